This design comes from an exercise in tuning for small area and a short achievable clock period on the open sky130 flow, not from production work.
The RTL was checked by simulation tests, not by an equivalence proof against the original design.
The runs stand in the order in which they began. Some may have run side by side, so a run need not build on the results above it, and the first need not be the original design.
Not every run is shown, and edits may drop behaviour that the tests do not exercise.
Power figures rest on the tool's default switching activity, not on a simulated workload.

==> design/flow/design.v <==
`timescale 1ns / 1ps
module mux2_1#(parameter width=32)(
    input [width-1:0] a, 
    input [width-1:0] b, 
    input op,
    output wire [width-1:0] c
    );
    assign c=(op==1'b1)?a:b;
endmodule
`timescale 1ns / 1ps
module adder(
	input wire[31:0] a,b,
	output wire signed[31:0] y
    );
	wire signed [31:0]a1 = a;
	wire signed [31:0]b1 = b;
	assign y = a + b;
endmodule
`timescale 1ns / 1ps
module sleft(
    input [31:0]data,
    output wire [31:0]sl_data
    );
    assign sl_data={data[30:0],1'b0};
endmodule
`timescale 1ns / 1ps
module ALU(
    input [31:0]num1, 
    input [31:0]num2, 
    input [3:0]alucontrol,
    output reg [31:0]ans
    );
    wire signed [31:0]r1 = num1;
    wire signed [31:0]r2 = num2;
    always@(*)begin
        case(alucontrol)
            4'b0001:begin
                ans<=num1+num2;
            end
            4'b0010:begin
                ans<=num1-num2;
            end
            4'b0011:begin
                ans<=num1&num2;
            end
            4'b0100:begin
                ans<=num1|num2;
            end
            4'b0101:begin
                ans<=num1^num2;
            end
            4'b0110:begin
                ans<=num1<<num2;
            end
            4'b0111:begin
                ans<=num1>>num2;
            end
            4'b1000:begin
                ans<=$signed(num1)>>>num2;
            end
            4'b1001:begin
                ans<=(num1<num2)?32'b1:32'b0;
            end
            4'b1010:begin
                ans<=(r1<r2)?32'b1:32'b0;
            end
            4'b0000:begin
                ans<=num2;  
            end
            default:begin
                ans<=32'b0;
            end
        endcase
    end
endmodule
`timescale 1ns / 1ps
module compare(
    input [4:0]opcode,
    input [2:0]f3, 
    input [31:0]rd1,
    input [31:0]rd2,
    output reg cmp
    );
    wire signed [31:0] a1 = rd1;
    wire signed [31:0] b1 = rd2;
    always@(*)begin
        if(opcode==5'b11011||opcode==5'b11001)cmp=1'b1;
        else begin
            case(f3)
                3'b000: begin
                    if(rd1==rd2)cmp=1'b1;
                    else cmp=1'b0;
                end
                3'b101: begin
                    if(a1>=b1)cmp=1'b1;
                    else cmp =1'b0;
                end
                3'b111: begin
                    if(rd1>=rd2)cmp=1'b1;
                    else cmp=1'b0;
                end
                3'b100: begin
                    if(a1<b1)cmp=1'b1;
                    else cmp=1'b0;
                end
                3'b110: begin
                    if(rd1<rd2)cmp=1'b1;
                    else cmp=1'b0;
                end
                3'b001: begin
                    if(rd1!=rd2)cmp=1'b1;
                    else cmp=1'b0;
                end
                default:begin
                    cmp = 1'b0;
                end
            endcase
        end
    end
endmodule
`timescale 1ns / 1ps
module alu_control(
    input [1:0]aluop, 
    input [3:0]f4, 
    output reg [3:0]alucontrol 
    );
    always@(*)begin
        case(aluop)
            2'b11:begin
                alucontrol=4'b0000;
            end
            2'b10:begin
                case(f4)
                    4'b0000:begin
                        alucontrol=4'b0001; 
                    end
                    4'b1000:begin
                        alucontrol=4'b0010; 
                    end
                    4'b0111:begin
                        alucontrol=4'b0011; 
                    end
                    4'b0110:begin
                        alucontrol=4'b0100; 
                    end
                    4'b0100:begin
                        alucontrol=4'b0101; 
                    end
                    4'b0001:begin
                        alucontrol=4'b0110; 
                    end
                    4'b0101:begin
                        alucontrol=4'b0111; 
                    end
                    4'b1101:begin
                        alucontrol=4'b1000; 
                    end
                    4'b0011:begin
                        alucontrol=4'b1001; 
                    end
                    4'b0010:begin 
                        alucontrol=4'b1010;
                    end
                    default:begin
                        alucontrol=4'b1111;
                    end
                endcase
            end
            2'b01:begin
                case(f4[2:0])
                    3'b000:begin
                        alucontrol=4'b0001; 
                    end
                    3'b111:begin
                        alucontrol=4'b0011; 
                    end
                    3'b110:begin
                        alucontrol=4'b0100; 
                    end
                    3'b100:begin
                        alucontrol=4'b0101; 
                    end
                    3'b001:begin
                        alucontrol=4'b0110; 
                    end
                    3'b101:begin
                        if(f4[3]==1'b0)alucontrol=4'b0111; 
                        else alucontrol=4'b1000;
                    end
                    3'b011:begin
                        alucontrol=4'b1001; 
                    end
                    3'b010:begin 
                        alucontrol=4'b1010;
                    end
                    default:begin
                        alucontrol=4'b1111;
                    end
                endcase
            end
            2'b00:begin
                alucontrol=4'b0001; 
            end
        endcase
    end
endmodule
`timescale 1ns / 1ps
module main_control(
    input [4:0]opcode,
    input [2:0]f3,
    output reg [1:0]aluop,
    output reg regwrite,regsrc,memread,memwrite,pc_rs1_sel,branch,alusrc,
    output reg [2:0]immsel
);
    always@(*)begin
        case(opcode)
            5'b01100:begin 
                aluop=2'b10;
                regwrite=1'b1;
                memwrite=1'b0;
                regsrc=1'b0; 
                memread=1'b0;
                immsel=3'b0;
                alusrc=1'b0; 
                pc_rs1_sel=1'b0;
                branch<=1'b0;
            end
            5'b00100:begin
                aluop=2'b01;
                regwrite=1'b1;
                memwrite=1'b0;
                regsrc=1'b0;
                memread=1'b0;
                case(f3)
                    3'b101:begin
                        immsel=3'b001;
                    end
                    3'b001:begin
                        immsel=3'b001;
                    end
                    default:begin
                        immsel=3'b000;
                    end
                endcase
                alusrc=1'b1;
                pc_rs1_sel=1'b0;
                branch<=1'b0;
            end
            5'b00000:begin  
                aluop=2'b00;
                regwrite=1'b1;
                memwrite=1'b0;
                regsrc=1'b1;
                memread=1'b1;
                immsel=3'b000;
                alusrc=1'b1;
                pc_rs1_sel=1'b0;
                branch<=1'b0;
            end
            5'b01000:begin  
                aluop=2'b00;
                regwrite=1'b0;
                memwrite=1'b1;
                regsrc=1'b0;
                memread=1'b0;
                immsel=3'b010;
                alusrc=1'b1;
                pc_rs1_sel=1'b0;
                branch<=1'b0;
            end
            5'b11000:begin
                aluop=2'b00;
                regwrite=1'b0;
                memwrite=1'b0;
                regsrc=1'b0;
                memread=1'b0;
                immsel=3'b011;
                alusrc=1'b0;
                pc_rs1_sel=1'b0;
                branch<=1'b1;
            end
            5'b11011:begin 
                aluop=2'b11;
                regwrite=1'b1;
                memread=1'b0;
                memwrite=1'b0;
                regsrc=1'b0;
                alusrc=1'b0;
                immsel= 3'b100;
                pc_rs1_sel=1'b0;    
                branch<=1'b1;   
            end
            5'b11001:begin 
                aluop=2'b11;
                regwrite=1'b1;
                regsrc=1'b0;
                memread=1'b0;
                memwrite=1'b0;
                alusrc=1'b0;
                immsel=3'b100;
                pc_rs1_sel=1'b1;
                branch<=1'b1;
            end
            5'b01101:begin 
                aluop=2'b11;
                regwrite=1'b1;
                memwrite=1'b0;
                regsrc=1'b0;
                memread=1'b0;
                immsel=3'b101;
                alusrc=1'b1;
                pc_rs1_sel=1'b0;
                branch<=1'b0;
            end
            5'b00101:begin 
                aluop=2'b00;
                regwrite=1'b1;
                memwrite=1'b0;
                regsrc=1'b0;
                memread=1'b0;
                immsel=3'b101;
                alusrc=1'b1;
                pc_rs1_sel=1'b0;
                branch<=1'b0;
            end
            default:begin
                aluop=2'b00;
                regwrite=1'b0;
                memwrite=1'b0;
                regsrc=1'b0;
                memread=1'b0;
                immsel=3'b000;
                alusrc=1'b0;
                pc_rs1_sel=1'b0;
                branch<=1'b0;
            end
        endcase
    end
endmodule
`timescale 1ns / 1ps
module controller(
    input [31:0]instr,  
    output [13:0]sigs
    );
    wire [1:0]aluop;
    main_control main_control(
        .opcode(instr[6:2]),
        .f3(instr[14:12]),
        .aluop(aluop),
        .regwrite(sigs[0]),
        .regsrc(sigs[1]),
        .memread(sigs[2]),
        .memwrite(sigs[3]),
        .pc_rs1_sel(sigs[4]),
        .branch(sigs[5]),
        .alusrc(sigs[6]),
        .immsel(sigs[13:11])
    );
    alu_control alu_control(
        .aluop(aluop),
        .f4({instr[30],instr[14:12]}),
        .alucontrol(sigs[10:7])
    );
endmodule
`timescale 1ns / 1ps
module Hazard_detect(
    input memread,
    input [4:0] rs1, rs2, opcode, rd,
    output reg  hazard
    );
    always@(*)begin
        if(memread==1'b1 && rd!=5'b0)begin
            if(rs1==rd)begin
                if(opcode==5'b01100||opcode==5'b00100||opcode==5'b00000||opcode==5'b01000||opcode==5'b11000||opcode==5'b11001)hazard=1'b1;
                else hazard=1'b0; 
            end 
            else begin
                if(rs2!=rd)hazard=1'b0;
                else begin
                    if(opcode==5'b01100||opcode==5'b01000||opcode==5'b11000)hazard=1'b1;
                    else hazard=1'b0;
                end
            end
        end 
        else hazard =1'b0;
    end
endmodule
`timescale 1ns / 1ps
module Forward_detect(
    input [4:0]opcode,rdM,rdW,rs1,rs2,
    input regwriteM,regwriteW,
    output reg[1:0] forwardA,forwardB
);
    always@(*)begin
        if(regwriteM && (rdM != 5'b0) && (rdM == rs1))forwardA<=2'b10;
        else if(regwriteW && (rdW != 5'b0) && (rdW == rs1))forwardA<=2'b01;
        else forwardA<=2'b00;
        if(regwriteM && (rdM != 5'b0) && (rdM == rs2))forwardB<=2'b10;
        else if(regwriteW && (rdW != 5'b0) && (rdW == rs2))forwardB<=2'b01;
        else forwardB<=2'b00;
    end
endmodule
`timescale 1ns / 1ps
module IF(
    input [31:0]dest,lastpc,
    input error,jump,validE,hazard,clk,rst,memhazard,
    input [31:0]imem_rdata,
    output [31:0]imem_addr,
    output reg[31:0]pc, npc, instr,
    output reg validD
);
    wire [1:0]st[31:0];
    wire [31:0]buf_q[31:0];
    wire [4:0]li = lastpc[4:0];
    wire [1:0]stl = st[li];
    assign imem_addr = (error==1'b1) ? dest : npc;
    reg st_we, buf_we;
    reg [1:0]st_d;
    always@(*)begin
        st_we = 1'b0;
        buf_we = 1'b0;
        st_d = stl;
        if(memhazard==1'b0)begin
            if(error==1'b1)begin
                st_we = 1'b1;
                if(jump==1'b1)begin
                    if(stl==2'b01)begin st_d = 2'b10; buf_we = 1'b1; end
                    else st_d = 2'b01;
                end
                else begin
                    if(stl==2'b10)begin st_d = 2'b01; buf_we = 1'b1; end
                    else st_d = 2'b10;
                end
            end
            else if(validE==1'b1)begin
                if(jump==1'b1)begin
                    if(stl==2'b10)begin st_d = 2'b11; st_we = 1'b1; end
                end
                else begin
                    if(stl==2'b01)begin st_d = 2'b00; st_we = 1'b1; end
                end
            end
        end
    end
    genvar g;
    generate
        for(g=0;g<32;g=g+1)begin: entry
            reg [1:0]state;
            reg [31:0]buffer;
            always@(posedge clk or posedge rst)begin
                if(rst)begin
                    state<=2'b00;
                    buffer<=g+1;
                end
                else begin
                    if(st_we==1'b1 && li==g)state<=st_d;
                    if(buf_we==1'b1 && li==g)buffer<=dest;
                end
            end
            assign st[g] = state;
            assign buf_q[g] = buffer;
        end
    endgenerate
    always@(posedge clk or posedge rst)begin
        if(rst)begin
            pc<=32'b0;
            npc<=32'b0;
            instr<=32'h00000013;
            validD<=1'b0;
        end
        else if(memhazard==1'b1)begin
            pc<=pc;
            npc<=npc;
            instr<=instr;
        end
        else if(error==1'b1)begin
            pc<=dest;
            npc<=buf_q[dest[4:0]];
            instr<=imem_rdata;
            validD<=1'b1;
        end
        else if(hazard==1'b0)begin
            pc<=npc;
            npc<=buf_q[npc[4:0]];
            instr<=imem_rdata;
            validD<=1'b1;
        end
    end
endmodule
`timescale 1ns / 1ps
module ID(
        input clk,rst,hazard,flush,pc_rs1_sel,memread,regwrite,memwrite,alusrc,regsrc,memhazard,validD,
        input [31:0]pc,instr,predictpc,
        input [3:0]alucontrol,
        input [2:0]immsel,
        output reg [31:0]pcE,predictpcE,imm,
        output reg regwriteE,regsrcE,memreadE,memwriteE,alusrcE,branch,pc_rs1_selE,validE,
        output reg [3:0]alucontrolE,
        output reg [4:0]rs1,rs2,rdE,opcode,
        output reg [2:0]f3
    );
    always@(posedge clk)begin
        if(rst||((flush==1'b1||hazard==1'b1)&&memhazard==1'b0))begin
            regwriteE<=1'b0;
            memreadE <=1'b0;
            memwriteE<=1'b0; 
            alusrcE<=1'b0;
            regsrcE <=1'b0;
            alucontrolE <= 4'b0;
            pcE<=32'b0;
            rs1<=5'b0;
            rs2<=5'b0;
            rdE<=5'b0;
            branch<=1'b0;
            opcode<=5'b0;
            pc_rs1_selE<=1'b0;
            f3<=3'b0;
            predictpcE<=32'b0;
            imm<=32'b0;
            validE<=1'b0;
        end 
        else if(memhazard==1'b0)begin
            regwriteE<=regwrite;
            memreadE <=memread;
            memwriteE<=memwrite; 
            alusrcE<=alusrc;
            regsrcE <=regsrc;
            alucontrolE <= alucontrol;
            pcE<=pc;
            rs1<=instr[19:15];
            rs2<=instr[24:20];
            rdE<=instr[11:7];
            if(instr[6:2]==5'b11000||instr[6:2]==5'b11011||instr[6:2]==5'b11001)branch<=1'b1;
            else branch<=1'b0;
            opcode<=instr[6:2];
            pc_rs1_selE<=pc_rs1_sel;
            f3<=instr[14:12];
            predictpcE<=predictpc;
            validE<=validD;
            case(immsel)
                3'b000: imm<={{20{instr[31]}},instr[31:20]};
                3'b001: imm<={27'b0,instr[24:20]};
                3'b010: imm<={{20{instr[31]}},instr[31:25],instr[11:7]};
                3'b011: imm<={{20{instr[31]}},instr[31],instr[7],instr[30:25],instr[11:8]};
                3'b100: imm<={{12{instr[31]}},instr[31],instr[19:12],instr[20],instr[30:21]};
                3'b101: imm<={instr[31:12],{12{1'b0}}};
                default: imm<=32'b0;
            endcase
        end
    end
endmodule
`timescale 1ns / 1ps
module EX(
        input clk,rst,regwrite,regsrc,memread,memwrite,memhazard,
        input [4:0]rd,
        input [31:0]ans,ans2,
        input [2:0]f3,
        output reg [2:0]f3M,
        output reg [31:0]B, aluout,
        output reg [4:0]rdM,
        output reg regsrcM,regwriteM,memreadM,memwriteM
);
    always@(posedge clk)begin
        if(rst)begin
            regsrcM<=1'b0;
            regwriteM<=1'b0;
            memreadM<=1'b0;
            memwriteM<=1'b0;
            aluout <=32'b0;
            B<=32'b0;
            rdM<=5'b0;
            f3M<=3'b0;
        end
        else if(memhazard==1'b1)begin
            regsrcM<=regsrcM;
            regwriteM<=regwriteM;
            memreadM<=memreadM;
            memwriteM<=memwriteM;
            aluout <=aluout;
            B<=B;
            rdM<=rdM;
            f3M<=f3M;
        end 
        else begin
            regsrcM<=regsrc;
            regwriteM<=regwrite;
            memreadM<=memread;
            memwriteM<=memwrite;
            aluout <=ans;
            B<=ans2;
            rdM<=rd;
            f3M<=f3;
        end
    end
endmodule
`timescale 1ns / 1ps
module MEM(
    input clk,rst,regsrc,regwrite,memread,memwrite,
    input [4:0]rd,
    input [31:0]aluout,B,
    input [2:0]f3,
    input [31:0]dmem_rdata,
    output dmem_en,dmem_we,
    output [9:0]dmem_addr,
    output [31:0]dmem_wdata,
    output reg[4:0]rdW,
    output reg regsrcW,regwriteW,memreadW,
    output hazard,
    output reg[31:0]ldata,aluoutW
);
    reg [31:0]D_cache[31:0];
    reg [24:0]tag[31:0];
    reg [31:0]valid,dirty;
    reg hazard_again,wb_pend;
    reg [9:0]wb_addr;
    reg [31:0]wb_data;
    wire [4:0]index = aluout[6:2];
    wire [24:0]atag = aluout[31:7];
    wire [31:0]line = D_cache[index];
    wire [24:0]ltag = tag[index];
    wire hit = valid[index]==1'b1 && ltag==atag;
    wire rmiss = memread==1'b1 && !hit;
    wire wmiss = memwrite==1'b1 && valid[index]==1'b1 && ltag!=atag;
    wire [9:0]victim = {ltag[2:0],index,2'b00};
    wire wmiss_wb = !hazard_again && !rmiss && wmiss && dirty[index]==1'b1;
    assign hazard = rmiss || hazard_again;
    assign dmem_en = hazard_again ? wb_pend : (rmiss | wmiss_wb);
    assign dmem_we = hazard_again ? wb_pend : wmiss_wb;
    assign dmem_addr = hazard_again ? wb_addr : (rmiss ? aluout[9:0] : victim);
    assign dmem_wdata = hazard_again ? wb_data : line;
    always@(posedge clk)begin
        if(!rst)begin
            if(hazard_again==1'b1)D_cache[index]<=dmem_rdata;
            else if(rmiss==1'b1)tag[index]<=atag;
            else if(memwrite==1'b1)begin
                D_cache[index]<=B;
                tag[index]<=atag;
            end
        end
    end
    always@(posedge clk or posedge rst)begin
        if(rst)begin
            regsrcW<=1'b0;
            regwriteW<=1'b0;
            ldata<=32'b0;
            aluoutW<=32'b0;
            rdW<=5'b0;
            memreadW<=1'b0;
            valid<=32'b0;
            dirty<=32'b0;
            hazard_again<=1'b0;
            wb_pend<=1'b0;
            wb_addr<=10'b0;
            wb_data<=32'b0;
        end
        else begin
            if(hazard_again==1'b1)begin
                hazard_again<=1'b0;
                wb_pend<=1'b0;
                dirty[index]<=1'b0;
            end
            else if(rmiss==1'b1)begin
                hazard_again<=1'b1;
                wb_pend<=dirty[index];
                wb_addr<=victim;
                wb_data<=line;
                valid[index]<=1'b1;
            end
            else begin
                memreadW<=memread;
                regsrcW<=regsrc;
                regwriteW<=regwrite;
                aluoutW<=aluout;
                rdW<=rd;
                if(memread==1'b1)begin
                    case(f3)
                        3'b000: ldata<={{24{line[7]}},line[7:0]};
                        3'b001: ldata<={{16{line[15]}},line[15:0]};
                        3'b010: ldata<=line;
                        3'b100: ldata<={{24{1'b0}},line[7:0]};
                        3'b101: ldata<={{16{1'b0}},line[15:0]};
                        default: ldata<=32'b0;
                    endcase
                end
                else ldata<=32'b0;
                if(memwrite==1'b1)begin
                    valid[index]<=1'b1;
                    dirty[index]<=1'b1;
                end
            end
        end
    end
endmodule
`timescale 1ns / 1ps
module WB(
	input clk,memhazard,
	input wena,
	input [4:0] rs1,rs2,wrd,
	input [31:0] wdata,
	output reg [31:0] rd1,rd2
    );
	reg [31:0] rf[31:0];
	always @(posedge clk) begin
		if(memhazard==1'b1)begin
			rd1<=rd1;
			rd2<=rd2;
		end
		else begin
			if(wena) begin
				rf[wrd] <= wdata;
			end
			if(rs1==5'b0)rd1<=32'b0;
			else if(wena && rs1==wrd)rd1<=wdata;
			else rd1<=rf[rs1];
			if(rs2==5'b0)rd2<=32'b0;
			else if(wena && rs2==wrd)rd2<=wdata;
			else rd2<=rf[rs2];
		end
	end
endmodule
`timescale 1ns / 1ps
module datapath(
        input clk, rst, hazard,
        input [31:0]imem_rdata,dmem_rdata,
        input [13:0]sigs, 
        input [1:0]forwardA,forwardB,
        output [31:0]instr,rd2M,npc,dest,aluoutM,
        output error,memreadM,memwriteM, memreadE,regwriteM,regwriteW,
        output [4:0]opcodeE,rdE,rdM,rdW,rs1,rs2,
        output [31:0]imem_addr,
        output dmem_en,dmem_we,
        output [9:0]dmem_addr,
        output [31:0]dmem_wdata,
        output wb_en,
        output [31:0]wb_data
    );
    wire [31:0]pc,pcE,predictpcE,ldata,regwritedata,rd1,rd2,imm,tpc,immsl1,r1,aluoutW,r11,r2,r22,r222,rd2true,rd1true,ans,Btrue1,Btrue2,tdest;
    wire regwriteE,regsrcE,memwriteE,alusrcE,branchE,pc_rs1_selE,regsrcW,regsrcM,cmp,jump,memreadW,memhazard;
    wire [3:0]alucontrolE;
    wire [2:0]f3E,f3M;
    wire validD,validE;
    IF IF(
        .clk(clk),
        .rst(rst),
        .error(error),
        .jump(jump),
        .validE(validE),
        .imem_rdata(imem_rdata),
        .imem_addr(imem_addr),
        .validD(validD),
        .lastpc(pcE),
        .dest(dest/4),
        .hazard(hazard),
        .memhazard(memhazard),
        .pc(pc),
        .npc(npc),
        .instr(instr)
    );
    ID ID(
        .clk(clk),
        .rst(rst),
        .pc(pc),
        .instr(instr),
        .hazard(hazard),
        .flush(error),
        .pc_rs1_sel(sigs[4]),
        .memread(sigs[2]),
        .regwrite(sigs[0]),
        .memwrite(sigs[3]),
        .alusrc(sigs[6]),
        .regsrc(sigs[1]),
        .alucontrol(sigs[10:7]),
        .predictpc(npc),
        .immsel(sigs[13:11]),
        .memhazard(memhazard),
        .validD(validD),
        .predictpcE(predictpcE),
        .validE(validE),
        .pcE(pcE),
        .regwriteE(regwriteE),
        .regsrcE(regsrcE),
        .memreadE(memreadE),
        .memwriteE(memwriteE),
        .alusrcE(alusrcE),
        .alucontrolE(alucontrolE),
        .rs1(rs1),
        .rs2(rs2),
        .rdE(rdE),
        .branch(branchE),
        .opcode(opcodeE),
        .pc_rs1_selE(pc_rs1_selE),
        .f3(f3E),
        .imm(imm)
    );
    assign wb_en = regwriteW & ~memhazard;
    assign wb_data = regwritedata;
    mux2_1 m1(.b(aluoutW),.a(ldata),.op(regsrcW),.c(regwritedata));
    WB WB(
        .clk(clk),
        .wena(regwriteW),
        .wrd(rdW),
        .wdata(regwritedata),
        .rs1(instr[19:15]),
        .rs2(instr[24:20]),
        .memhazard(memhazard),
        .rd1(rd1),
        .rd2(rd2)
    );
    mux2_1 m2(.a(rd1),.b(pcE*4),.op(pc_rs1_selE),.c(tpc));
    sleft sleft(.data(imm),.sl_data(immsl1));
    adder adder(.a(tpc),.b(immsl1),.y(tdest));
    assign dest=(branchE==1'b1&&cmp==1'b1)?tdest:4*pcE+32'd4;
    mux2_1 m3(.b(rd1),.a(aluoutM),.op(forwardA[1]),.c(r1));
    wire [31:0]t1,t2;
    mux2_1 m12(.b(aluoutW),.a(ldata),.op(memreadW==1'b1),.c(t1));
    mux2_1 m4(.b(r1),.a(t1),.op(forwardA[0]),.c(r11));
    mux2_1 m5(.b(rd2),.a(aluoutM),.op(forwardB[1]),.c(r2));
    mux2_1 m13(.b(aluoutW),.a(ldata),.op(memreadW==1'b1),.c(t2));
    mux2_1 m6(.b(r2),.a(t2),.op(forwardB[0]),.c(r22));
    mux2_1 m7(.b(r22),.a(imm),.op(alusrcE),.c(r222));
    mux2_1 m8(.b(r11),.a(4*pcE),.op((opcodeE==5'b00101)?1'b1:1'b0),.c(rd1true));
    mux2_1 m9(.b(r222),.a(4*pcE+32'd4),.op((opcodeE==5'b11011||opcodeE==5'b11001)?1'b1:1'b0),.c(rd2true));
    ALU alu(.num1(rd1true),.num2(rd2true),.alucontrol(alucontrolE),.ans(ans));
    mux2_1 m10(.b(rd2),.a(aluoutM),.op(forwardB[1]),.c(Btrue1));
    mux2_1 m11(.b(Btrue1),.a(t2),.op(forwardB[0]),.c(Btrue2));
    EX EX(
        .clk(clk),
        .rst(rst),
        .rd(rdE),
        .ans(ans),
        .ans2(Btrue2), 
        .regwrite(regwriteE),
        .regsrc(regsrcE),   
        .memread(memreadE),    
        .memwrite(memwriteE),
        .f3(f3E),
        .memhazard(memhazard),
        .B(rd2M),
        .aluout(aluoutM),
        .rdM(rdM),
        .regsrcM(regsrcM),
        .regwriteM(regwriteM),
        .memreadM(memreadM),
        .memwriteM(memwriteM),
        .f3M(f3M)
    );
    compare compare(
        .opcode(opcodeE),
        .f3(f3E),
        .rd1(rd1true),
        .rd2(rd2true),
        .cmp(cmp)
    );
    assign jump = (cmp==1'b1 && branchE==1'b1)?1'b1:1'b0; 
    assign error = validE==1'b1 && !((branchE==1'b0 && predictpcE==pcE+1) ||
                                    (branchE==1'b1 && dest/4==predictpcE));
    MEM MEM(
      .clk(clk),
      .rst(rst),
      .regsrc(regsrcM),
      .regwrite(regwriteM),
      .memread(memreadM),
      .memwrite(memwriteM),
      .rd(rdM),
      .aluout(aluoutM),
      .B(rd2M),
      .f3(f3M),
      .dmem_rdata(dmem_rdata),
      .dmem_en(dmem_en),
      .dmem_we(dmem_we),
      .dmem_addr(dmem_addr),
      .dmem_wdata(dmem_wdata),
      .memreadW(memreadW),
      .rdW(rdW),
      .regsrcW(regsrcW),
      .regwriteW(regwriteW),
      .ldata(ldata),
      .aluoutW(aluoutW),
      .hazard(memhazard)
    );
endmodule
`timescale 1ns / 1ps
module riscv(
    input clk,rst,
    output [31:0]memwdata,memaddra,pc,dest, 
    output memreadM,memwriteM,error,
    output [31:0]imem_addr,
    input [31:0]imem_rdata,
    output dmem_en,dmem_we,
    output [9:0]dmem_addr,
    output [31:0]dmem_wdata,
    input [31:0]dmem_rdata,
    output wb_en,
    output [4:0]wb_rd,
    output [31:0]wb_data
    );
    wire [31:0]instr;
    wire [13:0]sigs;
    wire [4:0]rdE,rdM,rdW,rs1,rs2,opcodeE;
    wire hazard,memreadE,regwriteM,regwriteW;
    wire [1:0]forwardA,forwardB;
    controller controller(
        .instr(instr),  
        .sigs(sigs)
    );
    datapath datapath(
        .clk(clk),
        .rst(rst),
        .hazard(hazard),
        .sigs(sigs),
        .imem_rdata(imem_rdata),
        .dmem_rdata(dmem_rdata),
        .imem_addr(imem_addr),
        .dmem_en(dmem_en),
        .dmem_we(dmem_we),
        .dmem_addr(dmem_addr),
        .dmem_wdata(dmem_wdata),
        .wb_en(wb_en),
        .wb_data(wb_data), 
        .forwardA(forwardA),
        .forwardB(forwardB),
        .instr(instr),
        .rd2M(memwdata),
        .npc(pc),
        .dest(dest),
        .error(error),
        .aluoutM(memaddra),
        .memreadM(memreadM),
        .memwriteM(memwriteM),
        .memreadE(memreadE),
        .opcodeE(opcodeE),
        .regwriteM(regwriteM),
        .regwriteW(regwriteW),
        .rdE(rdE),
        .rdM(rdM),
        .rdW(rdW),
        .rs1(rs1),
        .rs2(rs2)
    );
    assign wb_rd = rdW;
    Hazard_detect Hazard_detect(
        .opcode(instr[6:2]),
        .memread(memreadE),
        .rd(rdE),
        .rs1(instr[19:15]),
        .rs2(instr[24:20]),
        .hazard(hazard)
    );
    Forward_detect Forward_detect(
        .opcode(opcodeE),
        .rdM(rdM),
        .rdW(rdW),
        .rs1(rs1),
        .rs2(rs2),
        .regwriteM(regwriteM),
        .regwriteW(regwriteW),
        .forwardA(forwardA),
        .forwardB(forwardB)
    );
endmodule
`timescale 1ns / 1ps
module top(
    input clk,rst,
    output [31:0]imem_addr,
    input [31:0]imem_rdata,
    output dmem_en,dmem_we,
    output [9:0]dmem_addr,
    output [31:0]dmem_wdata,
    input [31:0]dmem_rdata,
    output [31:0]memwdata,memaddra,
    output memreadM,memwriteM,
    output wb_en,
    output [4:0]wb_rd,
    output [31:0]wb_data
);
    wire [31:0]pc,dest;
    wire error;
    riscv riscv(
        .clk(clk),
        .rst(rst),
        .memwdata(memwdata),
        .memaddra(memaddra),
        .pc(pc),
        .dest(dest),
        .memreadM(memreadM),
        .memwriteM(memwriteM),
        .error(error),
        .imem_addr(imem_addr),
        .imem_rdata(imem_rdata),
        .dmem_en(dmem_en),
        .dmem_we(dmem_we),
        .dmem_addr(dmem_addr),
        .dmem_wdata(dmem_wdata),
        .dmem_rdata(dmem_rdata),
        .wb_en(wb_en),
        .wb_rd(wb_rd),
        .wb_data(wb_data)
    );
endmodule
==> design/flow/run.sh <==
#!/bin/bash
# synth_recipe.tcl (not shown) runs the flow's synth.tcl, then flattens the netlist and writes it again
# the make line also repeats each setting of config.mk as NAME=value (left out here)
make -C /OpenROAD-flow-scripts/flow DESIGN_CONFIG=/design/flow/config.mk WORK_HOME=/design/flow/orfs CLKGATE_MAP_FILE= SYNTH_SCRIPT=/design/flow/synth_recipe.tcl finish
==> design/flow/config.mk <==
export PLATFORM = sky130hd
export DESIGN_NAME = top
export DESIGN_NICKNAME = top
export VERILOG_FILES = /design/flow/design.v
export SDC_FILE = /design/flow/constraint.sdc
export NUM_CORES = 4
export LEC_CHECK = 0
export CAP_MARGIN = 20
export CORE_MARGIN = 2
export CORE_UTILIZATION = 40
export SLEW_MARGIN = 20
==> design/flow/constraint.sdc <==
create_clock -name core_clock -period 20.0 [get_ports {clk}]
set_input_delay 4.0000 -clock core_clock [delete_from_list [all_inputs] [get_ports {clk}]]
set_output_delay 4.0000 -clock core_clock [all_outputs]
set_load 0.01 [all_outputs]
==> results.txt, run 1 <==
Critical path
STA classifies the critical path endpoint as an output pin. The kind of cell with the highest combined delay on the critical path is simple AND/OR/NAND/NOR gates. The most numerous cell on the critical path is sky130_fd_sc_hd__buf_4.

The critical path runs through a total of 28 cells. Measured in cells, the most critical reg-to-reg path has a length of 30. The startpoint type of the worst setup path is a register. Counting both buffers and inverters, the worst setup path holds a total of 7. The library cell contributing the largest single delay on the critical path is sky130_fd_sc_hd__nor4_1.

The category of the most critical setup path is register to output pin. Data arrives at the worst endpoint at about 13 ns. The delay of the slowest cell on the worst path is about 0.8 ns. The highest fanout seen on the critical path is between 40 and 50.

The required time reported for the critical path endpoint is 16.00 ns.

Timing
The shortest clock period the worst path allows after layout is ~17 ns. At the pin with the least slew margin, the transition time is about 1.3 ns. The number of hold violations in the final report was 0.

The setup total negative slack is 0 ns. The clock skew after layout is roughly 0.16 ns. The number of failing setup endpoints in the final timing report is 0.

The share of the clock period used by the worst path is 0.869. Setup repair after global routing left no endpoint under its margin. The relative slew slack is 0.107. The final-report max-slew violation count is 0.

The top achievable clock speed is 0.0575 GHz.

Synth
The combined area of all synthesized cells is 0.206 sq mm. The number of flops mapped to enable cells by yosys is 2912. In the synthesized netlist the dominant register cell turns out to be sky130_fd_sc_hd__edfxtp_1. By area the synthesized netlist is led by sky130_fd_sc_hd__edfxtp_1 43%, sky130_fd_sc_hd__dfrtp_1 15%, sky130_fd_sc_hd__mux4_2 13%, sky130_fd_sc_hd__mux2_2 7.0%, sky130_fd_sc_hd__a22oi_1 2.1%. After synthesis, the mean cell area works out to 15.3 sq um. By count the netlist is led by 2912 x sky130_fd_sc_hd__edfxtp_1, 1272 x sky130_fd_sc_hd__mux2_2, 1226 x sky130_fd_sc_hd__mux4_2. The area share of the largest cell type after synthesis is 0.425. Synthesis instantiated 95 different standard cells from the library. Synthesis produced a netlist whose cell count is 13500. The post-synthesis register bit count is around 4400.

The Yosys step of the flow raised 11 warnings. The most repeated cell in the gate-level netlist after synthesis is sky130_fd_sc_hd__edfxtp_1. The fraction of registers with async set or reset after synthesis is 0.293. The biggest area consumer among synthesized cells is sky130_fd_sc_hd__edfxtp_1.

The share of the Yosys chip area taken by registers is 0.603.

Floorplan
For this configuration, the core starts out at a cell density of 0.401. The chip height is 721 microns. The area of the core region is 0.513 sq mm. The floorplan die area is slightly above 0.5 sq mm.

The I/O pin total is between 200 and 250. The die is between 700 and 800 microns wide. Row generation in the floorplan step produced about 260 rows.

Global route
The first global-routing pass estimated between 1000000 and 1500000 microns of wire. The via count of the first global-routing pass was 134000. The number of antenna violations at the first check in global routing is 49.

Global routing finished with a remaining overflow of 0. In the global route stage, overall resource usage came out at 0.298. The largest net degree at the start of global routing is 170.

Routing
The total wirelength of the detailed-routed design is 798000 microns. The number of detailed-route iterations in the first pass is 7. Once detail routing completed, the nets flagged for antenna violations numbered 0. The detailed router placed 140000 vias in this run.

After detailed routing, the average wire length per cell comes to 38.4 microns. The via count normalized by instance count is 6.75. The initial DRC count is 22900. In the routed design, unresolved DRC markers number 0.

Placement
The number of buffer cells added on primary ports is 241. The placer congestion estimate is 0.994. The instance area after placement is 0.218 sq mm. Summed over all nets, the half-perimeter wirelength after detailed placement is around 470000 microns.

CTS
The number of gates resized after cts is 0. The TritonCTS clock tree is built. The number of H-tree levels is 5. For the worst-skew pair, the clock arrives at the later sink with an insertion delay of around 1.1 ns.

The number of buffers inserted by post-CTS setup repair is 0. The number of buffers on the longest clock path is 4. In this run, CTS created clock tree buffers numbering approximately 460.

The root buffer cell is sky130_fd_sc_hd__clkbuf_16. The clock transition at the registers of the reported paths is approximately 0.060 ns. The number of sinks driven by the clock tree is ~4400. Hold repair after CTS inserted 0 buffers.

Pwr
The leakage component of the power is between 80 and 90 nW. For this design the ratio of total power to cell area is 109 mW/mm^2. VDD sags by at most ~90 uV.

Layout
The storage element area is 0.124 sq mm. For this run, the post-layout net count is between 10000 and 15000. The final standard cell area without fillers is 0.233 sq mm. The multi-input combinational cells in the finished layout cover a total of 0.0785 sq mm. The synthesis-to-layout area growth is 13.4%. Counting the fill cells in the layout gives 44800.

The fraction of final layout cells sized beyond drive strength 1 is 0.296.

Worst hold path
The worst hold path passes through 2 cells. The min-delay analysis places its worst path in the category register to register.

Run
Across the run, the number of max-cap violations was 0.

Run status
The run finished with no timing, DRC or antenna violations.
## cell type report
class | count | area share
sequential | 4410 | 0.532
multi-input combinational | 7801 | 0.336
clock buffer | 629 | 0.0546
tap | 6757 | 0.0362
timing repair buffer | 780 | 0.0284
clock inverter | 224 | 0.00947
inverter | 158 | 0.00258
antenna | 19 | 0.000204
## report_power, final
| part | switching, W | internal, W | total, W |
|---|---|---|---|
| combinational | 0.00394 | 0.00215 | 0.00609 |
| clock | 0.00379 | 0.00481 | 0.00861 |
| sequential | 0.000445 | 0.0103 | 0.0108 |
## per-stage QoR
stage / cells / utilization / hold WS (ns) / setup slack [ns] / power [W]
final: 20800 / 0.455 / 0.447 / 2.62 / 0.0255
after global routing: 20800 / 0.455 / 0.466 / 2.45 / 0.0261
after CTS: 20800 / 0.455 / 0.454 / 2.52 / 0.0254
after detailed placement: 19900 / 0.426 / 0.441 / 3.71 / 0.0168
after global placement: 19900 / 0.426 / 0.433 / 3.75 / 0.0168
after floorplan: 13500 / - / 0.423 / -6.24 / 0.0141
## per-layer routing
layer / vias to the layer above / track usage / share of wire
met2: 9846 / 0.433 / 0.43
met3: 2350 / 0.0871 / 0.12
met5: - / 0 / 0.00034
li1: 54500 / - / -
met4: 28 / 0.153 / 0.064
met1: 73500 / 0.407 / 0.39
## sequential cells by signal (all words and copies together), names as in the netlist, 64 cells and up, named ones only
name	count
riscv.datapath.MEM.D_cache	1024
riscv.datapath.WB.rf	1024
riscv.datapath.IF.entry.buffer	960
riscv.datapath.MEM.tag	800
riscv.datapath.IF.entry.state	64
## cell families (layout without fill, tap and decap cells)
family                     Yosys count  after routing  share of synthesized area
other                                1             21                  0.0000182
xor gates and xnor gates           175            175                    0.00752
buffers and inverters             1270           1791                     0.0239
AOI/OAI and AO/OA                 2602           2602                     0.0905
DFF                               4410           4410                      0.603
and+or+nand+nor                   2082           2082                     0.0476
muxes                             2795           2795                      0.219
adders and majority gates          145            145                    0.00893
## worst min-delay path, delay by kind of cell (launching register included)
family | cells | cell delay [ns]
compound gates | 1 | 0.10
flops | 1 | 0.37
simple gates | 1 | 0.06
## placed cells by master (no fill, tap or decap), drive strengths merged, types with 136 or more instances in the layout
master / Yosys / final
clkbuf: 852 / 629
dfxtp: 206 / 206
inv: 153 / 167
o21ai: 351 / 351
a22oi: 586 / 586
edfxtp: 2912 / 2912
a221oi: 211 / 211
clkdlybuf4s50: 0 / 240
nand2: 585 / 585
dfrtp: 1210 / 1210
mux4: 1226 / 1226
nand3: 161 / 161
a21oi: 408 / 408
nor3: 136 / 136
mux2i: 240 / 240
buf: 260 / 540
ha: 142 / 142
mux2: 1329 / 1329
nand4: 165 / 165
clkinv: 5 / 181
nor2: 636 / 636
a22o: 254 / 254
## path summary, 6_finish.rpt
path                                                                    from                                            endpoint  slack (ns)
max                                    riscv.datapath.MEM.rdW[4]$_DFFE_PP0P_                                        imem_addr[0]        2.62
min in group asynchronous                                                rst             riscv.datapath.MEM.ldata[8]$_DFFE_PP0P_        3.24
min                        riscv.datapath.IF.entry[0].buffer[21]$_DFFE_PP0P_               riscv.datapath.IF.npc[21]$_DFFE_PP0P_        0.45
min reg2reg                riscv.datapath.IF.entry[0].buffer[21]$_DFFE_PP0P_               riscv.datapath.IF.npc[21]$_DFFE_PP0P_        0.45
max reg2reg                            riscv.datapath.MEM.rdW[4]$_DFFE_PP0P_  riscv.datapath.IF.entry[15].buffer[27]$_DFFE_PP0P_        6.90
max in group asynchronous                                                rst   riscv.datapath.IF.entry[0].buffer[18]$_DFFE_PP0P_       12.19
==> run 2: changes to the inputs <==
==> design/flow/design.v (replaced) <==
`timescale 1ns / 1ps
module top(
    input clk,rst,
    output [31:0]imem_addr,
    input [31:0]imem_rdata,
    output dmem_en,dmem_we,
    output [9:0]dmem_addr,
    output [31:0]dmem_wdata,
    input [31:0]dmem_rdata,
    output [31:0]memwdata,memaddra,
    output memreadM,memwriteM,
    output wb_en,
    output [4:0]wb_rd,
    output [31:0]wb_data
);
    reg [29:0] pcD, npcD;
    reg [31:0] instr;
    reg validD;
    wire [1:0]  st [0:31];
    wire [31:0] bw;
    wire [29:0] bdata [0:31];
    reg validE, errE, jumpE;
    reg [29:0] destE;
    reg [4:0] pcE;
    reg regwriteE, memreadE, memwriteE;
    reg [4:0] rdE;
    reg [2:0] f3E;
    reg alusrcE;
    reg [31:0] immE;
    reg fAM, fAW, fBM, fBW;
    reg [10:0] opE;
    reg [31:0] rd1, rd2;
    reg [31:0] rf [1:31];
    reg regwriteM, memreadM_r, memwriteM_r;
    reg [4:0] rdM;
    reg [2:0] f3M;
    reg [31:0] aluM, BM;
    reg [31:0] lineM;
    reg [2:0] ltagM;
    reg validM, dirtyM, teqM;
    reg regwriteW;
    reg [4:0] rdW;
    reg [31:0] wdW;
    reg [31:0] dc [0:31];
    reg [24:0] tg [0:31];
    reg [31:0] valid, dirty;
    reg hagain, wb_pend;
    reg [9:0] wb_addr;
    reg [31:0] wb_dat;
    localparam OADD=0, OSUB=1, OAND=2, OOR=3, OXOR=4, OSLL=5, OSRL=6, OSRA=7, OSLTU=8, OSLT=9, OPB=10;
    wire hitM = validM & teqM;
    wire rmiss = memreadM_r & ~hitM;
    wire mh = rmiss | hagain;
    wire wmiss_wb = ~hagain & memwriteM_r & validM & ~teqM & dirtyM;
    wire [4:0] idxM = aluM[6:2];
    assign dmem_en = hagain ? wb_pend : (rmiss | wmiss_wb);
    assign dmem_we = hagain ? wb_pend : wmiss_wb;
    assign dmem_addr = hagain ? wb_addr : (rmiss ? aluM[9:0] : {ltagM, idxM, 2'b00});
    assign dmem_wdata = hagain ? wb_dat : lineM;
    assign memaddra = aluM;
    assign memwdata = BM;
    assign memreadM = memreadM_r;
    assign memwriteM = memwriteM_r;
    reg [31:0] ldext;
    always @(*) begin
        case (f3M)
            3'b000: ldext = {{24{lineM[7]}}, lineM[7:0]};
            3'b001: ldext = {{16{lineM[15]}}, lineM[15:0]};
            3'b010: ldext = lineM;
            3'b100: ldext = {24'b0, lineM[7:0]};
            3'b101: ldext = {16'b0, lineM[15:0]};
            default: ldext = 32'b0;
        endcase
    end
    wire [31:0] resM = memreadM_r ? ldext : aluM;
    wire dc_we = hagain | (~rmiss & memwriteM_r);
    wire [31:0] dc_wd = hagain ? dmem_rdata : BM;
    wire tg_we = ~hagain & (rmiss | memwriteM_r);
    wire v_set = tg_we;
    wire d_set = ~hagain & ~rmiss & memwriteM_r;
    always @(posedge clk) begin
        if (dc_we) dc[idxM] <= dc_wd;
        if (tg_we) tg[idxM] <= aluM[31:7];
    end
    always @(posedge clk or posedge rst) begin
        if (rst) begin
            valid <= 32'b0;
            dirty <= 32'b0;
            hagain <= 1'b0;
        end else begin
            if (v_set) valid[idxM] <= 1'b1;
            if (hagain) dirty[idxM] <= 1'b0;
            else if (d_set) dirty[idxM] <= 1'b1;
            hagain <= rmiss;
        end
    end
    always @(posedge clk) begin
        if (rmiss) begin
            wb_pend <= dirtyM;
            wb_addr <= {ltagM, idxM, 2'b00};
            wb_dat <= lineM;
        end
    end
    always @(posedge clk or posedge rst) begin
        if (rst) regwriteW <= 1'b0;
        else if (~mh) regwriteW <= regwriteM;
    end
    always @(posedge clk) begin
        if (~mh) begin
            rdW <= rdM;
            wdW <= resM;
        end
    end
    assign wb_en = regwriteW & ~mh;
    assign wb_rd = rdW;
    assign wb_data = wdW;
    wire [31:0] A  = fAM ? aluM : (fAW ? wdW : rd1);
    wire [31:0] Bf = fBM ? aluM : (fBW ? wdW : rd2);
    wire [31:0] Bo = alusrcE ? immE : Bf;
    wire sub = opE[OSUB] | opE[OSLT] | opE[OSLTU];
    wire [32:0] sum = {1'b0, A} + {1'b0, sub ? ~Bo : Bo} + {32'b0, sub};
    wire ltu = ~sum[32];
    wire lts = (A[31] ^ Bo[31]) ? A[31] : sum[31];
    wire big = |Bo[31:5];
    wire [4:0] sh = Bo[4:0];
    wire [31:0] sll_r = A << sh;
    wire [31:0] srl_r = A >> sh;
    wire [31:0] sra_r = $signed(A) >>> sh;
    wire [31:0] ansE =
          ({32{opE[OADD] | opE[OSUB]}} & sum[31:0])
        | ({32{opE[OAND]}} & (A & Bo))
        | ({32{opE[OOR]}}  & (A | Bo))
        | ({32{opE[OXOR]}} & (A ^ Bo))
        | ({32{opE[OSLL] & ~big}} & sll_r)
        | ({32{opE[OSRL] & ~big}} & srl_r)
        | ({32{opE[OSRA]}} & (big ? {32{A[31]}} : sra_r))
        | {31'b0, (opE[OSLTU] & ltu) | (opE[OSLT] & lts)}
        | ({32{opE[OPB]}} & Bo);
    wire [31:0] aN = mh ? aluM : sum[31:0];
    wire [4:0] idxN = aN[6:2];
    wire same = idxN == idxM;
    wire [31:0] lineN = (dc_we & same) ? dc_wd : dc[idxN];
    wire [24:0] tagN = (tg_we & same) ? aluM[31:7] : tg[idxN];
    wire validN = (v_set & same) | valid[idxN];
    wire dirtyN = (same & hagain) ? 1'b0 : ((same & d_set) | dirty[idxN]);
    wire teqN = tagN == aN[31:7];
    always @(posedge clk) begin
        lineM <= lineN;
        ltagM <= tagN[2:0];
        teqM <= teqN;
    end
    always @(posedge clk or posedge rst) begin
        if (rst) begin
            validM <= 1'b0;
            dirtyM <= 1'b0;
        end else begin
            validM <= validN;
            dirtyM <= dirtyN;
        end
    end
    always @(posedge clk or posedge rst) begin
        if (rst) begin
            regwriteM <= 1'b0;
            memreadM_r <= 1'b0;
            memwriteM_r <= 1'b0;
        end else if (~mh) begin
            regwriteM <= regwriteE;
            memreadM_r <= memreadE;
            memwriteM_r <= memwriteE;
        end
    end
    always @(posedge clk) begin
        if (~mh) begin
            rdM <= rdE;
            f3M <= f3E;
            aluM <= ansE;
            BM <= Bf;
        end
    end
    wire [4:0] op5 = instr[6:2];
    wire [2:0] f3 = instr[14:12];
    wire [4:0] rs1D = instr[19:15];
    wire [4:0] rs2D = instr[24:20];
    wire [4:0] rdD = instr[11:7];
    wire isR = op5 == 5'b01100;
    wire isI = op5 == 5'b00100;
    wire isLd = op5 == 5'b00000;
    wire isSt = op5 == 5'b01000;
    wire isB = op5 == 5'b11000;
    wire isJal = op5 == 5'b11011;
    wire isJalr = op5 == 5'b11001;
    wire isLui = op5 == 5'b01101;
    wire isAuipc = op5 == 5'b00101;
    wire regwriteD = isR | isI | isLd | isJal | isJalr | isLui | isAuipc;
    wire branchD = isB | isJal | isJalr;
    wire [31:0] immI = {{20{instr[31]}}, instr[31:20]};
    wire [31:0] immS = {{20{instr[31]}}, instr[31:25], instr[11:7]};
    wire [31:0] offB = {{19{instr[31]}}, instr[31], instr[7], instr[30:25], instr[11:8], 1'b0};
    wire [31:0] offJ = {{11{instr[31]}}, instr[31], instr[19:12], instr[20], instr[30:21], 1'b0};
    wire [31:0] immU = {instr[31:12], 12'b0};
    wire L1 = isR | isI | isLd | isSt | isB | isJalr;
    wire L2 = isR | isSt | isB;
    wire hz = memreadE & (rdE != 5'b0) & (((rs1D == rdE) & L1) | ((rs2D == rdE) & L2));
    wire [31:0] rfr1 = rf[rs1D];
    wire [31:0] rfr2 = rf[rs2D];
    wire [31:0] rf1 = (rs1D == 5'b0) ? 32'b0 : ((regwriteW & (rs1D == rdW)) ? wdW : rfr1);
    wire [31:0] rf2 = (rs2D == 5'b0) ? 32'b0 : ((regwriteW & (rs2D == rdW)) ? wdW : rfr2);
    wire fAMn = regwriteE & (rdE != 5'b0) & (rdE == rs1D);
    wire fAWn = regwriteM & (rdM != 5'b0) & (rdM == rs1D);
    wire fBMn = regwriteE & (rdE != 5'b0) & (rdE == rs2D);
    wire fBWn = regwriteM & (rdM != 5'b0) & (rdM == rs2D);
    wire [31:0] nA = fAMn ? ansE : (fAWn ? resM : rf1);
    wire [31:0] nB = fBMn ? ansE : (fBWn ? resM : rf2);
    wire ceq = nA == nB;
    wire cltu = nA < nB;
    wire clt = $signed(nA) < $signed(nB);
    reg cmpD;
    always @(*) begin
        case (f3)
            3'b000: cmpD = ceq;
            3'b001: cmpD = ~ceq;
            3'b100: cmpD = clt;
            3'b101: cmpD = ~clt;
            3'b110: cmpD = cltu;
            3'b111: cmpD = ~cltu;
            default: cmpD = 1'b0;
        endcase
    end
    wire [31:0] tbase = isJalr ? rf1 : {pcD, 2'b00};
    wire [31:0] toff = isAuipc ? immU : (isB ? offB : offJ);
    wire [31:0] tsum = tbase + toff;
    wire [30:0] pc1 = {1'b0, pcD} + 31'd1;
    wire eq_t = tsum[31:2] == npcD;
    wire eq_n = pc1[29:0] == npcD;
    wire takenD = isJal | isJalr | (isB & cmpD);
    wire errD = validD & (branchD ? (takenD ? ~eq_t : ~eq_n) : (~eq_n | pc1[30]));
    wire [29:0] destD = takenD ? tsum[31:2] : pc1[29:0];
    reg [10:0] opD;
    always @(*) begin
        opD = 11'b0;
        if (isR) begin
            case ({instr[30], f3})
                4'b0000: opD[OADD] = 1'b1;
                4'b1000: opD[OSUB] = 1'b1;
                4'b0111: opD[OAND] = 1'b1;
                4'b0110: opD[OOR] = 1'b1;
                4'b0100: opD[OXOR] = 1'b1;
                4'b0001: opD[OSLL] = 1'b1;
                4'b0101: opD[OSRL] = 1'b1;
                4'b1101: opD[OSRA] = 1'b1;
                4'b0011: opD[OSLTU] = 1'b1;
                4'b0010: opD[OSLT] = 1'b1;
                default: opD = 11'b0;
            endcase
        end else if (isI) begin
            case (f3)
                3'b000: opD[OADD] = 1'b1;
                3'b111: opD[OAND] = 1'b1;
                3'b110: opD[OOR] = 1'b1;
                3'b100: opD[OXOR] = 1'b1;
                3'b001: opD[OSLL] = 1'b1;
                3'b101: if (instr[30]) opD[OSRA] = 1'b1; else opD[OSRL] = 1'b1;
                3'b011: opD[OSLTU] = 1'b1;
                default: opD[OSLT] = 1'b1;
            endcase
        end else if (isJal | isJalr | isLui | isAuipc) opD[OPB] = 1'b1;
        else opD[OADD] = 1'b1;
    end
    wire alusrcD = isI | isLd | isSt | isJal | isJalr | isLui | isAuipc;
    wire [31:0] immD = isI ? (((f3 == 3'b001) | (f3 == 3'b101)) ? {27'b0, instr[24:20]} : immI) :
                       isSt ? immS :
                       isLui ? immU :
                       isAuipc ? tsum :
                       (isJal | isJalr) ? {pc1[29:0], 2'b00} : immI;
    wire bubble = errE | hz;
    always @(posedge clk or posedge rst) begin
        if (rst) begin
            validE <= 1'b0;
            errE <= 1'b0;
            jumpE <= 1'b0;
            regwriteE <= 1'b0;
            memreadE <= 1'b0;
            memwriteE <= 1'b0;
        end else if (~mh) begin
            validE <= validD & ~bubble;
            errE <= errD & ~bubble;
            jumpE <= takenD & ~bubble;
            regwriteE <= regwriteD & ~bubble;
            memreadE <= isLd & ~bubble;
            memwriteE <= isSt & ~bubble;
        end
    end
    always @(posedge clk) begin
        if (~mh) begin
            destE <= destD;
            pcE <= pcD[4:0];
            rdE <= rdD;
            f3E <= f3;
            alusrcE <= alusrcD;
            immE <= immD;
            opE <= opD;
            fAM <= fAMn;
            fAW <= fAWn;
            fBM <= fBMn;
            fBW <= fBWn;
            rd1 <= rf1;
            rd2 <= rf2;
            if (regwriteW & (rdW != 5'b0)) rf[rdW] <= wdW;
        end
    end
    wire [29:0] fpc = errE ? destE : npcD;
    assign imem_addr = {2'b00, fpc};
    wire [4:0] fi = fpc[4:0];
    wire [5:0] fi1 = {1'b0, fi} + 6'd1;
    wire [29:0] predN = bw[fi] ? bdata[fi] : {24'b0, fi1};
    always @(posedge clk or posedge rst) begin
        if (rst) begin
            pcD <= 30'b0;
            npcD <= 30'b0;
            instr <= 32'h00000013;
            validD <= 1'b0;
        end else if (~mh & (errE | ~hz)) begin
            pcD <= fpc;
            npcD <= predN;
            instr <= imem_rdata;
            validD <= 1'b1;
        end
    end
    wire [1:0] stl = st[pcE];
    reg st_we, buf_we;
    reg [1:0] st_d;
    always @(*) begin
        st_we = 1'b0;
        buf_we = 1'b0;
        st_d = stl;
        if (~mh) begin
            if (errE) begin
                st_we = 1'b1;
                if (jumpE) begin
                    if (stl == 2'b01) begin st_d = 2'b10; buf_we = 1'b1; end
                    else st_d = 2'b01;
                end else begin
                    if (stl == 2'b10) begin st_d = 2'b01; buf_we = 1'b1; end
                    else st_d = 2'b10;
                end
            end else if (validE) begin
                if (jumpE) begin
                    if (stl == 2'b10) begin st_d = 2'b11; st_we = 1'b1; end
                end else begin
                    if (stl == 2'b01) begin st_d = 2'b00; st_we = 1'b1; end
                end
            end
        end
    end
    genvar g;
    generate
        for (g = 0; g < 32; g = g + 1) begin : pe
            reg [1:0] s;
            reg w;
            reg [29:0] b;
            always @(posedge clk or posedge rst) begin
                if (rst) begin
                    s <= 2'b00;
                    w <= 1'b0;
                end else begin
                    if (st_we && pcE == g) s <= st_d;
                    if (buf_we && pcE == g) w <= 1'b1;
                end
            end
            always @(posedge clk) begin
                if (buf_we && pcE == g) b <= destE;
            end
            assign st[g] = s;
            assign bw[g] = w;
            assign bdata[g] = b;
        end
    endgenerate
endmodule
==> run 2 against run 1 <==
  * Synthesized cell count decreased by 3.5%
  * Hold slack got worse by 0.030 ns
  * Highest routed layer unchanged
  * Maximum frequency increased by 54%
  * Core utilization increased by 0.31 points
==> results.txt, run 2 <==
Timing
The share of the clock period used by the worst path came to 0.563 (-0.306). The setup total negative slack is 0 ns (unchanged). The number of failing setup endpoints in the final timing report is 0 (unchanged). The number of hold violations in the final report came to 0 (unchanged). The worst-margin pin slew is 1.40 ns (+0.0669 ns). The relative slew slack is 0.0677 (-0.0397). Setup repair after global routing left no endpoint under its margin. The top achievable clock speed is 0.0888 GHz (+54%). The shortest clock period the worst path allows after layout is 11.26 ns (-6.12 ns).

The final-report max-slew violation count is 0 (unchanged). The clock skew after layout was 0.121 ns (-0.0355 ns).

Synth
The number of warnings printed during yosys synthesis is 1 (-10). The simple-gate share of the synthesized area is 0.0653 (+0.0177). The share of cell area taken by muxes after synthesis is 0.128 (-0.0902). The share of synthesized area occupied by flip-flops and latches was 0.670 (+0.0667). The post-synthesis compound-gate area fraction is 0.0937 (+0.00325). The biggest area consumer among synthesized cells is sky130_fd_sc_hd__edfxtp_1. By area, the combinational part of the netlist is dominated by multiplexers. The combined area of all synthesized cells is 0.193 sq mm (-6.1%). The post-synthesis register bit count came to 4354 (-1.3%). The instance count of the mapped netlist is 13000 (-3.5%). The most repeated cell in the gate-level netlist after synthesis is sky130_fd_sc_hd__edfxtp_1. The most used flip-flop cell after synthesis is sky130_fd_sc_hd__edfxtp_1. The area share of fa/ha/maj cells after synthesis is 0.0112 (+0.00222). The commonest cells after synthesis are 4081 x sky130_fd_sc_hd__edfxtp_1, 1455 x sky130_fd_sc_hd__nand2_1, 825 x sky130_fd_sc_hd__a21oi_1. The count of distinct cell types in the synthesized netlist is 96 (+1.1%). The post-synthesis average cell area is 14.8 sq um (-2.7%). The area share of the largest cell type after synthesis came to 0.634 (+0.209). The xor-xnor portion of the synthesized cell area is 0.0109 (+0.00337). The number of flops mapped to enable cells by yosys is 4081 (+40%). After synthesis, the cell types taking the most area are sky130_fd_sc_hd__edfxtp_1 63%, sky130_fd_sc_hd__mux4_2 8.7%, sky130_fd_sc_hd__dfrtp_1 3.4%, sky130_fd_sc_hd__nand2_1 2.8%, sky130_fd_sc_hd__mux2i_1 2.7%. The fraction of registers with async set or reset after synthesis is 0.0606 (-0.232).

Routing
The post-route DRC violation count came to 0 (unchanged). The total wirelength of the detailed-routed design is 674000 microns (-15%). The number of detailed-route iterations in the first pass is 6 (-1). The initial DRC count is 16900 (-26%). The via count normalized by instance count is 6.22 (-7.7%).

The number of vias after detailed routing came to 125000 (-11%). The detail-routed net length per standard cell came to 33.5 microns (-13%). The count of nets left with antenna violations after detail routing is 0 (unchanged).

Layout
The register with the most flip-flops is dc. The largest registers in the layout are dc (1024), rf (992), pe.b (960). The flip-flop count of the largest register after layout is 1024.

The core occupancy in the finished layout is 0.458 (+0.00314). The final net count came to 13500 (-2.0%). The fraction of final layout cells sized beyond drive strength 1 is 0.179 (-0.117). The synthesis-to-layout area growth is 14.2%. The area taken by multi-input logic gates was 0.0611 sq mm (-22%).

The library cells used most frequently in the layout, excluding fill and tap cells, are 4081 x sky130_fd_sc_hd__edfxtp_1, 1452 x sky130_fd_sc_hd__nand2_1, 823 x sky130_fd_sc_hd__a21oi_1. The number of fill cells came to 41700 (-6.8%). The storage element area was 0.129 sq mm (+4.3%).

The library cell used most frequently in the layout, excluding fill and tap cells, is sky130_fd_sc_hd__edfxtp_1.

Critical path
The worst path arrival time came to 12.20 ns (-1.18 ns). By startpoint and endpoint, the worst setup path is classified as register to register. The worst reg2reg path depth is 36 (+20%). STA classifies the critical path endpoint as a register. The worst register-to-register path ends at errE$_DFFE_PP0N_. The launch point of the worst reg-to-reg path is fBW$_DFFE_PN_. The delay of the slowest cell on the worst path was 0.77 ns (-0.03 ns). The endpoint of the worst setup timing path is errE$_DFFE_PP0N_.

STA classifies the critical path startpoint as a register. The worst setup slack for register-to-register paths is 8.74 ns (+1.84 ns). The highest fanout seen on the critical path is 61 (+39%). Among all stages on the critical path, the largest delay is contributed by sky130_fd_sc_hd__o21ai_0. Counting stages on the worst path, the most repeated cell is sky130_fd_sc_hd__a21oi_1.

The most critical setup path has its startpoint at fBW$_DFFE_PN_. The required time reported for the critical path endpoint is 20.94 ns (+4.94 ns).

CTS
The number of buffers inserted by post-CTS setup repair is 0 (unchanged). The hold buffer count at cts is 0 (unchanged). The number of gates resized after cts is 0 (unchanged). The number of buffers on the longest clock path is 4 (unchanged).

The number of buffers inserted during clock tree synthesis was 449 (-2.8%). Clock tree synthesis selected as its root buffer the cell sky130_fd_sc_hd__clkbuf_16. The number of sinks driven by the clock tree is 4354 (-1.3%). The worst-skew pair later-pin latency is 1.08 ns (-0.04 ns). The TritonCTS clock tree is built. The number of H-tree levels is 5 (unchanged). The clock transition at the registers of the reported paths was 0.07 ns (about the same).

Global route
The number of antenna violations at the first check in global routing is 36 (-27%). The global-route wire length before repair is 933000 microns (-15%). The remaining global-route overflow came to 0 (unchanged).

The via count of the first global-routing pass came to 119000 (-11%). The overall global routing resource usage is 0.267 (-0.0306). The largest net degree at the start of global routing was 179 (+5.3%).

Floorplan
The chip width is 699 microns (-3.1%). The area of the core region is 0.481 sq mm (-6.1%). The floorplan die area was 0.488 sq mm (-6.1%). The chip height came to 699 microns (-3.1%). The number of placement rows is 255 (-3.0%).

The I/O pin total is 246 (unchanged). The initial core utilization was 0.401 (about the same).

Run
The max-cap violation count is 0 (unchanged).

Placement
The HPWL after detailed placement came to 406000 microns (-14%). The placer congestion estimate is 0.973 (-2.1%). The number of buffer cells added on primary ports is 241 (unchanged).

Worst hold path
The path class of the tightest hold or removal check is register to register. The startpoint of the lowest-slack hold path is f3E[1]$_DFFE_PN_.

Run status
The run finished with no timing, DRC or antenna violations.
==> run 2: stage by stage <==
stage / hold WS, ns / worst slack, ns / area [sq um] / cells
floorplan: 0.400 / 8.73 / 193000 / 13000
global placement: 0.403 / 8.95 / 205000 / 19300
detailed placement: 0.413 / 9.01 / 205000 / 19300
CTS: 0.424 / 9.02 / 220000 / 20100
global route: 0.436 / 8.39 / 221000 / 20100
finish: 0.416 / 8.74 / 221000 / 20100
==> run 2: worst min path at each step <==
stage	end	slack, ns	cells after the start
after global placement	f3M[1]$_DFFE_PN_	0.40	0
after global routing	f3M[1]$_DFFE_PN_	0.44	0
after floorplan	f3M[0]$_DFFE_PN_	0.40	0
after detailed placement	f3M[1]$_DFFE_PN_	0.41	0
final	f3M[1]$_DFFE_PN_	0.42	0
after CTS	f3M[1]$_DFFE_PN_	0.42	0
==> run 2: cell type report <==
type | instances | share of cell area
Clock buffer | 571 | 0.0544
Multi-Input combinational cell | 7610 | 0.277
Sequential cell | 4354 | 0.587
Clock inverter | 269 | 0.0133
Antenna cell | 11 | 0.000125
Timing Repair Buffer | 720 | 0.0289
Inverter | 169 | 0.00303
Tap cell | 6425 | 0.0365
==> run 2: worst max-delay path, delay by kind of cell, from the launching register on <==
kind	cells	cell delay, ns
compound gates	18	5.54
xor+xnor	1	0.23
fa+ha+maj	2	0.89
buf+inv	3	0.97
flops	1	0.33
mux	2	0.69
simple gates	10	2.44
==> run 2: per-layer routing <==
metal / track usage / vias to the layer above / routed length, microns
met4: 0.109 / 14 / 32800
met5: 0 / - / 103
li1: - / 52000 / -
met2: 0.426 / 6835 / 314000
met1: 0.364 / 65100 / 266000
met3: 0.0468 / 1316 / 62000
==> run 2: cell families after synthesis <==
family / count (synthesis)
xor gates and xnor gates: 237
other: 1
and+or+nand+nor: 2908
buffers and inverters: 1049
adders and majority gates: 171
muxes: 1511
AOI/OAI and AO/OA: 2781
DFF: 4354
Power of run 2 is not shown: default switching activity piles up to over one toggle a cycle in this logic, so the estimate is an artifact.
==> run 3: changes to the inputs <==
--- a/design/flow/design.v
+++ b/design/flow/design.v
@@ -1,3 +1,167 @@
 `timescale 1ns / 1ps
+module ohmux #(parameter W = 32, parameter N = 32) (
+    input [N-1:0] sel,
+    input [N*W-1:0] d,
+    output [W-1:0] q
+);
+    wire [W-1:0] t [0:N];
+    assign t[0] = {W{1'b0}};
+    genvar i;
+    generate
+        for (i = 0; i < N; i = i + 1) begin : m
+            assign t[i+1] = t[i] | ({W{sel[i]}} & d[i*W +: W]);
+        end
+    endgenerate
+    assign q = t[N];
+endmodule
+module dec32 (
+    input [4:0] a,
+    output [31:0] y
+);
+    genvar i;
+    generate
+        for (i = 0; i < 32; i = i + 1) begin : d
+            assign y[i] = a == i;
+        end
+    endgenerate
+endmodule
+`timescale 1ns / 1ps
+module ks_add #(parameter N = 32, parameter L = 5) (
+    input [N-1:0] a, b,
+    input ci,
+    output [N-1:0] s,
+    output co
+);
+    wire [N-1:0] G [0:L];
+    wire [N-1:0] P [0:L];
+    wire [N-1:0] c;
+    genvar i, l;
+    generate
+        for (i = 0; i < N; i = i + 1) begin : lv0
+            if (i == 0) begin : b0
+                assign G[0][0] = (a[0] & b[0]) | ((a[0] | b[0]) & ci);
+            end else begin : bi
+                assign G[0][i] = a[i] & b[i];
+            end
+            assign P[0][i] = a[i] | b[i];
+        end
+        for (l = 0; l < L; l = l + 1) begin : lv
+            for (i = 0; i < N; i = i + 1) begin : bt
+                if (i >= (1 << l)) begin : m
+                    assign G[l+1][i] = G[l][i] | (P[l][i] & G[l][i-(1<<l)]);
+                    assign P[l+1][i] = P[l][i] & P[l][i-(1<<l)];
+                end else begin : p
+                    assign G[l+1][i] = G[l][i];
+                    assign P[l+1][i] = P[l][i];
+                end
+            end
+        end
+        for (i = 0; i < N; i = i + 1) begin : sm
+            if (i == 0) begin : c0
+                assign c[0] = ci;
+            end else begin : ci_
+                assign c[i] = G[L][i-1];
+            end
+            assign s[i] = a[i] ^ (b[i] ^ c[i]);
+        end
+    endgenerate
+    assign co = G[L][N-1];
+endmodule
+`timescale 1ns / 1ps
+module cmp_tree #(parameter N = 32) (
+    input [N-1:0] a, b,
+    output lt, eq
+);
+    wire gt;
+    cmp_node #(N) n(.a(a), .b(b), .lt(lt), .gt(gt));
+    assign eq = ~(lt | gt);
+endmodule
+module cmp_node #(parameter N = 32) (
+    input [N-1:0] a, b,
+    output lt, gt
+);
+    generate
+        if (N == 1) begin : leaf
+            assign lt = ~a[0] & b[0];
+            assign gt = a[0] & ~b[0];
+        end else begin : node
+            localparam H = N / 2;
+            wire lt_h, gt_h, lt_l, gt_l;
+            cmp_node #(N - H) hi(.a(a[N-1:H]), .b(b[N-1:H]), .lt(lt_h), .gt(gt_h));
+            cmp_node #(H) lo(.a(a[H-1:0]), .b(b[H-1:0]), .lt(lt_l), .gt(gt_l));
+            assign lt = lt_h | (~gt_h & lt_l);
+            assign gt = gt_h | (~lt_h & gt_l);
+        end
+    endgenerate
+endmodule
+module br_cmp (
+    input [31:0] x, y,
+    input ci,
+    input [31:0] s,
+    input c1,
+    input sbit,
+    input [31:0] ex,
+    input [31:0] za, zb,
+    input fam, fbm, cadd, cslt,
+    output eq, ltu, lt
+);
+    wire both = fam & fbm;
+    wire one = fam ^ fbm;
+    wire nlt, neq;
+    cmp_tree #(32) ncmp(.a(za), .b(zb), .lt(nlt), .eq(neq));
+    wire nslt = (za[31] ^ zb[31]) ? za[31] : nlt;
+    wire [31:0] z = fam ? zb : za;
+    wire elt, eeq;
+    cmp_tree #(32) ecmp(.a(ex), .b(z), .lt(elt), .eq(eeq));
+    wire eslt = (ex[31] ^ z[31]) ? ex[31] : elt;
+    wire [31:0] k = (x & y) | ((x | y) & ~z);
+    wire [31:0] r = x ^ y ^ z;
+    wire eqS = &(~(r ^ {k[30:0], ci}));
+    wire [31:0] unused_s;
+    wire c32;
+    ks_add #(32) csa(.a(~r), .b({k[30:0], ci}), .ci(1'b1), .s(unused_s), .co(c32));
+    wire geS = c1 ? (k[31] & c32) : (k[31] | c32);
+    wire ltuS = ~geS;
+    wire ltS = (s[31] ^ z[31]) ? s[31] : ltuS;
+    wire zhi0 = ~(|z[31:1]);
+    wire eqB = zhi0 & (z[0] == sbit);
+    wire ltuB = ~zhi0 | (z[0] & ~sbit);
+    wire ltB = ~z[31] & ltuB;
+    wire veq  = cadd ? eqS : cslt ? eqB : eeq;
+    wire vltu = cadd ? ltuS : cslt ? ltuB : elt;
+    wire vlt  = cadd ? ltS : cslt ? ltB : eslt;
+    assign eq  = both | (one ? veq : neq);
+    assign ltu = ~both & (one ? (fam ? vltu : (~vltu & ~veq)) : nlt);
+    assign lt  = ~both & (one ? (fam ? vlt : (~vlt & ~veq)) : nslt);
+endmodule
+module tag_eq (
+    input [31:0] a, b,
+    input ci,
+    input [24:0] t,
+    output eq
+);
+    wire [6:0] low_unused;
+    wire c7;
+    ks_add #(7, 3) lowadd(.a(a[6:0]), .b(b[6:0]), .ci(ci), .s(low_unused), .co(c7));
+    wire [24:0] ah = a[31:7];
+    wire [24:0] bh = b[31:7];
+    wire [24:0] r = ah ^ bh ^ t;
+    wire [24:0] k = (ah & bh) | ((ah | bh) & ~t);
+    assign eq = &(~(r ^ {k[23:0], c7}));
+endmodule
+module sum_eq30 (
+    input [31:0] a, b,
+    input ci,
+    input [29:0] t,
+    output eq
+);
+    wire c2 = (a[1] & b[1]) | ((a[1] | b[1]) & ((a[0] & b[0]) | ((a[0] | b[0]) & ci)));
+    wire [29:0] ah = a[31:2];
+    wire [29:0] bh = b[31:2];
+    wire [29:0] r = ah ^ bh ^ t;
+    wire [29:0] k = (ah & bh) | ((ah | bh) & ~t);
+    assign eq = &(~(r ^ {k[28:0], c2}));
+endmodule
+`timescale 1ns / 1ps
 module top(
     input clk,rst,
@@ -19,17 +183,18 @@
     wire [1:0]  st [0:31];
     wire [31:0] bw;
-    wire [29:0] bdata [0:31];
     reg validE, errE, jumpE;
-    reg [29:0] destE;
     reg [4:0] pcE;
+    reg [4:0] idxE;
+    reg [4:0] shE;
+    reg bigE;
     reg regwriteE, memreadE, memwriteE;
     reg [4:0] rdE;
     reg [2:0] f3E;
-    reg alusrcE;
     reg [31:0] immE;
-    reg fAM, fAW, fBM, fBW;
+    reg sAM, sAW, sAR, sFM, sFW, sFR, sBM, sBW, sBR, sBI;
     reg [10:0] opE;
     reg [31:0] rd1, rd2;
-    reg [31:0] rf [1:31];
+    wire [32*32-1:0] rfq;
+    reg [31:0] rs1OH, rs2OH;
     reg regwriteM, memreadM_r, memwriteM_r;
     reg [4:0] rdM;
@@ -37,25 +202,23 @@
     reg [31:0] aluM, BM;
     reg [31:0] lineM;
-    reg [2:0] ltagM;
-    reg validM, dirtyM, teqM;
+    reg rmissR;
+    reg dmem_enR, dmem_weR, wb_enR;
+    reg [9:0] dmem_addrR;
     reg regwriteW;
     reg [4:0] rdW;
     reg [31:0] wdW;
-    reg [31:0] dc [0:31];
-    reg [24:0] tg [0:31];
+    wire [32*32-1:0] dcq;
+    wire [32*25-1:0] tgq;
+    reg [31:0] idxOH;
     reg [31:0] valid, dirty;
-    reg hagain, wb_pend;
-    reg [9:0] wb_addr;
-    reg [31:0] wb_dat;
+    reg hagain;
     localparam OADD=0, OSUB=1, OAND=2, OOR=3, OXOR=4, OSLL=5, OSRL=6, OSRA=7, OSLTU=8, OSLT=9, OPB=10;
-    wire hitM = validM & teqM;
-    wire rmiss = memreadM_r & ~hitM;
+    wire rmiss = rmissR;
     wire mh = rmiss | hagain;
-    wire wmiss_wb = ~hagain & memwriteM_r & validM & ~teqM & dirtyM;
     wire [4:0] idxM = aluM[6:2];
-    assign dmem_en = hagain ? wb_pend : (rmiss | wmiss_wb);
-    assign dmem_we = hagain ? wb_pend : wmiss_wb;
-    assign dmem_addr = hagain ? wb_addr : (rmiss ? aluM[9:0] : {ltagM, idxM, 2'b00});
-    assign dmem_wdata = hagain ? wb_dat : lineM;
+    assign dmem_en = dmem_enR;
+    assign dmem_we = dmem_weR;
+    assign dmem_addr = dmem_addrR;
+    assign dmem_wdata = lineM;
     assign memaddra = aluM;
     assign memwdata = BM;
@@ -74,13 +237,20 @@
     end
     wire [31:0] resM = memreadM_r ? ldext : aluM;
-    wire dc_we = hagain | (~rmiss & memwriteM_r);
+    wire dc_we = hagain | memwriteM_r;
     wire [31:0] dc_wd = hagain ? dmem_rdata : BM;
-    wire tg_we = ~hagain & (rmiss | memwriteM_r);
-    wire v_set = tg_we;
-    wire d_set = ~hagain & ~rmiss & memwriteM_r;
-    always @(posedge clk) begin
-        if (dc_we) dc[idxM] <= dc_wd;
-        if (tg_we) tg[idxM] <= aluM[31:7];
-    end
+    wire tg_we = rmiss | memwriteM_r;
+    genvar gc;
+    generate
+        for (gc = 0; gc < 32; gc = gc + 1) begin : cl
+            reg [31:0] d;
+            reg [24:0] t;
+            always @(posedge clk) begin
+                if (dc_we && idxM == gc) d <= dc_wd;
+                if (tg_we && idxM == gc) t <= aluM[31:7];
+            end
+            assign dcq[gc*32 +: 32] = d;
+            assign tgq[gc*25 +: 25] = t;
+        end
+    endgenerate
     always @(posedge clk or posedge rst) begin
         if (rst) begin
@@ -89,17 +259,10 @@
             hagain <= 1'b0;
         end else begin
-            if (v_set) valid[idxM] <= 1'b1;
+            if (tg_we) valid[idxM] <= 1'b1;
             if (hagain) dirty[idxM] <= 1'b0;
-            else if (d_set) dirty[idxM] <= 1'b1;
+            else if (memwriteM_r) dirty[idxM] <= 1'b1;
             hagain <= rmiss;
         end
     end
-    always @(posedge clk) begin
-        if (rmiss) begin
-            wb_pend <= dirtyM;
-            wb_addr <= {ltagM, idxM, 2'b00};
-            wb_dat <= lineM;
-        end
-    end
     always @(posedge clk or posedge rst) begin
         if (rst) regwriteW <= 1'b0;
@@ -112,22 +275,24 @@
         end
     end
-    assign wb_en = regwriteW & ~mh;
+    assign wb_en = wb_enR;
     assign wb_rd = rdW;
     assign wb_data = wdW;
-    wire [31:0] A  = fAM ? aluM : (fAW ? wdW : rd1);
-    wire [31:0] Bf = fBM ? aluM : (fBW ? wdW : rd2);
-    wire [31:0] Bo = alusrcE ? immE : Bf;
+    wire [31:0] A  = ({32{sAM}} & aluM) | ({32{sAW}} & wdW) | ({32{sAR}} & rd1);
+    wire [31:0] Bf = ({32{sFM}} & aluM) | ({32{sFW}} & wdW) | ({32{sFR}} & rd2);
+    wire [31:0] Bo = ({32{sBM}} & aluM) | ({32{sBW}} & wdW) | ({32{sBR}} & rd2) | ({32{sBI}} & immE);
     wire sub = opE[OSUB] | opE[OSLT] | opE[OSLTU];
-    wire [32:0] sum = {1'b0, A} + {1'b0, sub ? ~Bo : Bo} + {32'b0, sub};
+    wire [31:0] Bx = Bo ^ {32{sub}};
+    wire [32:0] sum;
+    ks_add #(32) alu_add(.a(A), .b(Bx), .ci(sub), .s(sum[31:0]), .co(sum[32]));
     wire ltu = ~sum[32];
     wire lts = (A[31] ^ Bo[31]) ? A[31] : sum[31];
-    wire big = |Bo[31:5];
-    wire [4:0] sh = Bo[4:0];
+    wire big = bigE;
+    wire [4:0] sh = shE;
     wire [31:0] sll_r = A << sh;
     wire [31:0] srl_r = A >> sh;
     wire [31:0] sra_r = $signed(A) >>> sh;
-    wire [31:0] ansE =
-          ({32{opE[OADD] | opE[OSUB]}} & sum[31:0])
-        | ({32{opE[OAND]}} & (A & Bo))
+    wire addE = opE[OADD] | opE[OSUB];
+    wire [31:0] ansNA =
+          ({32{opE[OAND]}} & (A & Bo))
         | ({32{opE[OOR]}}  & (A | Bo))
         | ({32{opE[OXOR]}} & (A ^ Bo))
@@ -135,26 +300,46 @@
         | ({32{opE[OSRL] & ~big}} & srl_r)
         | ({32{opE[OSRA]}} & (big ? {32{A[31]}} : sra_r))
-        | {31'b0, (opE[OSLTU] & ltu) | (opE[OSLT] & lts)}
         | ({32{opE[OPB]}} & Bo);
-    wire [31:0] aN = mh ? aluM : sum[31:0];
-    wire [4:0] idxN = aN[6:2];
-    wire same = idxN == idxM;
-    wire [31:0] lineN = (dc_we & same) ? dc_wd : dc[idxN];
-    wire [24:0] tagN = (tg_we & same) ? aluM[31:7] : tg[idxN];
-    wire validN = (v_set & same) | valid[idxN];
-    wire dirtyN = (same & hagain) ? 1'b0 : ((same & d_set) | dirty[idxN]);
-    wire teqN = tagN == aN[31:7];
+    wire sltE = opE[OSLTU] | opE[OSLT];
+    wire sbit = (opE[OSLTU] & ltu) | (opE[OSLT] & lts);
+    wire [31:0] ansE = ({32{addE}} & sum[31:0]) | {31'b0, sbit} | ansNA;
+    wire regwriteW_n = mh ? regwriteW : regwriteM;
+    wire [4:0] idxS = idxE;
+    wire sameS = (idxS == idxM) & memwriteM_r;
+    wire [24:0] tgS;
+    wire [31:0] dcS;
+    ohmux #(25, 32) tgrd(.sel(idxOH), .d(tgq), .q(tgS));
+    ohmux #(32, 32) dcrd(.sel(idxOH), .d(dcq), .q(dcS));
+    wire [31:0] lineS = sameS ? BM : dcS;
+    wire teqS;
+    tag_eq teq(.a(A), .b(Bx), .ci(sub), .t(sameS ? aluM[31:7] : tgS), .eq(teqS));
+    wire validS = sameS | (|(valid & idxOH));
+    wire dirtyS = sameS | (|(dirty & idxOH));
+    wire [2:0] ltagS = sameS ? aluM[9:7] : tgS[2:0];
+    wire dirtyH = dirty[idxM];
+    reg [2:0] ltagH;
+    integer ih;
+    always @(*) begin
+        ltagH = 3'b0;
+        for (ih = 0; ih < 32; ih = ih + 1)
+            if (idxM == ih) ltagH = tgq[ih*25 +: 3];
+    end
+    wire rmiss_n = ~mh & memreadE & ~(validS & teqS);
+    wire wmwb_n = ~mh & memwriteE & validS & ~teqS & dirtyS;
     always @(posedge clk) begin
-        lineM <= lineN;
-        ltagM <= tagN[2:0];
-        teqM <= teqN;
+        lineM <= mh ? (hagain ? dmem_rdata : lineM) : lineS;
+        dmem_addrR <= mh ? {ltagH, idxM, 2'b00} : (memreadE ? sum[9:0] : {ltagS, idxS, 2'b00});
     end
     always @(posedge clk or posedge rst) begin
         if (rst) begin
-            validM <= 1'b0;
-            dirtyM <= 1'b0;
+            rmissR <= 1'b0;
+            dmem_enR <= 1'b0;
+            dmem_weR <= 1'b0;
+            wb_enR <= 1'b0;
         end else begin
-            validM <= validN;
-            dirtyM <= dirtyN;
+            rmissR <= rmiss_n;
+            dmem_enR <= rmiss ? dirtyH : (rmiss_n | wmwb_n);
+            dmem_weR <= rmiss ? dirtyH : wmwb_n;
+            wb_enR <= regwriteW_n & ~(rmiss_n | rmiss);
         end
     end
@@ -202,17 +387,29 @@
     wire L2 = isR | isSt | isB;
     wire hz = memreadE & (rdE != 5'b0) & (((rs1D == rdE) & L1) | ((rs2D == rdE) & L2));
-    wire [31:0] rfr1 = rf[rs1D];
-    wire [31:0] rfr2 = rf[rs2D];
-    wire [31:0] rf1 = (rs1D == 5'b0) ? 32'b0 : ((regwriteW & (rs1D == rdW)) ? wdW : rfr1);
-    wire [31:0] rf2 = (rs2D == 5'b0) ? 32'b0 : ((regwriteW & (rs2D == rdW)) ? wdW : rfr2);
+    wire [31:0] rfr1, rfr2;
+    ohmux #(32, 32) rfrd1(.sel(rs1OH), .d(rfq), .q(rfr1));
+    ohmux #(32, 32) rfrd2(.sel(rs2OH), .d(rfq), .q(rfr2));
+    reg byp1, byp2;
+    wire [31:0] rf1 = byp1 ? wdW : rfr1;
+    wire [31:0] rf2 = byp2 ? wdW : rfr2;
     wire fAMn = regwriteE & (rdE != 5'b0) & (rdE == rs1D);
     wire fAWn = regwriteM & (rdM != 5'b0) & (rdM == rs1D);
     wire fBMn = regwriteE & (rdE != 5'b0) & (rdE == rs2D);
     wire fBWn = regwriteM & (rdM != 5'b0) & (rdM == rs2D);
-    wire [31:0] nA = fAMn ? ansE : (fAWn ? resM : rf1);
-    wire [31:0] nB = fBMn ? ansE : (fBWn ? resM : rf2);
-    wire ceq = nA == nB;
-    wire cltu = nA < nB;
-    wire clt = $signed(nA) < $signed(nB);
+    wire [31:0] nBfull = ({32{fBMn}} & ansE) | ({32{~fBMn & fBWn}} & resM) | ({32{~fBMn & ~fBWn}} & rf2);
+    wire [31:0] zA = fAWn ? resM : rf1;
+    wire [31:0] zB = fBWn ? resM : rf2;
+    wire ceq, cltu, clt;
+    br_cmp bcmp(.x(A), .y(Bx), .ci(sub), .s(sum[31:0]), .c1(sum[32]), .sbit(sbit), .ex(ansNA), .za(zA), .zb(zB),
+                .fam(fAMn), .fbm(fBMn), .cadd(addE), .cslt(sltE), .eq(ceq), .ltu(cltu), .lt(clt));
+    wire [6:0] nAlo = ({7{fAMn}} & (addE ? sum[6:0] : ansNA[6:0])) | ({7{~fAMn & fAWn}} & resM[6:0]) | ({7{~fAMn & ~fAWn}} & rf1[6:0]);
+    wire [6:0] aoff = isSt ? immS[6:0] : immI[6:0];
+    wire [6:0] idxsum, idxsum1;
+    wire idx_co_unused, idx1_co_unused;
+    ks_add #(7, 3) idxadd(.a(nAlo), .b(aoff), .ci(1'b0), .s(idxsum), .co(idx_co_unused));
+    ks_add #(7, 3) idxadd1(.a(7'd1), .b(aoff), .ci(1'b0), .s(idxsum1), .co(idx1_co_unused));
+    wire [4:0] idxD = (fAMn & sltE) ? (sbit ? idxsum1[6:2] : aoff[6:2]) : idxsum[6:2];
+    wire [31:0] idxDOH;
+    dec32 idxdec(.a(idxD), .y(idxDOH));
     reg cmpD;
     always @(*) begin
@@ -227,13 +424,18 @@
         endcase
     end
-    wire [31:0] tbase = isJalr ? rf1 : {pcD, 2'b00};
-    wire [31:0] toff = isAuipc ? immU : (isB ? offB : offJ);
-    wire [31:0] tsum = tbase + toff;
-    wire [30:0] pc1 = {1'b0, pcD} + 31'd1;
-    wire eq_t = tsum[31:2] == npcD;
+    wire [31:0] toffP = isAuipc ? immU : (isB ? offB : offJ);
+    wire [31:0] psum, jsum;
+    wire psum_co_unused, jsum_co_unused;
+    ks_add #(32) pc_add(.a({pcD, 2'b00}), .b(toffP), .ci(1'b0), .s(psum), .co(psum_co_unused));
+    ks_add #(32) jr_add(.a(rf1), .b(offJ), .ci(1'b0), .s(jsum), .co(jsum_co_unused));
+    wire [31:0] tsum = isJalr ? jsum : psum;
+    wire [30:0] pc1;
+    ks_add #(30) pc_inc(.a(pcD), .b(30'b0), .ci(1'b1), .s(pc1[29:0]), .co(pc1[30]));
+    wire eqP, eqJ;
+    sum_eq30 peq(.a({pcD, 2'b00}), .b(toffP), .ci(1'b0), .t(npcD), .eq(eqP));
+    sum_eq30 jeq(.a(rf1), .b(offJ), .ci(1'b0), .t(npcD), .eq(eqJ));
+    wire eq_t = isJalr ? eqJ : eqP;
     wire eq_n = pc1[29:0] == npcD;
     wire takenD = isJal | isJalr | (isB & cmpD);
-    wire errD = validD & (branchD ? (takenD ? ~eq_t : ~eq_n) : (~eq_n | pc1[30]));
-    wire [29:0] destD = takenD ? tsum[31:2] : pc1[29:0];
     reg [10:0] opD;
     always @(*) begin
@@ -271,7 +473,14 @@
                        isSt ? immS :
                        isLui ? immU :
-                       isAuipc ? tsum :
+                       isAuipc ? psum :
                        (isJal | isJalr) ? {pc1[29:0], 2'b00} : immI;
+    wire [4:0] shD = alusrcD ? immD[4:0] : nBfull[4:0];
+    wire bigD = ~alusrcD & (|nBfull[31:5]);
     wire bubble = errE | hz;
+    wire errT = validD & ~eq_t & ~bubble;
+    wire errN = validD & (branchD ? ~eq_n : (~eq_n | pc1[30])) & ~bubble;
+    wire [29:0] fX = (errE | ~hz) ? predN : npcD;
+    wire [29:0] fT = errT ? tsum[31:2] : fX;
+    wire [29:0] fN = errN ? pc1[29:0] : fX;
     always @(posedge clk or posedge rst) begin
         if (rst) begin
@@ -284,5 +493,5 @@
         end else if (~mh) begin
             validE <= validD & ~bubble;
-            errE <= errD & ~bubble;
+            errE <= takenD ? errT : errN;
             jumpE <= takenD & ~bubble;
             regwriteE <= regwriteD & ~bubble;
@@ -293,25 +502,39 @@
     always @(posedge clk) begin
         if (~mh) begin
-            destE <= destD;
             pcE <= pcD[4:0];
+            idxE <= idxD;
+            shE <= shD;
+            bigE <= bigD;
+            idxOH <= idxDOH;
             rdE <= rdD;
             f3E <= f3;
-            alusrcE <= alusrcD;
             immE <= immD;
             opE <= opD;
-            fAM <= fAMn;
-            fAW <= fAWn;
-            fBM <= fBMn;
-            fBW <= fBWn;
+            sAM <= fAMn;
+            sAW <= ~fAMn & fAWn;
+            sAR <= ~fAMn & ~fAWn;
+            sFM <= fBMn;
+            sFW <= ~fBMn & fBWn;
+            sFR <= ~fBMn & ~fBWn;
+            sBM <= ~alusrcD & fBMn;
+            sBW <= ~alusrcD & ~fBMn & fBWn;
+            sBR <= ~alusrcD & ~fBMn & ~fBWn;
+            sBI <= alusrcD;
             rd1 <= rf1;
             rd2 <= rf2;
-            if (regwriteW & (rdW != 5'b0)) rf[rdW] <= wdW;
         end
     end
-    wire [29:0] fpc = errE ? destE : npcD;
+    reg [29:0] fpcR;
+    wire [29:0] fpc = fpcR;
     assign imem_addr = {2'b00, fpc};
     wire [4:0] fi = fpc[4:0];
     wire [5:0] fi1 = {1'b0, fi} + 6'd1;
-    wire [29:0] predN = bw[fi] ? bdata[fi] : {24'b0, fi1};
+    wire [30*32-1:0] bq;
+    wire [29:0] predB;
+    wire [31:0] fiOH;
+    dec32 fidec(.a(fi), .y(fiOH));
+    ohmux #(30, 32) bdrd(.sel(fiOH), .d(bq), .q(predB));
+    wire predW = |(bw & fiOH);
+    wire [29:0] predN = predW ? predB : {24'b0, fi1};
     always @(posedge clk or posedge rst) begin
         if (rst) begin
@@ -319,4 +542,6 @@
             npcD <= 30'b0;
             instr <= 32'h00000013;
+            rs1OH <= 32'h1;
+            rs2OH <= 32'h1;
             validD <= 1'b0;
         end else if (~mh & (errE | ~hz)) begin
@@ -324,7 +549,43 @@
             npcD <= predN;
             instr <= imem_rdata;
+            rs1OH <= nrs1OH;
+            rs2OH <= nrs2OH;
             validD <= 1'b1;
         end
     end
+    always @(posedge clk or posedge rst) begin
+        if (rst) begin
+            fpcR <= 30'b0;
+        end else if (~mh) begin
+            fpcR <= takenD ? fT : fN;
+        end
+    end
+    wire fetchEn = ~mh & (errE | ~hz);
+    wire [4:0] rdW_n = mh ? rdW : rdM;
+    wire [4:0] rs1_n = fetchEn ? imem_rdata[19:15] : rs1D;
+    wire [4:0] rs2_n = fetchEn ? imem_rdata[24:20] : rs2D;
+    always @(posedge clk or posedge rst) begin
+        if (rst) begin
+            byp1 <= 1'b0;
+            byp2 <= 1'b0;
+        end else begin
+            byp1 <= regwriteW_n & (rdW_n != 5'b0) & (rs1_n == rdW_n);
+            byp2 <= regwriteW_n & (rdW_n != 5'b0) & (rs2_n == rdW_n);
+        end
+    end
+    wire [31:0] nrs1OH, nrs2OH;
+    dec32 rs1dec(.a(imem_rdata[19:15]), .y(nrs1OH));
+    dec32 rs2dec(.a(imem_rdata[24:20]), .y(nrs2OH));
+    assign rfq[31:0] = 32'b0;
+    genvar gr;
+    generate
+        for (gr = 1; gr < 32; gr = gr + 1) begin : rfe
+            reg [31:0] q;
+            always @(posedge clk) begin
+                if (~mh && regwriteW && rdW == gr) q <= wdW;
+            end
+            assign rfq[gr*32 +: 32] = q;
+        end
+    endgenerate
     wire [1:0] stl = st[pcE];
     reg st_we, buf_we;
@@ -369,9 +630,9 @@
             end
             always @(posedge clk) begin
-                if (buf_we && pcE == g) b <= destE;
+                if (buf_we && pcE == g) b <= fpcR;
             end
             assign st[g] = s;
             assign bw[g] = w;
-            assign bdata[g] = b;
+            assign bq[g*30 +: 30] = b;
         end
     endgenerate
==> design/flow/flow/run.sh (new file) <==
#!/bin/bash
# Standard ORFS layout, with repair_timing asked for more setup slack than the
# clock period needs so that the resizer works on the real critical paths.
set -euo pipefail
bash standard.sh SETUP_SLACK_MARGIN=13 finish > run_standard.log 2>&1
==> design/flow/standard.sh (new file) <==
#!/bin/bash
# synth_recipe.tcl (not shown) runs the flow's synth.tcl, then flattens the netlist and writes it again
# the make line also repeats each setting of config.mk as NAME=value (left out here)
make -C /OpenROAD-flow-scripts/flow DESIGN_CONFIG=/design/flow/config.mk WORK_HOME=/design/flow/orfs CLKGATE_MAP_FILE= SYNTH_SCRIPT=/design/flow/synth_recipe.tcl "${@:-finish}"
--- a/design/flow/config.mk
+++ b/design/flow/config.mk
@@ -7,4 +7,5 @@
 export LEC_CHECK = 0
 export CAP_MARGIN = 20
+export CELL_PAD_IN_SITES_DETAIL_PLACEMENT = 1
 export CORE_MARGIN = 2
 export CORE_UTILIZATION = 40
removed: design/flow/run.sh
==> run 3 against run 2 <==
  * Largest cell class unchanged
  * Core utilization rose by 1.2 points
  * Wire length rose by 41%
  * Synthesized cell count up 8.9%
  * Still clean
  * Hold slack better by 0.050 ns
  * Via count up 26%
==> results.txt, run 3 <==
CTS
The number of buffers on the longest clock path came to 4 (unchanged). The number of buffers inserted during clock tree synthesis is 451 (+0.45%). The worst-skew pair later-pin latency came to 1.10 ns (+0.02 ns). The number of H-tree levels was 5 (unchanged). The root buffer cell is sky130_fd_sc_hd__clkbuf_16.

TritonCTS built the clock tree. The hold buffer count at cts came to 0 (unchanged). The number of sinks driven by the clock tree is 4460 (+2.4%).

The clock transition at the registers of the reported paths is 0.06 ns (about the same).

Timing
The number of failing setup endpoints in the final timing report was 0 (unchanged). Setup repair after global routing could not meet its margin everywhere. The final-report max-slew violation count is 0 (unchanged). The shortest clock period the worst path allows after layout is 7.35 ns (-3.91 ns). The setup total negative slack is 0 ns (unchanged). The relative slew slack is 0.126 (+0.0587). The number of hold violations in the final report came to 0 (unchanged). The top achievable clock speed was 0.136 GHz (+53%).

The share of the clock period used by the worst path was 0.367 (-0.196). The worst-margin pin slew came to 1.31 ns (-0.0880 ns). The clock skew after layout is 0.110 ns (-0.0112 ns).

Routing
The post-route DRC violation count was 0 (unchanged). The number of vias after detailed routing is 158000 (+26%). The number of detailed-route iterations in the first pass is 14 (+8).

The via count normalized by instance count is 7.28 (+17%). The total wirelength of the detailed-routed design is 953000 microns (+41%). The initial DRC count was 31200 (+85%).

The detail-routed net length per standard cell is 43.9 microns (+31%). The count of nets left with antenna violations after detail routing was 0 (unchanged).

Critical path
Walking the worst path, the cells encountered are buf_4 -> a22oi_1 -> a22oi_1 -> nand3_1 -> nand3_1 -> a211oi_1 -> o21a_1 -> maj3_1 -> maj3_1 -> o21ai_0 -> nor4b_1 -> nand3b_1 -> o311ai_1 -> xnor2_1 -> a41oi_1 -> o211ai_1 -> nor3_4 -> buf_8 -> buf_12 -> buf_16 -> mux2_2 -> o21ai_1. The required time reported for the critical path endpoint is 20.97 ns (+0.03 ns). The count of buffer and inverter cells on the critical path is 4 (+1). The most critical setup path has its endpoint at fpcR[25]$_DFFE_PP0P_. Broken down by cell family, the worst path's largest delay share belongs to compound AO/OA/AOI/OAI gates.

The library cell contributing the largest single delay on the critical path is sky130_fd_sc_hd__a22oi_1. The number of gates on the worst path with buffers counted came to 22 (-39%). The beginning of the critical path is wdW[8]$_DFFE_PP_. The worst setup path is captured at a register. The delay of the slowest cell on the worst path is 1.04 ns (+0.27 ns). The worst register-to-register path ends at fpcR[25]$_DFFE_PP0P_. The launch point of the worst reg-to-reg path is wdW[8]$_DFFE_PP_. The worst setup slack for register-to-register paths is 12.65 ns (+3.91 ns). The highest fanout seen on the critical path came to 37 (-39%).

The startpoint type of the worst setup path is a register. The worst reg2reg path depth was 22 (-39%). The worst path arrival time is 8.32 ns (-3.88 ns). The setup path with the least slack is of type register to register.

Pwr
The cell area power density is 150 mW/mm^2. The reported net switching power is 0.0140 W. The share of total power dissipated in combinational logic is 0.383. The share of power burned in the clock network is 0.251. The part of the power in registers is 0.366. For this design the static power due to leakage is 77.4 nW.

The maximum vdd ir drop is 109 uV. Of the total power, the share spent switching nets is 0.406. The internal portion of the total power is 0.0204 W.

Layout
The synthesis-to-layout area growth is 16.9%. The final net count is 15300 (+13%). The storage element area was 0.132 sq mm (+2.1%). The number of fill cells came to 48600 (+17%). The largest registers in the layout are cl.d (1024), rfe.q (992), pe.b (960). The library cell used most frequently in the layout, excluding fill and tap cells, is sky130_fd_sc_hd__edfxtp_1.

More flip-flops sit in one register than any other, and that register is cl.d. The fraction of final layout cells sized beyond drive strength 1 is 0.154 (-0.0248). The top cell types in the final layout, fill and taps aside, are 4085 x sky130_fd_sc_hd__edfxtp_1, 1533 x sky130_fd_sc_hd__a22oi_1, 785 x sky130_fd_sc_hd__nand2_1.

The area taken by multi-input logic gates is 0.0627 sq mm (+2.7%). The final cell count without fillers came to 21700 (+7.7%). The flip-flop count of the largest register after layout was 1024 (unchanged).

Synth
The fraction of registers with async set or reset after synthesis is 0.0807 (+0.0201). The instance count of the mapped netlist was 14200 (+8.9%). The number of warnings printed during yosys synthesis is 7 (+6).

The count of distinct cell types in the synthesized netlist is 104 (+8.3%). The post-synthesis register bit count came to 4460 (+2.4%). The post-synthesis average cell area is 13.9 sq um (-6.3%). By area the synthesized netlist is led by sky130_fd_sc_hd__edfxtp_1 62%, sky130_fd_sc_hd__a22oi_1 5.9%, sky130_fd_sc_hd__dfrtp_1 4.6%, sky130_fd_sc_hd__a221oi_1 2.3%, sky130_fd_sc_hd__a22o_1 2.2%.

The combined area of all synthesized cells is 0.197 sq mm (+2.1%). The biggest area consumer among synthesized cells is sky130_fd_sc_hd__edfxtp_1. For this run, the leading register cell type out of synthesis is sky130_fd_sc_hd__edfxtp_1. The share of synthesized area occupied by flip-flops and latches is 0.670 (about the same). The commonest cells after synthesis are 4085 x sky130_fd_sc_hd__edfxtp_1, 1542 x sky130_fd_sc_hd__a22oi_1, 794 x sky130_fd_sc_hd__nand2_1.

The number of flops mapped to enable cells by yosys came to 4085 (+0.098%). The most repeated cell in the gate-level netlist after synthesis is sky130_fd_sc_hd__edfxtp_1. The area share of the largest cell type after synthesis is 0.622 (-0.0122).

Run
The max-cap violation count was 0 (unchanged).

Worst hold path
The startpoint identified for the worst hold timing path is valid[31]$_DFFE_PP0N_. In this run the worst hold path is classified as register to register.

Placement
The number of instances in the placed design is 20600 (+6.9%). The HPWL after detailed placement is 553000 microns (+36%). The placer congestion estimate was 1.07 (+9.8%). The number of buffer cells added on primary ports was 241 (unchanged).

Run status
The run finished with no timing, DRC or antenna violations.

Global route
The overall global routing resource usage is 0.366 (+0.0988). The remaining global-route overflow came to 0 (unchanged). The via count of the first global-routing pass is 152000 (+27%). The number of antenna violations at the first check in global routing came to 65 (+81%). The global-route wire length before repair is 1270000 microns (+36%). The largest net degree at the start of global routing came to 151 (-16%).

Floorplan
The area of the core region is 0.490 sq mm (+1.9%). The I/O pin total is 246 (unchanged). The initial core utilization is 0.402 (+0.000800). The chip width is 706 microns (+1.0%). The chip height is 706 microns (+1.0%). The number of placement rows is 257 (+0.78%). The floorplan die area is 0.498 sq mm (+2.0%).
run 3: changes by cell type in the layout (fill, tap and decap cells not counted), moves of 357 or more:
cell / delta
sky130_fd_sc_hd__mux4_2: -711
sky130_fd_sc_hd__nand2_1: -667
sky130_fd_sc_hd__a221oi_1: +357
sky130_fd_sc_hd__a22oi_1: +1342
sky130_fd_sc_hd__a22o_1: +385
sky130_fd_sc_hd__mux2i_1: -386
sky130_fd_sc_hd__a21oi_1: -372
run 3: kinds of logic (layout without fill, tap and decap cells):
kind of cell	Yosys count	count (layout)	share of synthesized area
buffers and inverters	1393	2403	0.0271
other	1	32	0.0000190
and+or+nand+nor	2809	2810	0.0684
xor gates and xnor gates	389	389	0.0173
AOI/OAI and AO/OA	4300	4300	0.163
DFF	4460	4460	0.670
muxes	347	347	0.0211
adders and majority gates	471	471	0.0340
run 3: how the worst min path moves through the flow:
stage	to	slack (ns)	cells after the start
after CTS	valid[31]$_DFFE_PP0N_	0.47	1
after global routing	valid[25]$_DFFE_PP0N_	0.48	1
after global placement	valid[29]$_DFFE_PP0N_	0.44	1
final	valid[31]$_DFFE_PP0N_	0.47	1
after floorplan	f3M[0]$_DFFE_PP_	0.40	0
after detailed placement	valid[29]$_DFFE_PP0N_	0.45	1
run 3: layout make-up:
class	instances	share of cell area
Sequential cell	4460	0.574
Multi-Input combinational cell	8319	0.272
Clock buffer	535	0.0505
Timing Repair Buffer	1072	0.0457
Tap cell	6475	0.0352
Clock inverter	307	0.0140
Inverter	488	0.00838
Antenna cell	30	0.000326
Timing Repair inverter	1	0.0000217
run 3: power groups by stage:
stage          registers, W  logic (W)  clock network, W
3_5_place_dp         0.0127     0.0119                 0
6_report             0.0126     0.0132           0.00866
5_1_grt              0.0126     0.0134           0.00895
4_1_cts              0.0125     0.0123           0.00864
2_1_floorplan        0.0128    0.00579                 0
3_3_place_gp         0.0127     0.0117                 0
run 3: worst register-to-register path: stages, from the launching register on:
cell and delay, ns:
sky130_fd_sc_hd__edfxtp_1 0.53, sky130_fd_sc_hd__buf_4 0.58, sky130_fd_sc_hd__a22oi_1 0.27, sky130_fd_sc_hd__a22oi_1 1.04, sky130_fd_sc_hd__nand3_1 0.32, sky130_fd_sc_hd__nand3_1 0.27, sky130_fd_sc_hd__a211oi_1 0.12, sky130_fd_sc_hd__o21a_1 0.28
sky130_fd_sc_hd__maj3_1 0.42, sky130_fd_sc_hd__maj3_1 0.35, sky130_fd_sc_hd__o21ai_0 0.45, sky130_fd_sc_hd__nor4b_1 0.29, sky130_fd_sc_hd__nand3b_1 0.29, sky130_fd_sc_hd__o311ai_1 0.44, sky130_fd_sc_hd__xnor2_1 0.13, sky130_fd_sc_hd__a41oi_1 0.25
sky130_fd_sc_hd__o211ai_1 0.17, sky130_fd_sc_hd__nor3_4 0.22, sky130_fd_sc_hd__buf_8 0.21, sky130_fd_sc_hd__buf_12 0.13, sky130_fd_sc_hd__buf_16 0.13, sky130_fd_sc_hd__mux2_2 0.33, sky130_fd_sc_hd__o21ai_1 0.11
run 3: layer usage:
metal,GRT usage,up-vias,wire length (microns)
met5,0.0101,-,1150
met1,0.457,79700,322000
met2,0.522,15600,391000
met4,0.254,62,86800
li1,-,58100,-
met3,0.140,4363,152000
run 3: stage by stage:
| stage | utilization | hold slack [ns] | cell area (sq um) | setup slack (ns) | power, W |
|---|---|---|---|---|---|
| 6_report | 0.470 | 0.466 | 230000 | 12.65 | 0.0344 |
| 5_1_grt | 0.470 | 0.483 | 230000 | 12.77 | 0.0349 |
| 4_1_cts | 0.467 | 0.467 | 229000 | 12.92 | 0.0334 |
| 3_5_place_dp | 0.429 | 0.450 | 210000 | 10.88 | 0.0247 |
| 3_3_place_gp | 0.429 | 0.439 | 210000 | 10.90 | 0.0244 |
| 2_1_floorplan | - | 0.400 | 197000 | 11.17 | 0.0186 |
run 3: repair_timing:
item,in CTS,in global routing
cloned,15,11
gates resized for setup,426,194
pin swaps,29,47
setup endpoints to repair,74,70
setup buffers,148,54

## what the ideal ports hide
No port has a modelled driver above. Below, the same layouts with a new extraction and two added sets of constraints. Step 1: set_driving_cell puts a clkbuf_16 on clk and a buf_2 on each other input, an assumption about the parent block. Step 2 moves the port delays by t, midway between the first and last clock arrival at a register: inputs arrive t later, outputs are due t later. That takes back most of the time a late clock gives input paths. a / b / c = ideal ports / drivers / drivers and shift; a / b = the first two.
run | t, ns | setup slack, ns | latest minus earliest clock arrival (ns) | worst register clock-pin slew, ns
run 1 | 1.165 | 2.616 / 2.490 / 3.655 | 0.167 / 0.166 | 0.07 / 0.07
run 2 | 1.159 | 8.740 / 8.740 / 8.740 | 0.153 / 0.153 | 0.07 / 0.07
run 3 | 1.180 | 12.652 / 12.652 / 12.652 | 0.124 / 0.124 | 0.08 / 0.08
After both steps setup and hold are still met in every run listed.
